Source: an optimization exercise on an open RTL-to-GDS flow (aim: small area). Production flows keep margins and buffers that such runs may drop. RTL that was checked went through simulation tests only; none was proved equivalent to the original. The runs stand in the order in which they began. Some may have run side by side, so a run need not build on the results above it, and the first need not be the original design. Not every run is shown, and edits may drop behaviour that the tests do not exercise. Only the layout flow was run in run 1; the RTL was not checked for function there. Power and IR drop assume default switching activity.

===== run.sh =====
#!/bin/bash
# synth_recipe.tcl (not shown) runs the flow's synth.tcl, then flattens the netlist and writes it again
# the make line also repeats each setting of config.mk as NAME=value (left out here)
make -C /OpenROAD-flow-scripts/flow DESIGN_CONFIG=/design/flow/config.mk WORK_HOME=/design/flow/orfs CLKGATE_MAP_FILE= SYNTH_SCRIPT=/design/flow/synth_recipe.tcl finish

===== config.mk =====
export PLATFORM = sky130hd
export DESIGN_NAME = Pong_cyclone2
export DESIGN_NICKNAME = Pong_cyclone2
export VERILOG_FILES = /design/flow/design.v
export SDC_FILE = /design/flow/constraint.sdc
export NUM_CORES = 4
export LEC_CHECK = 0
export CAP_MARGIN = 20
export CORE_MARGIN = 2
export CORE_UTILIZATION = 40
export SLEW_MARGIN = 20

===== constraint.sdc =====
create_clock -name core_clock -period 10.0 [get_ports {CLK}]
set_input_delay 2.0000 -clock core_clock [delete_from_list [all_inputs] [get_ports {CLK}]]
set_output_delay 2.0000 -clock core_clock [all_outputs]
set_load 0.01 [all_outputs]

===== design.v =====
module Pong_cyclone2(
    input wire CLK,
    input wire RST_BTN,
    output wire VGA_HS_O,
    output wire VGA_VS_O,
    output wire [3:0] VGA_R,
    output wire [3:0] VGA_G,
    output wire [3:0] VGA_B,
    input key0,
    input key1,
    input key2,
    input key3,
    input startsig
    );
wire rst = ~RST_BTN;
function gt10(input [9:0] a, input [9:0] b);
    integer i; reg g;
    begin
        g = 1'b0;
        for (i = 0; i < 10; i = i + 1)
            g = (a[i] & ~b[i]) | (a[i] & g) | (~b[i] & g);
        gt10 = g;
    end
endfunction
function [9:0] step10(input [9:0] p, input en, input up);
    integer i; reg t;
    begin
        t = en;
        for (i = 0; i < 10; i = i + 1) begin
            step10[i] = p[i] ^ t;
            t = t & ~(p[i] ^ up);
        end
    end
endfunction
reg [10:0] u;
reg [9:0]  v;
wire [9:0] xr = u[10:1];
wire blank = u[10] & u[9] & (u[8] | (u[7] & u[6]));    
wire eol   = u[10] & ~u[9] & u[8] & u[0];               
wire v525  = v[9] & v[3] & v[2] & v[0];                 
always @(posedge CLK)
    if (rst)
        u <= 11'd1727;
    else if (eol)
        u <= 11'd1728;
    else
        u <= u + 11'd1;
always @(posedge CLK)
    if (rst | (v525 & u[0]))
        v <= 10'd0;
    else if (eol)
        v <= v + 10'd1;
assign VGA_HS_O = ~((u >= 11'd1760) & (u < 11'd1952));
assign VGA_VS_O = ~((v >= 10'd490) & (v < 10'd492));
wire vb = v[9] | (v[8] & v[7] & v[6] & v[5]);
wire [8:0] y = vb ? 9'd479 : v[8:0];
reg [2:0] s1, ns1;
reg gos, nsgo, sgo;
wire ss   = s1[2] & ~s1[0];
wire go2  = s1[2] & s1[0];
wire play = ~ss & ~sgo;
reg [14:0] c;
wire ptick = (c == 15'h61ca);
always @(posedge CLK)
    if (rst)
        c <= 15'h03ff;
    else
        c <= {c[13:0], c[14] ^ c[13] ^ ptick};
reg [15:0] cb;
wire btick = (cb == 16'he1b8);
always @(posedge CLK)
    if (rst)
        cb <= 16'hc370;
    else
        cb <= {cb[14:0], cb[15] ^ cb[14] ^ cb[12] ^ cb[3] ^ btick};
reg [9:0] bx;
reg [8:0] by;
reg [8:0] ply1, ply2, pry1, pry2;
wire [9:0] yy = {1'b0, y};
wire [9:0] byy = {1'b0, by};
wire [10:0] dx = {1'b0, xr} - {1'b0, bx};
wire [10:0] dy = {1'b0, yy} - {1'b0, byy};
wire ballx = ~blank & (dx[10:5] == 6'd0) & (dx[4:0] != 5'd0) & (dx[4:0] < 5'd20);
wire bally = (dy[10:5] == 6'd0) & (dy[4:0] != 5'd0) & (dy[4:0] < 5'd20);
wire ball = ballx & bally;
wire pl = (xr != 10'd0) & (xr < 10'd20)
        & gt10(yy, {1'b0, ply1}) & gt10({1'b0, ply2}, yy);
wire pr = (xr > 10'd620) & (xr < 10'd640)
        & gt10(yy, {1'b0, pry1}) & gt10({1'b0, pry2}, yy);
wire inx     = (xr != 10'd0) & (xr < 10'd640);
wire toprow  = (v != 10'd0) & (v < 10'd10);
wire botrow  = (v > 10'd470);
wire top     = inx & toprow;
wire bottom  = inx & botrow;
wire left    = (xr != 10'd0) & (xr < 10'd10) & (v != 10'd0);
wire right   = (xr > 10'd630) & (xr < 10'd640) & (v != 10'd0);
wire border  = top | bottom | left | right;
wire redbg   = inx & (v != 10'd0);
wire ywall = s1[0] ? bottom : top;
wire xpad  = s1[1] ? pr : pl;
wire xwall = s1[1] ? right : left;
always @(posedge CLK)
    if (rst) begin
        s1 <= 3'b100;
        ns1 <= 3'b100;
        gos <= 1'b0;
        nsgo <= 1'b0;
        sgo <= 1'b0;
    end else begin
        s1 <= ns1;
        gos <= gos | go2;
        nsgo <= gos;
        sgo <= nsgo;
        if (ss)
            ns1 <= startsig ? 3'b011 : 3'b100;
        else if (~s1[2]) begin
            if (ball & ywall)
                ns1 <= {1'b0, s1[1], ~s1[0]};
            else if (ball & xpad)
                ns1 <= {1'b0, ~s1[1], s1[0]};
            else if (ball & xwall)
                ns1 <= 3'b101;
        end else
            ns1 <= 3'b101;
    end
wire bmove = ~s1[2] & btick;
wire [9:0] bx_n = step10(bx, bmove, s1[1]);
wire [9:0] by_n = step10({1'b0, by}, bmove, s1[0]);
always @(posedge CLK)
    if (ss) begin
        bx <= 10'd310;
        by <= 9'd230;
    end else begin
        bx <= bx_n;
        by <= by_n[8:0];
    end
wire pmove = play & ptick;
wire lmv = pmove & ~(key3 & key2);
wire rmv = pmove & ~(key1 & key0);
wire lhold = pl & (toprow | botrow);
wire rhold = pr & (toprow | botrow);
wire [9:0] ply1_n = step10({1'b0, ply1}, lmv & ~lhold, ~key3);
wire [9:0] ply2_n = step10({1'b0, ply2}, lmv, ~key3);
wire [9:0] pry1_n = step10({1'b0, pry1}, rmv & ~rhold, ~key1);
wire [9:0] pry2_n = step10({1'b0, pry2}, rmv, ~key1);
always @(posedge CLK)
    if (ss) begin
        ply1 <= 9'd190;
        ply2 <= 9'd290;
        pry1 <= 9'd360;
        pry2 <= 9'd460;
    end else begin
        ply1 <= ply1_n[8:0];
        ply2 <= ply2_n[8:0];
        pry1 <= pry1_n[8:0];
        pry2 <= pry2_n[8:0];
    end
wire t1, t2;
assign t1 = ((xr > 10'd16) & (xr < 10'd48) & (v > 10'd8) & (v < 10'd16)) |
    ((xr > 10'd8) & (xr < 10'd24) & (v > 10'd16) & (v < 10'd24)) |
    ((xr > 10'd8) & (xr < 10'd32) & (v > 10'd24) & (v < 10'd32)) |
    ((xr > 10'd16) & (xr < 10'd40) & (v > 10'd32) & (v < 10'd40)) |
    ((xr > 10'd24) & (xr < 10'd48) & (v > 10'd40) & (v < 10'd48)) |
    ((xr > 10'd32) & (xr < 10'd48) & (v > 10'd48) & (v < 10'd56)) |
    ((xr > 10'd8) & (xr < 10'd40) & (v > 10'd56) & (v < 10'd64)) |
    ((xr > 10'd64) & (xr < 10'd80) & (v > 10'd8) & (v < 10'd16)) |
    ((xr > 10'd64) & (xr < 10'd80) & (v > 10'd16) & (v < 10'd24)) |
    ((xr > 10'd64) & (xr < 10'd80) & (v > 10'd24) & (v < 10'd32)) |
    ((xr > 10'd64) & (xr < 10'd80) & (v > 10'd32) & (v < 10'd40)) |
    ((xr > 10'd64) & (xr < 10'd80) & (v > 10'd40) & (v < 10'd48)) |
    ((xr > 10'd64) & (xr < 10'd88) & (v > 10'd48) & (v < 10'd56)) |
    ((xr > 10'd72) & (xr < 10'd96) & (v > 10'd56) & (v < 10'd64)) |
    ((xr > 10'd96) & (xr < 10'd104) & (v > 10'd48) & (v < 10'd64)) |
    ((xr > 10'd104) & (xr < 10'd112) & (v > 10'd8) & (v < 10'd56)) |
    ((xr > 10'd120) & (xr < 10'd160) & (v > 10'd8) & (v < 10'd16)) |
    ((xr > 10'd120) & (xr < 10'd136) & (v > 10'd16) & (v < 10'd24)) |
    ((xr > 10'd152) & (xr < 10'd168) & (v > 10'd16) & (v < 10'd24)) |
    ((xr > 10'd120) & (xr < 10'd136) & (v > 10'd24) & (v < 10'd32)) |
    ((xr > 10'd160) & (xr < 10'd176) & (v > 10'd24) & (v < 10'd32)) |
    ((xr > 10'd120) & (xr < 10'd136) & (v > 10'd32) & (v < 10'd40)) |
    ((xr > 10'd160) & (xr < 10'd176) & (v > 10'd32) & (v < 10'd40)) |
    ((xr > 10'd120) & (xr < 10'd136) & (v > 10'd40) & (v < 10'd48)) |
    ((xr > 10'd160) & (xr < 10'd176) & (v > 10'd40) & (v < 10'd48)) |
    ((xr > 10'd120) & (xr < 10'd136) & (v > 10'd48) & (v < 10'd56)) |
    ((xr > 10'd152) & (xr < 10'd168) & (v > 10'd48) & (v < 10'd56)) |
    ((xr > 10'd120) & (xr < 10'd160) & (v > 10'd56) & (v < 10'd64)) |
    ((xr > 10'd184) & (xr < 10'd224) & (v > 10'd8) & (v < 10'd16)) |
    ((xr > 10'd184) & (xr < 10'd200) & (v > 10'd16) & (v < 10'd24)) |
    ((xr > 10'd216) & (xr < 10'd232) & (v > 10'd16) & (v < 10'd24)) |
    ((xr > 10'd184) & (xr < 10'd200) & (v > 10'd24) & (v < 10'd32)) |
    ((xr > 10'd224) & (xr < 10'd240) & (v > 10'd24) & (v < 10'd32)) |
    ((xr > 10'd184) & (xr < 10'd200) & (v > 10'd32) & (v < 10'd40)) |
    ((xr > 10'd224) & (xr < 10'd240) & (v > 10'd32) & (v < 10'd40)) |
    ((xr > 10'd184) & (xr < 10'd200) & (v > 10'd40) & (v < 10'd48)) |
    ((xr > 10'd224) & (xr < 10'd240) & (v > 10'd40) & (v < 10'd48)) |
    ((xr > 10'd184) & (xr < 10'd200) & (v > 10'd48) & (v < 10'd56)) |
    ((xr > 10'd216) & (xr < 10'd232) & (v > 10'd48) & (v < 10'd56)) |
    ((xr > 10'd184) & (xr < 10'd224) & (v > 10'd56) & (v < 10'd64)) |
    ((xr > 10'd248) & (xr < 10'd288) & (v > 10'd8) & (v < 10'd16)) |
    ((xr > 10'd248) & (xr < 10'd264) & (v > 10'd16) & (v < 10'd24)) |
    ((xr > 10'd248) & (xr < 10'd280) & (v > 10'd24) & (v < 10'd32)) |
    ((xr > 10'd248) & (xr < 10'd264) & (v > 10'd32) & (v < 10'd40)) |
    ((xr > 10'd248) & (xr < 10'd264) & (v > 10'd40) & (v < 10'd48)) |
    ((xr > 10'd248) & (xr < 10'd264) & (v > 10'd48) & (v < 10'd56)) |
    ((xr > 10'd248) & (xr < 10'd288) & (v > 10'd56) & (v < 10'd64)) |
    ((xr > 10'd296) & (xr < 10'd304) & (v > 10'd8) & (v < 10'd64)) |
    ((xr > 10'd304) & (xr < 10'd312) & (v > 10'd16) & (v < 10'd40)) |
    ((xr > 10'd312) & (xr < 10'd320) & (v > 10'd24) & (v < 10'd48)) |
    ((xr > 10'd320) & (xr < 10'd328) & (v > 10'd32) & (v < 10'd56)) |
    ((xr > 10'd328) & (xr < 10'd336) & (v > 10'd8) & (v < 10'd64)) |
    ((xr > 10'd184) & (xr < 10'd224) & (v > 10'd72) & (v < 10'd80)) |
    ((xr > 10'd184) & (xr < 10'd200) & (v > 10'd80) & (v < 10'd88)) |
    ((xr > 10'd216) & (xr < 10'd232) & (v > 10'd80) & (v < 10'd88)) |
    ((xr > 10'd184) & (xr < 10'd200) & (v > 10'd88) & (v < 10'd96)) |
    ((xr > 10'd224) & (xr < 10'd240) & (v > 10'd88) & (v < 10'd96)) |
    ((xr > 10'd184) & (xr < 10'd200) & (v > 10'd96) & (v < 10'd104)) |
    ((xr > 10'd224) & (xr < 10'd240) & (v > 10'd96) & (v < 10'd104)) |
    ((xr > 10'd184) & (xr < 10'd200) & (v > 10'd104) & (v < 10'd112)) |
    ((xr > 10'd224) & (xr < 10'd240) & (v > 10'd104) & (v < 10'd112)) |
    ((xr > 10'd184) & (xr < 10'd200) & (v > 10'd112) & (v < 10'd120)) |
    ((xr > 10'd216) & (xr < 10'd232) & (v > 10'd112) & (v < 10'd120)) |
    ((xr > 10'd184) & (xr < 10'd224) & (v > 10'd120) & (v < 10'd128)) |
    ((xr > 10'd248) & (xr < 10'd288) & (v > 10'd72) & (v < 10'd80)) |
    ((xr > 10'd248) & (xr < 10'd264) & (v > 10'd80) & (v < 10'd88)) |
    ((xr > 10'd248) & (xr < 10'd280) & (v > 10'd88) & (v < 10'd96)) |
    ((xr > 10'd248) & (xr < 10'd264) & (v > 10'd96) & (v < 10'd104)) |
    ((xr > 10'd248) & (xr < 10'd264) & (v > 10'd104) & (v < 10'd112)) |
    ((xr > 10'd248) & (xr < 10'd264) & (v > 10'd112) & (v < 10'd120)) |
    ((xr > 10'd248) & (xr < 10'd288) & (v > 10'd120) & (v < 10'd128)) |
    ((xr > 10'd304) & (xr < 10'd320) & (v > 10'd72) & (v < 10'd80)) |
    ((xr > 10'd296) & (xr < 10'd304) & (v > 10'd80) & (v < 10'd128)) |
    ((xr > 10'd304) & (xr < 10'd320) & (v > 10'd80) & (v < 10'd88)) |
    ((xr > 10'd304) & (xr < 10'd320) & (v > 10'd104) & (v < 10'd112)) |
    ((xr > 10'd320) & (xr < 10'd328) & (v > 10'd72) & (v < 10'd128)) |
    ((xr > 10'd328) & (xr < 10'd336) & (v > 10'd80) & (v < 10'd128)) |
    ((xr > 10'd344) & (xr < 10'd392) & (v > 10'd72) & (v < 10'd80)) |
    ((xr > 10'd360) & (xr < 10'd376) & (v > 10'd80) & (v < 10'd128)) |
    ((xr > 10'd400) & (xr < 10'd416) & (v > 10'd72) & (v < 10'd128)) |
    ((xr > 10'd416) & (xr < 10'd440) & (v > 10'd96) & (v < 10'd104)) |
    ((xr > 10'd440) & (xr < 10'd456) & (v > 10'd72) & (v < 10'd128)) |
    ((xr > 10'd60) & (xr < 10'd90) & (v > 10'd230) & (v < 10'd400)) |
    ((xr > 10'd90) & (xr < 10'd180) & (v > 10'd230) & (v < 10'd260)) |
    ((xr > 10'd90) & (xr < 10'd180) & (v > 10'd280) & (v < 10'd310)) |
    ((xr > 10'd150) & (xr < 10'd180) & (v > 10'd260) & (v < 10'd280)) |
    ((xr > 10'd200) & (xr < 10'd230) & (v > 10'd230) & (v < 10'd400)) |
    ((xr > 10'd230) & (xr < 10'd290) & (v > 10'd230) & (v < 10'd260)) |
    ((xr > 10'd290) & (xr < 10'd320) & (v > 10'd230) & (v < 10'd400)) |
    ((xr > 10'd230) & (xr < 10'd290) & (v > 10'd370) & (v < 10'd400)) |
    ((xr > 10'd340) & (xr < 10'd370) & (v > 10'd230) & (v < 10'd400)) |
    ((xr > 10'd370) & (xr < 10'd385) & (v > 10'd265) & (v < 10'd320)) |
    ((xr > 10'd385) & (xr < 10'd400) & (v > 10'd285) & (v < 10'd350)) |
    ((xr > 10'd400) & (xr < 10'd430) & (v > 10'd230) & (v < 10'd400)) |
    ((xr > 10'd450) & (xr < 10'd480) & (v > 10'd230) & (v < 10'd400)) |
    ((xr > 10'd480) & (xr < 10'd570) & (v > 10'd230) & (v < 10'd260)) |
    ((xr > 10'd480) & (xr < 10'd570) & (v > 10'd370) & (v < 10'd400)) |
    ((xr > 10'd540) & (xr < 10'd570) & (v > 10'd320) & (v < 10'd370)) |
    ((xr > 10'd510) & (xr < 10'd570) & (v > 10'd290) & (v < 10'd320));
assign t2 = ((xr > 10'd24) & (xr < 10'd56) & (v > 10'd8) & (v < 10'd16)) |
    ((xr > 10'd16) & (xr < 10'd32) & (v > 10'd16) & (v < 10'd24)) |
    ((xr > 10'd8) & (xr < 10'd24) & (v > 10'd24) & (v < 10'd32)) |
    ((xr > 10'd8) & (xr < 10'd24) & (v > 10'd32) & (v < 10'd40)) |
    ((xr > 10'd8) & (xr < 10'd24) & (v > 10'd40) & (v < 10'd48)) |
    ((xr > 10'd16) & (xr < 10'd32) & (v > 10'd48) & (v < 10'd56)) |
    ((xr > 10'd24) & (xr < 10'd64) & (v > 10'd56) & (v < 10'd64)) |
    ((xr > 10'd48) & (xr < 10'd64) & (v > 10'd48) & (v < 10'd56)) |
    ((xr > 10'd48) & (xr < 10'd64) & (v > 10'd40) & (v < 10'd48)) |
    ((xr > 10'd40) & (xr < 10'd64) & (v > 10'd32) & (v < 10'd40)) |
    ((xr > 10'd80) & (xr < 10'd96) & (v > 10'd8) & (v < 10'd16)) |
    ((xr > 10'd72) & (xr < 10'd80) & (v > 10'd16) & (v < 10'd64)) |
    ((xr > 10'd80) & (xr < 10'd96) & (v > 10'd16) & (v < 10'd24)) |
    ((xr > 10'd80) & (xr < 10'd96) & (v > 10'd40) & (v < 10'd48)) |
    ((xr > 10'd96) & (xr < 10'd104) & (v > 10'd8) & (v < 10'd64)) |
    ((xr > 10'd104) & (xr < 10'd112) & (v > 10'd16) & (v < 10'd64)) |
    ((xr > 10'd120) & (xr < 10'd128) & (v > 10'd8) & (v < 10'd60)) |
    ((xr > 10'd128) & (xr < 10'd136) & (v > 10'd16) & (v < 10'd32)) |
    ((xr > 10'd136) & (xr < 10'd144) & (v > 10'd24) & (v < 10'd40)) |
    ((xr > 10'd144) & (xr < 10'd152) & (v > 10'd16) & (v < 10'd32)) |
    ((xr > 10'd152) & (xr < 10'd160) & (v > 10'd8) & (v < 10'd60)) |
    ((xr > 10'd160) & (xr < 10'd168) & (v > 10'd8) & (v < 10'd60)) |
    ((xr > 10'd176) & (xr < 10'd216) & (v > 10'd8) & (v < 10'd16)) |
    ((xr > 10'd176) & (xr < 10'd192) & (v > 10'd16) & (v < 10'd24)) |
    ((xr > 10'd176) & (xr < 10'd208) & (v > 10'd24) & (v < 10'd32)) |
    ((xr > 10'd176) & (xr < 10'd192) & (v > 10'd32) & (v < 10'd40)) |
    ((xr > 10'd176) & (xr < 10'd192) & (v > 10'd40) & (v < 10'd48)) |
    ((xr > 10'd176) & (xr < 10'd192) & (v > 10'd48) & (v < 10'd56)) |
    ((xr > 10'd176) & (xr < 10'd216) & (v > 10'd56) & (v < 10'd64)) |
    ((xr > 10'd256) & (xr < 10'd288) & (v > 10'd8) & (v < 10'd16)) |
    ((xr > 10'd248) & (xr < 10'd264) & (v > 10'd16) & (v < 10'd24)) |
    ((xr > 10'd280) & (xr < 10'd296) & (v > 10'd16) & (v < 10'd24)) |
    ((xr > 10'd240) & (xr < 10'd256) & (v > 10'd24) & (v < 10'd32)) |
    ((xr > 10'd288) & (xr < 10'd304) & (v > 10'd24) & (v < 10'd32)) |
    ((xr > 10'd240) & (xr < 10'd256) & (v > 10'd32) & (v < 10'd40)) |
    ((xr > 10'd288) & (xr < 10'd304) & (v > 10'd32) & (v < 10'd40)) |
    ((xr > 10'd240) & (xr < 10'd256) & (v > 10'd40) & (v < 10'd48)) |
    ((xr > 10'd288) & (xr < 10'd304) & (v > 10'd40) & (v < 10'd48)) |
    ((xr > 10'd248) & (xr < 10'd264) & (v > 10'd48) & (v < 10'd56)) |
    ((xr > 10'd280) & (xr < 10'd296) & (v > 10'd48) & (v < 10'd56)) |
    ((xr > 10'd256) & (xr < 10'd288) & (v > 10'd56) & (v < 10'd64)) |
    ((xr > 10'd312) & (xr < 10'd320) & (v > 10'd8) & (v < 10'd24)) |
    ((xr > 10'd320) & (xr < 10'd328) & (v > 10'd8) & (v < 10'd48)) |
    ((xr > 10'd328) & (xr < 10'd336) & (v > 10'd24) & (v < 10'd72)) |
    ((xr > 10'd336) & (xr < 10'd344) & (v > 10'd56) & (v < 10'd72)) |
    ((xr > 10'd344) & (xr < 10'd352) & (v > 10'd40) & (v < 10'd72)) |
    ((xr > 10'd352) & (xr < 10'd360) & (v > 10'd8) & (v < 10'd40)) |
    ((xr > 10'd360) & (xr < 10'd368) & (v > 10'd8) & (v < 10'd24)) |
    ((xr > 10'd376) & (xr < 10'd416) & (v > 10'd8) & (v < 10'd16)) |
    ((xr > 10'd376) & (xr < 10'd392) & (v > 10'd16) & (v < 10'd24)) |
    ((xr > 10'd376) & (xr < 10'd408) & (v > 10'd24) & (v < 10'd32)) |
    ((xr > 10'd376) & (xr < 10'd392) & (v > 10'd32) & (v < 10'd40)) |
    ((xr > 10'd376) & (xr < 10'd392) & (v > 10'd40) & (v < 10'd48)) |
    ((xr > 10'd376) & (xr < 10'd392) & (v > 10'd48) & (v < 10'd56)) |
    ((xr > 10'd376) & (xr < 10'd416) & (v > 10'd56) & (v < 10'd64)) |
    ((xr > 10'd424) & (xr < 10'd432) & (v > 10'd8) & (v < 10'd64)) |
    ((xr > 10'd432) & (xr < 10'd440) & (v > 10'd8) & (v < 10'd64)) |
    ((xr > 10'd440) & (xr < 10'd464) & (v > 10'd8) & (v < 10'd16)) |
    ((xr > 10'd456) & (xr < 10'd472) & (v > 10'd16) & (v < 10'd24)) |
    ((xr > 10'd456) & (xr < 10'd472) & (v > 10'd24) & (v < 10'd32)) |
    ((xr > 10'd440) & (xr < 10'd464) & (v > 10'd32) & (v < 10'd40)) |
    ((xr > 10'd432) & (xr < 10'd456) & (v > 10'd40) & (v < 10'd48)) |
    ((xr > 10'd456) & (xr < 10'd472) & (v > 10'd48) & (v < 10'd56)) |
    ((xr > 10'd456) & (xr < 10'd480) & (v > 10'd56) & (v < 10'd64));
reg r3, g3, b3;
always @(posedge CLK)
    if (ss) begin
        r3 <= redbg;
        g3 <= t1;
        b3 <= t1;
    end else if (sgo) begin
        r3 <= t2;
        g3 <= t2;
        b3 <= t2;
    end else begin
        r3 <= pr | border;
        g3 <= pl | border;
        b3 <= ball | border;
    end
assign VGA_R = {r3, 3'b000};
assign VGA_G = {g3, 3'b000};
assign VGA_B = {b3, 3'b000};
endmodule

==> qor.txt, run 1 <==
status -> no timing/DRC/antenna violations
area of the multi-input gates -> 7100 µm²
Starting DRT DRC Count -> 1496
Avg Inst Size Synth -> 7.22 µm²
FF/Latch Area -> 2380 µm²
dominant cell type by area after synthesis -> dfxtp_1
first-pass GRT wire length -> 57.7 mm
max_cap viols -> 0
Post-CTS Repair Setup Buffers -> 0
worst ir drop on vdd -> 0.103 mV
Setup CP Type -> reg2reg
Worst EP required -> 10.36 ns
HP Start -> cb[4]
I/O pins -> 21
final WL -> 37.4 mm
area grow syn2layout -> 7.82%
via count -> 10900
Global Route Usage Sum -> 0.279
post_cts resized -> 0
input/output buffers -> 11
Endpoint, Worst Hold -> cb[5]
largest net degree at the start of global routing -> 48
count of different cell masters after synthesis -> 94
Clock Skew -> 0.0153 ns
Finish-stage setup viols -> 0
layout cells sized above 1 -> 0.0661
row count -> 58
Seq cells post-synth -> 119
CP arrival -> 5.08 ns
Clk pin slew, worst setup/hold paths -> 0.06 ns
Main synth FF type -> dfxtp_1
Sink Count -> 119
chip width -> 163 µm
Worst Path Max Fanout -> 31
Fill cells -> 2578
Worst Setup End Kind -> register
DP HPWL -> 27.3 mm
routed len/inst -> 22.1 µm
# diodes -> 0
CTS Buf Count -> 17
Place WS -> 5.43 ns
Final Hold Viols -> 0
core area -> 25000 µm²
CTS root buf -> clkbuf_16
antenna violations before repair -> 0
YS warnings -> 1
Hold Slack -> 0.437 ns
Slew Viols, Final -> 0
Startpoint Class -> register
top-area cell type share of the netlist area -> 0.235
later-pin clock latency in the skew report -> 0.43 ns
placed cells -> 1659
asr flop ratio synth -> 0
CTS Buffer Depth -> 2
Seq/Total Area, Yosys -> 0.235
EDFF count, synth -> 0
GPL Wtd Cong -> 1.02
Synth Cell Area -> 10200 µm²
die footprint -> 26700 µm²
Residual DRC -> 0
Layout Nets -> 1383
initial core utilization -> 0.406
CTS tree -> done
FF-to-FF setup slack -> 5.28 ns
Pwr Density -> 134 nW/µm²
Via density -> 6.43
number of global-route vias before repair -> 10000
H-tree levels -> 4
drt pass-1 iters -> 7
worst slew pin tran -> 1.13 ns
Min-Delay Path Class -> reg2reg
Critical R2R Launch -> v[6]
post-route ant nets -> 0
Worst R2R End -> ns1[1]
P_leak -> 3.77 nW
R2R cell count -> 12
RSZ-0062 raised after global routing -> no
synthesized netlist cell count -> 1407
Hold Path Cell Cnt -> 1
die height -> 163 µm
Tmin final -> 4.72 ns
ranking of synthesized cells by area -> dfxtp_1, nor2_1, a21oi_1
Fin Setup TNS -> 0 ns
Max-slew headroom -> 0.246
fin crit share -> 0.472
final global-route overflow total -> 0
Fmax -> 212 MHz
Final WS setup -> 5.28 ns
Layout Cells excl Fill -> 1691
cts hold-fix bufs -> 0
==> how the worst max path moves through the flow <==
| stage | from | to | slack [ns] | cells past startpoint |
|---|---|---|---|---|
| after floorplan | v[9] | ns1[2] | 6.16 | 15 |
| final | v[6] | ns1[1] | 5.28 | 12 |
| after global routing | v[6] | ns1[1] | 5.03 | 12 |
| after CTS | v[6] | VGA_VS_O | 5.38 | 3 |
| after detailed placement | v[6] | ns1[1] | 5.43 | 12 |
| after global placement | v[6] | ns1[2] | 5.58 | 12 |
==> worst max-delay path: stages (launching register included) <==
cell and delay (ns):
dfxtp_1 0.68, and4_1 0.50, nor3_1 0.56, inv_1 0.12, ha_1 0.36, a21o_1 0.22
a221oi_1 0.40, nor2b_1 0.09, o21a_1 0.19, or4b_2 0.63, a31oi_1 0.38, mux2_2 0.38
o2bb2ai_1 0.13
==> flip-flops by register name, indices dropped and copies added (netlist names), 3 cells and up <==
register	cells
s1	3
ns1	3
u	11
c	15
bx	10
v	10
pry2	9
by	9
cb	16
ply2	9
ply1	9
pry1	9
==> synthesized netlist by cell type, types with 6 or more instances <==
library cell and n:
nor2_1 132, a221oi_1 6, clkbuf_1 75, a2111oi_0 7
nor2b_1 21, o21ai_0 77, ha_1 26, o211ai_1 18
nand3_1 57, or4_1 10, and3_1 20, a211oi_1 14
or3_1 22, nor4bb_1 6, nand4_1 33, o31ai_1 14
o21a_1 9, xnor2_1 47, buf_1 14, o21bai_1 8
nor4_1 25, o221ai_1 8, nand2b_1 50, nor3b_1 6
nand2_1 116, a22oi_1 6, inv_1 48, o2111ai_1 16
and2_1 28, or2_2 7, a21o_1 13, xor2_1 32
dfxtp_1 119, nor3_1 48, maj3_1 6, a21oi_1 89
a21boi_0 6, buf_4 12, buf_2 16, a31oi_1 18
o22ai_1 11
==> cell usage in the layout (no fill, tap or decap), types with 13 or more instances in the layout <==
cell	instances
xnor2_1	47
nor2_1	131
a31oi_1	18
nor2b_1	21
nor3_1	48
nand2_1	116
ha_1	26
nand3_1	57
o211ai_1	18
o31ai_1	14
a21oi_1	89
nand4_1	33
a21o_1	13
o21ai_0	77
and2_1	28
a211oi_1	14
o2111ai_1	16
dfxtp_1	119
or3_1	22
nor4_1	25
clkbuf_16	17
inv_1	48
xor2_1	32
buf_4	21
nand2b_1	50
and3_1	20
==> layer usage <==
layer | part of all wire | vias up | track usage
li1 | - | 5036 | -
met1 | 0.43 | 5121 | 0.382
met2 | 0.43 | 593 | 0.417
met3 | 0.086 | 127 | 0.0505
met4 | 0.051 | 0 | 0.144
met5 | 0 | - | 0
==> through the flow <==
| stage | cell area [µm²] | utilization | power, W |
|---|---|---|---|
| finish | 11000 | 0.437 | 0.00146 |
| detailed placement | 10400 | 0.414 | 0.000838 |
| CTS | 11000 | 0.437 | 0.00146 |
| floorplan | 10200 | - | 0.000745 |
| global route | 11000 | 0.437 | 0.00152 |
| global placement | 10300 | 0.413 | 0.000840 |
==> cell families (layout without fill, tap and decap cells) <==
group | Yosys count | in the layout | synth area share
fa+ha+maj | 34 | 34 | 0.0419
compound gates | 379 | 379 | 0.252
other cells | 1 | 9 | 0.000369
simple gates | 621 | 621 | 0.327
buf+inv | 168 | 114 | 0.0694
flops | 119 | 119 | 0.235
mux | 6 | 6 | 0.00616
xor+xnor | 79 | 79 | 0.0681
==> layout make-up <==
| cell class | instances | share of cell area |
|---|---|---|
| Clock buffer | 17 | 0.0388 |
| Clock inverter | 15 | 0.0157 |
| Inverter | 49 | 0.0168 |
| Multi-Input combinational cell | 1128 | 0.649 |
| Sequential cell | 119 | 0.218 |
| Tap cell | 330 | 0.0377 |
| Timing Repair Buffer | 33 | 0.0249 |
==> report_power, final <==
group | internal [W] | switching [W]
logic | 0.000104 | 0.000222
clock network | 0.000338 | 0.000284
registers | 0.000489 | 0.0000268
==> run 2, diff against run 1 <==
==> design.v (replaced) <==
module Pong_cyclone2(
    input wire CLK,
    input wire RST_BTN,
    output wire VGA_HS_O,
    output wire VGA_VS_O,
    output wire [3:0] VGA_R,
    output wire [3:0] VGA_G,
    output wire [3:0] VGA_B,
    input key0,
    input key1,
    input key2,
    input key3,
    input startsig
    );
wire rst = ~RST_BTN;
function gt10(input [9:0] a, input [9:0] b);
    integer i; reg g;
    begin
        g = 1'b0;
        for (i = 0; i < 10; i = i + 1)
            g = (a[i] & ~b[i]) | (a[i] & g) | (~b[i] & g);
        gt10 = g;
    end
endfunction
function inr(input [9:0] a, input [9:0] b);
    integer i; reg br; reg [9:0] d;
    begin
        br = 1'b0;
        for (i = 0; i < 10; i = i + 1) begin
            d[i] = a[i] ^ b[i] ^ br;
            br = (~a[i] & b[i]) | (~a[i] & br) | (b[i] & br);
        end
        inr = ~br & (d[9:5] == 5'd0) & (d[4:0] != 5'd0) & (d[4:0] < 5'd20);
    end
endfunction
function [9:0] step10(input [9:0] p, input en, input up);
    integer i; reg t;
    begin
        t = en;
        for (i = 0; i < 10; i = i + 1) begin
            step10[i] = p[i] ^ t;
            t = t & ~(p[i] ^ up);
        end
    end
endfunction
reg [10:0] u;
reg [9:0]  v;
wire [9:0] xr = u[10:1];
wire blank = u[10] & u[9] & (u[8] | (u[7] & u[6]));    
wire eol   = u[10] & ~u[9] & u[8] & u[0];               
wire v525  = v[9] & v[3] & v[2] & v[0];                 
always @(posedge CLK)
    if (rst)
        u <= 11'd1727;
    else if (eol)
        u <= 11'd1728;
    else
        u <= u + 11'd1;
always @(posedge CLK)
    if (rst | (v525 & u[0]))
        v <= 10'd0;
    else if (eol)
        v <= v + 10'd1;
assign VGA_HS_O = ~((u >= 11'd1760) & (u < 11'd1952));
assign VGA_VS_O = ~((v >= 10'd490) & (v < 10'd492));
wire vb = v[9] | (v[8] & v[7] & v[6] & v[5]);
wire [8:0] y = vb ? 9'd479 : v[8:0];
reg [2:0] s1, ns1;
reg gos, nsgo, sgo;
wire ss   = s1[2] & ~s1[0];
wire go2  = s1[2] & s1[0];
wire play = ~ss & ~sgo;
reg [14:0] c;
wire ptick = (c == 15'h61ca);
always @(posedge CLK)
    if (rst)
        c <= 15'h03ff;
    else
        c <= {c[13:0], c[14] ^ c[13] ^ ptick};
reg [15:0] cb;
wire btick = (cb == 16'he1b8);
always @(posedge CLK)
    if (rst)
        cb <= 16'hc370;
    else
        cb <= {cb[14:0], cb[15] ^ cb[14] ^ cb[12] ^ cb[3] ^ btick};
reg [9:0] bx;
reg [8:0] by;
reg [8:0] ply1, ply2, pry1, pry2;
wire [9:0] yy = {1'b0, y};
wire [9:0] byy = {1'b0, by};
wire ballx = ~blank & inr(xr, bx);
wire bally = inr(yy, byy);
wire ball = ballx & bally;
wire [8:0] pa = xr[9] ? pry1 : ply1;
wire [8:0] pb = xr[9] ? pry2 : ply2;
wire pin = gt10(yy, {1'b0, pa}) & gt10({1'b0, pb}, yy);
wire pl = (xr != 10'd0) & (xr < 10'd20) & pin;
wire pr = (xr > 10'd620) & (xr < 10'd640) & pin;
wire inx     = (xr != 10'd0) & (xr < 10'd640);
wire toprow  = (v != 10'd0) & (v < 10'd10);
wire botrow  = (v > 10'd470);
wire top     = inx & toprow;
wire bottom  = inx & botrow;
wire left    = (xr != 10'd0) & (xr < 10'd10) & (v != 10'd0);
wire right   = (xr > 10'd630) & (xr < 10'd640) & (v != 10'd0);
wire border  = top | bottom | left | right;
wire redbg   = inx & (v != 10'd0);
wire ywall = s1[0] ? bottom : top;
wire xpad  = s1[1] ? pr : pl;
wire xwall = s1[1] ? right : left;
always @(posedge CLK)
    if (rst) begin
        s1 <= 3'b100;
        ns1 <= 3'b100;
        gos <= 1'b0;
        nsgo <= 1'b0;
        sgo <= 1'b0;
    end else begin
        s1 <= ns1;
        gos <= gos | go2;
        nsgo <= gos;
        sgo <= nsgo;
        if (ss)
            ns1 <= startsig ? 3'b011 : 3'b100;
        else if (~s1[2]) begin
            if (ball & ywall)
                ns1 <= {1'b0, s1[1], ~s1[0]};
            else if (ball & xpad)
                ns1 <= {1'b0, ~s1[1], s1[0]};
            else if (ball & xwall)
                ns1 <= 3'b101;
        end else
            ns1 <= 3'b101;
    end
wire bmove = ~s1[2] & btick;
wire [9:0] bx_n = step10(bx, bmove, s1[1]);
wire [9:0] by_n = step10({1'b0, by}, bmove, s1[0]);
always @(posedge CLK)
    if (ss) begin
        bx <= 10'd310;
        by <= 9'd230;
    end else begin
        bx <= bx_n;
        by <= by_n[8:0];
    end
wire pmove = play & ptick;
wire lmv = pmove & ~(key3 & key2);
wire rmv = pmove & ~(key1 & key0);
wire lhold = pl & (toprow | botrow);
wire rhold = pr & (toprow | botrow);
wire [9:0] ply1_n = step10({1'b0, ply1}, lmv & ~lhold, ~key3);
wire [9:0] ply2_n = step10({1'b0, ply2}, lmv, ~key3);
wire [9:0] pry1_n = step10({1'b0, pry1}, rmv & ~rhold, ~key1);
wire [9:0] pry2_n = step10({1'b0, pry2}, rmv, ~key1);
always @(posedge CLK)
    if (ss) begin
        ply1 <= 9'd190;
        ply2 <= 9'd290;
        pry1 <= 9'd360;
        pry2 <= 9'd460;
    end else begin
        ply1 <= ply1_n[8:0];
        ply2 <= ply2_n[8:0];
        pry1 <= pry1_n[8:0];
        pry2 <= pry2_n[8:0];
    end
wire t1, t2;
assign t1 = ((((xr > 10'd540) & (xr < 10'd570))) & (((v > 10'd230) & (v < 10'd260)) | ((v > 10'd290) & (v < 10'd320)) | ((v > 10'd320) & (v < 10'd370)) | ((v > 10'd370) & (v < 10'd400)))) |
    ((((xr > 10'd344) & (xr < 10'd361))) & (((v > 10'd72) & (v < 10'd80)) | ((v > 10'd230) & (v < 10'd400)))) |
    ((((xr > 10'd400) & (xr < 10'd416)) | ((xr > 10'd450) & (xr < 10'd456))) & (((v > 10'd72) & (v < 10'd128)) | ((v > 10'd230) & (v < 10'd400)))) |
    ((((xr > 10'd64) & (xr < 10'd73))) & (((v > 10'd8) & (v < 10'd16)) | ((v > 10'd16) & (v < 10'd24)) | ((v > 10'd24) & (v < 10'd32)) | ((v > 10'd32) & (v < 10'd40)) | ((v > 10'd40) & (v < 10'd48)) | ((v > 10'd48) & (v < 10'd56)) | ((v > 10'd230) & (v < 10'd400)))) |
    ((((xr > 10'd239) & (xr < 10'd249)) | ((xr > 10'd287) & (xr < 10'd290)) | ((xr > 10'd480) & (xr < 10'd511))) & (((v > 10'd230) & (v < 10'd260)) | ((v > 10'd370) & (v < 10'd400)))) |
    ((((xr > 10'd510) & (xr < 10'd541))) & (((v > 10'd230) & (v < 10'd260)) | ((v > 10'd290) & (v < 10'd320)) | ((v > 10'd370) & (v < 10'd400)))) |
    ((((xr > 10'd60) & (xr < 10'd65)) | ((xr > 10'd290) & (xr < 10'd297)) | (xr == 10'd304) | ((xr > 10'd340) & (xr < 10'd345)) | (xr == 10'd416) | ((xr > 10'd455) & (xr < 10'd480))) & (((v > 10'd230) & (v < 10'd400)))) |
    ((((xr > 10'd160) & (xr < 10'd168))) & (((v > 10'd16) & (v < 10'd24)) | ((v > 10'd24) & (v < 10'd32)) | ((v > 10'd32) & (v < 10'd40)) | ((v > 10'd40) & (v < 10'd48)) | ((v > 10'd48) & (v < 10'd56)) | ((v > 10'd230) & (v < 10'd260)) | ((v > 10'd260) & (v < 10'd280)) | ((v > 10'd280) & (v < 10'd310)))) |
    ((((xr > 10'd328) & (xr < 10'd336))) & (((v > 10'd8) & (v < 10'd64)) | ((v > 10'd80) & (v < 10'd128)))) |
    ((((xr > 10'd416) & (xr < 10'd430))) & (((v > 10'd96) & (v < 10'd104)) | ((v > 10'd230) & (v < 10'd400)))) |
    ((((xr > 10'd216) & (xr < 10'd224))) & (((v > 10'd8) & (v < 10'd16)) | ((v > 10'd16) & (v < 10'd24)) | ((v > 10'd48) & (v < 10'd56)) | ((v > 10'd56) & (v < 10'd64)) | ((v > 10'd72) & (v < 10'd80)) | ((v > 10'd80) & (v < 10'd88)) | ((v > 10'd112) & (v < 10'd120)) | ((v > 10'd120) & (v < 10'd128)) | ((v > 10'd230) & (v < 10'd400)))) |
    ((((xr > 10'd39) & (xr < 10'd48))) & (((v > 10'd8) & (v < 10'd16)) | ((v > 10'd40) & (v < 10'd48)) | ((v > 10'd48) & (v < 10'd56)))) |
    ((((xr > 10'd312) & (xr < 10'd320))) & (((v > 10'd24) & (v < 10'd48)) | ((v > 10'd72) & (v < 10'd80)) | ((v > 10'd80) & (v < 10'd88)) | ((v > 10'd104) & (v < 10'd112)) | ((v > 10'd230) & (v < 10'd400)))) |
    ((((xr > 10'd440) & (xr < 10'd451))) & (((v > 10'd72) & (v < 10'd128)))) |
    ((((xr > 10'd135) & (xr < 10'd151))) & (((v > 10'd8) & (v < 10'd16)) | ((v > 10'd56) & (v < 10'd64)) | ((v > 10'd230) & (v < 10'd260)) | ((v > 10'd280) & (v < 10'd310)))) |
    ((((xr > 10'd248) & (xr < 10'd264))) & (((v > 10'd8) & (v < 10'd16)) | ((v > 10'd16) & (v < 10'd24)) | ((v > 10'd24) & (v < 10'd32)) | ((v > 10'd32) & (v < 10'd40)) | ((v > 10'd40) & (v < 10'd48)) | ((v > 10'd48) & (v < 10'd56)) | ((v > 10'd56) & (v < 10'd64)) | ((v > 10'd72) & (v < 10'd80)) | ((v > 10'd80) & (v < 10'd88)) | ((v > 10'd88) & (v < 10'd96)) | ((v > 10'd96) & (v < 10'd104)) | ((v > 10'd104) & (v < 10'd112)) | ((v > 10'd112) & (v < 10'd120)) | ((v > 10'd120) & (v < 10'd128)) | ((v > 10'd230) & (v < 10'd260)) | ((v > 10'd370) & (v < 10'd400)))) |
    ((((xr > 10'd96) & (xr < 10'd104))) & (((v > 10'd48) & (v < 10'd64)) | ((v > 10'd230) & (v < 10'd260)) | ((v > 10'd280) & (v < 10'd310)))) |
    ((((xr > 10'd200) & (xr < 10'd217))) & (((v > 10'd8) & (v < 10'd16)) | ((v > 10'd56) & (v < 10'd64)) | ((v > 10'd72) & (v < 10'd80)) | ((v > 10'd120) & (v < 10'd128)) | ((v > 10'd230) & (v < 10'd400)))) |
    ((((xr > 10'd184) & (xr < 10'd200))) & (((v > 10'd8) & (v < 10'd16)) | ((v > 10'd16) & (v < 10'd24)) | ((v > 10'd24) & (v < 10'd32)) | ((v > 10'd32) & (v < 10'd40)) | ((v > 10'd40) & (v < 10'd48)) | ((v > 10'd48) & (v < 10'd56)) | ((v > 10'd56) & (v < 10'd64)) | ((v > 10'd72) & (v < 10'd80)) | ((v > 10'd80) & (v < 10'd88)) | ((v > 10'd88) & (v < 10'd96)) | ((v > 10'd96) & (v < 10'd104)) | ((v > 10'd104) & (v < 10'd112)) | ((v > 10'd112) & (v < 10'd120)) | ((v > 10'd120) & (v < 10'd128)))) |
    ((((xr > 10'd296) & (xr < 10'd304))) & (((v > 10'd8) & (v < 10'd64)) | ((v > 10'd80) & (v < 10'd128)) | ((v > 10'd230) & (v < 10'd400)))) |
    ((((xr > 10'd150) & (xr < 10'd153))) & (((v > 10'd8) & (v < 10'd16)) | ((v > 10'd56) & (v < 10'd64)) | ((v > 10'd230) & (v < 10'd260)) | ((v > 10'd260) & (v < 10'd280)) | ((v > 10'd280) & (v < 10'd310)))) |
    ((((xr > 10'd224) & (xr < 10'd230))) & (((v > 10'd16) & (v < 10'd24)) | ((v > 10'd24) & (v < 10'd32)) | ((v > 10'd32) & (v < 10'd40)) | ((v > 10'd40) & (v < 10'd48)) | ((v > 10'd48) & (v < 10'd56)) | ((v > 10'd80) & (v < 10'd88)) | ((v > 10'd88) & (v < 10'd96)) | ((v > 10'd96) & (v < 10'd104)) | ((v > 10'd104) & (v < 10'd112)) | ((v > 10'd112) & (v < 10'd120)) | ((v > 10'd230) & (v < 10'd400)))) |
    ((((xr > 10'd320) & (xr < 10'd328))) & (((v > 10'd32) & (v < 10'd56)) | ((v > 10'd72) & (v < 10'd128)))) |
    ((((xr > 10'd360) & (xr < 10'd370))) & (((v > 10'd72) & (v < 10'd80)) | ((v > 10'd80) & (v < 10'd128)) | ((v > 10'd230) & (v < 10'd400)))) |
    ((((xr > 10'd120) & (xr < 10'd136))) & (((v > 10'd8) & (v < 10'd16)) | ((v > 10'd16) & (v < 10'd24)) | ((v > 10'd24) & (v < 10'd32)) | ((v > 10'd32) & (v < 10'd40)) | ((v > 10'd40) & (v < 10'd48)) | ((v > 10'd48) & (v < 10'd56)) | ((v > 10'd56) & (v < 10'd64)) | ((v > 10'd230) & (v < 10'd260)) | ((v > 10'd280) & (v < 10'd310)))) |
    ((((xr > 10'd304) & (xr < 10'd312))) & (((v > 10'd16) & (v < 10'd40)) | ((v > 10'd72) & (v < 10'd80)) | ((v > 10'd80) & (v < 10'd88)) | ((v > 10'd104) & (v < 10'd112)) | ((v > 10'd230) & (v < 10'd400)))) |
    ((((xr > 10'd375) & (xr < 10'd385))) & (((v > 10'd72) & (v < 10'd80)) | ((v > 10'd265) & (v < 10'd320)))) |
    ((((xr > 10'd279) & (xr < 10'd288))) & (((v > 10'd8) & (v < 10'd16)) | ((v > 10'd56) & (v < 10'd64)) | ((v > 10'd72) & (v < 10'd80)) | ((v > 10'd120) & (v < 10'd128)) | ((v > 10'd230) & (v < 10'd260)) | ((v > 10'd370) & (v < 10'd400)))) |
    ((((xr > 10'd104) & (xr < 10'd112))) & (((v > 10'd8) & (v < 10'd56)) | ((v > 10'd230) & (v < 10'd260)) | ((v > 10'd280) & (v < 10'd310)))) |
    ((((xr > 10'd391) & (xr < 10'd400))) & (((v > 10'd285) & (v < 10'd350)))) |
    (((xr == 10'd312)) & (((v > 10'd72) & (v < 10'd80)) | ((v > 10'd80) & (v < 10'd88)) | ((v > 10'd104) & (v < 10'd112)) | ((v > 10'd230) & (v < 10'd400)))) |
    ((((xr > 10'd385) & (xr < 10'd392))) & (((v > 10'd72) & (v < 10'd80)) | ((v > 10'd285) & (v < 10'd350)))) |
    ((((xr > 10'd16) & (xr < 10'd24))) & (((v > 10'd8) & (v < 10'd16)) | ((v > 10'd16) & (v < 10'd24)) | ((v > 10'd24) & (v < 10'd32)) | ((v > 10'd32) & (v < 10'd40)) | ((v > 10'd56) & (v < 10'd64)))) |
    ((((xr > 10'd72) & (xr < 10'd80))) & (((v > 10'd8) & (v < 10'd16)) | ((v > 10'd16) & (v < 10'd24)) | ((v > 10'd24) & (v < 10'd32)) | ((v > 10'd32) & (v < 10'd40)) | ((v > 10'd40) & (v < 10'd48)) | ((v > 10'd48) & (v < 10'd56)) | ((v > 10'd56) & (v < 10'd64)) | ((v > 10'd230) & (v < 10'd400)))) |
    ((((xr > 10'd167) & (xr < 10'd176))) & (((v > 10'd24) & (v < 10'd32)) | ((v > 10'd32) & (v < 10'd40)) | ((v > 10'd40) & (v < 10'd48)) | ((v > 10'd230) & (v < 10'd260)) | ((v > 10'd260) & (v < 10'd280)) | ((v > 10'd280) & (v < 10'd310)))) |
    (((xr == 10'd96) | (xr == 10'd104) | ((xr > 10'd111) & (xr < 10'd121))) & (((v > 10'd230) & (v < 10'd260)) | ((v > 10'd280) & (v < 10'd310)))) |
    ((((xr > 10'd263) & (xr < 10'd280))) & (((v > 10'd8) & (v < 10'd16)) | ((v > 10'd24) & (v < 10'd32)) | ((v > 10'd56) & (v < 10'd64)) | ((v > 10'd72) & (v < 10'd80)) | ((v > 10'd88) & (v < 10'd96)) | ((v > 10'd120) & (v < 10'd128)) | ((v > 10'd230) & (v < 10'd260)) | ((v > 10'd370) & (v < 10'd400)))) |
    ((((xr > 10'd90) & (xr < 10'd96))) & (((v > 10'd56) & (v < 10'd64)) | ((v > 10'd230) & (v < 10'd260)) | ((v > 10'd280) & (v < 10'd310)))) |
    ((((xr > 10'd152) & (xr < 10'd160))) & (((v > 10'd8) & (v < 10'd16)) | ((v > 10'd16) & (v < 10'd24)) | ((v > 10'd48) & (v < 10'd56)) | ((v > 10'd56) & (v < 10'd64)) | ((v > 10'd230) & (v < 10'd260)) | ((v > 10'd260) & (v < 10'd280)) | ((v > 10'd280) & (v < 10'd310)))) |
    ((((xr > 10'd79) & (xr < 10'd88))) & (((v > 10'd48) & (v < 10'd56)) | ((v > 10'd56) & (v < 10'd64)) | ((v > 10'd230) & (v < 10'd400)))) |
    ((((xr > 10'd370) & (xr < 10'd376))) & (((v > 10'd72) & (v < 10'd80)) | ((v > 10'd80) & (v < 10'd128)) | ((v > 10'd265) & (v < 10'd320)))) |
    ((((xr > 10'd175) & (xr < 10'd180))) & (((v > 10'd230) & (v < 10'd260)) | ((v > 10'd260) & (v < 10'd280)) | ((v > 10'd280) & (v < 10'd310)))) |
    ((((xr > 10'd87) & (xr < 10'd90))) & (((v > 10'd56) & (v < 10'd64)) | ((v > 10'd230) & (v < 10'd400)))) |
    (((xr == 10'd32)) & (((v > 10'd8) & (v < 10'd16)) | ((v > 10'd32) & (v < 10'd40)) | ((v > 10'd40) & (v < 10'd48)) | ((v > 10'd56) & (v < 10'd64)))) |
    ((((xr > 10'd231) & (xr < 10'd240))) & (((v > 10'd24) & (v < 10'd32)) | ((v > 10'd32) & (v < 10'd40)) | ((v > 10'd40) & (v < 10'd48)) | ((v > 10'd88) & (v < 10'd96)) | ((v > 10'd96) & (v < 10'd104)) | ((v > 10'd104) & (v < 10'd112)) | ((v > 10'd230) & (v < 10'd260)) | ((v > 10'd370) & (v < 10'd400)))) |
    ((((xr > 10'd24) & (xr < 10'd32))) & (((v > 10'd8) & (v < 10'd16)) | ((v > 10'd24) & (v < 10'd32)) | ((v > 10'd32) & (v < 10'd40)) | ((v > 10'd40) & (v < 10'd48)) | ((v > 10'd56) & (v < 10'd64)))) |
    ((((xr > 10'd32) & (xr < 10'd40))) & (((v > 10'd8) & (v < 10'd16)) | ((v > 10'd32) & (v < 10'd40)) | ((v > 10'd40) & (v < 10'd48)) | ((v > 10'd48) & (v < 10'd56)) | ((v > 10'd56) & (v < 10'd64)))) |
    ((((xr > 10'd429) & (xr < 10'd440))) & (((v > 10'd96) & (v < 10'd104)))) |
    (((xr == 10'd230)) & (((v > 10'd16) & (v < 10'd24)) | ((v > 10'd24) & (v < 10'd32)) | ((v > 10'd32) & (v < 10'd40)) | ((v > 10'd40) & (v < 10'd48)) | ((v > 10'd48) & (v < 10'd56)) | ((v > 10'd80) & (v < 10'd88)) | ((v > 10'd88) & (v < 10'd96)) | ((v > 10'd96) & (v < 10'd104)) | ((v > 10'd104) & (v < 10'd112)) | ((v > 10'd112) & (v < 10'd120)))) |
    (((xr == 10'd224)) & (((v > 10'd16) & (v < 10'd24)) | ((v > 10'd48) & (v < 10'd56)) | ((v > 10'd80) & (v < 10'd88)) | ((v > 10'd112) & (v < 10'd120)) | ((v > 10'd230) & (v < 10'd400)))) |
    (((xr == 10'd24)) & (((v > 10'd8) & (v < 10'd16)) | ((v > 10'd24) & (v < 10'd32)) | ((v > 10'd32) & (v < 10'd40)) | ((v > 10'd56) & (v < 10'd64)))) |
    (((xr == 10'd231)) & (((v > 10'd16) & (v < 10'd24)) | ((v > 10'd24) & (v < 10'd32)) | ((v > 10'd32) & (v < 10'd40)) | ((v > 10'd40) & (v < 10'd48)) | ((v > 10'd48) & (v < 10'd56)) | ((v > 10'd80) & (v < 10'd88)) | ((v > 10'd88) & (v < 10'd96)) | ((v > 10'd96) & (v < 10'd104)) | ((v > 10'd104) & (v < 10'd112)) | ((v > 10'd112) & (v < 10'd120)) | ((v > 10'd230) & (v < 10'd260)) | ((v > 10'd370) & (v < 10'd400)))) |
    (((xr == 10'd160)) & (((v > 10'd16) & (v < 10'd24)) | ((v > 10'd48) & (v < 10'd56)) | ((v > 10'd230) & (v < 10'd260)) | ((v > 10'd260) & (v < 10'd280)) | ((v > 10'd280) & (v < 10'd310)))) |
    ((((xr > 10'd8) & (xr < 10'd17))) & (((v > 10'd16) & (v < 10'd24)) | ((v > 10'd24) & (v < 10'd32)) | ((v > 10'd56) & (v < 10'd64)))) |
    (((xr == 10'd385)) & (((v > 10'd72) & (v < 10'd80)))) |
    (((xr == 10'd370)) & (((v > 10'd72) & (v < 10'd80)) | ((v > 10'd80) & (v < 10'd128)))) |
    (((xr == 10'd200)) & (((v > 10'd8) & (v < 10'd16)) | ((v > 10'd56) & (v < 10'd64)) | ((v > 10'd72) & (v < 10'd80)) | ((v > 10'd120) & (v < 10'd128)))) |
    (((xr == 10'd90)) & (((v > 10'd56) & (v < 10'd64))));
assign t2 = ((((xr > 10'd96) & (xr < 10'd104)) | ((xr > 10'd424) & (xr < 10'd432)) | ((xr > 10'd432) & (xr < 10'd440))) & (((v > 10'd8) & (v < 10'd64)))) |
    ((((xr > 10'd8) & (xr < 10'd17)) | ((xr > 10'd240) & (xr < 10'd249)) | ((xr > 10'd295) & (xr < 10'd304))) & (((v > 10'd24) & (v < 10'd32)) | ((v > 10'd32) & (v < 10'd40)) | ((v > 10'd40) & (v < 10'd48)))) |
    ((((xr > 10'd328) & (xr < 10'd336))) & (((v > 10'd24) & (v < 10'd72)))) |
    ((((xr > 10'd463) & (xr < 10'd472))) & (((v > 10'd16) & (v < 10'd24)) | ((v > 10'd24) & (v < 10'd32)) | ((v > 10'd48) & (v < 10'd56)) | ((v > 10'd56) & (v < 10'd64)))) |
    ((((xr > 10'd80) & (xr < 10'd96))) & (((v > 10'd8) & (v < 10'd16)) | ((v > 10'd16) & (v < 10'd24)) | ((v > 10'd40) & (v < 10'd48)))) |
    ((((xr > 10'd16) & (xr < 10'd24)) | ((xr > 10'd248) & (xr < 10'd256)) | ((xr > 10'd288) & (xr < 10'd296))) & (((v > 10'd16) & (v < 10'd24)) | ((v > 10'd24) & (v < 10'd32)) | ((v > 10'd32) & (v < 10'd40)) | ((v > 10'd40) & (v < 10'd48)) | ((v > 10'd48) & (v < 10'd56)))) |
    ((((xr > 10'd440) & (xr < 10'd456))) & (((v > 10'd8) & (v < 10'd16)) | ((v > 10'd32) & (v < 10'd40)) | ((v > 10'd40) & (v < 10'd48)))) |
    ((((xr > 10'd120) & (xr < 10'd128)) | ((xr > 10'd152) & (xr < 10'd160)) | ((xr > 10'd160) & (xr < 10'd168))) & (((v > 10'd8) & (v < 10'd60)))) |
    ((((xr > 10'd320) & (xr < 10'd328))) & (((v > 10'd8) & (v < 10'd48)))) |
    ((((xr > 10'd176) & (xr < 10'd192)) | ((xr > 10'd376) & (xr < 10'd392))) & (((v > 10'd8) & (v < 10'd16)) | ((v > 10'd16) & (v < 10'd24)) | ((v > 10'd24) & (v < 10'd32)) | ((v > 10'd32) & (v < 10'd40)) | ((v > 10'd40) & (v < 10'd48)) | ((v > 10'd48) & (v < 10'd56)) | ((v > 10'd56) & (v < 10'd64)))) |
    ((((xr > 10'd191) & (xr < 10'd208)) | ((xr > 10'd391) & (xr < 10'd408))) & (((v > 10'd8) & (v < 10'd16)) | ((v > 10'd24) & (v < 10'd32)) | ((v > 10'd56) & (v < 10'd64)))) |
    ((((xr > 10'd456) & (xr < 10'd464))) & (((v > 10'd8) & (v < 10'd16)) | ((v > 10'd16) & (v < 10'd24)) | ((v > 10'd24) & (v < 10'd32)) | ((v > 10'd32) & (v < 10'd40)) | ((v > 10'd48) & (v < 10'd56)) | ((v > 10'd56) & (v < 10'd64)))) |
    ((((xr > 10'd72) & (xr < 10'd80)) | ((xr > 10'd104) & (xr < 10'd112))) & (((v > 10'd16) & (v < 10'd64)))) |
    ((((xr > 10'd48) & (xr < 10'd56))) & (((v > 10'd8) & (v < 10'd16)) | ((v > 10'd32) & (v < 10'd40)) | ((v > 10'd40) & (v < 10'd48)) | ((v > 10'd48) & (v < 10'd56)) | ((v > 10'd56) & (v < 10'd64)))) |
    (((xr == 10'd24) | (xr == 10'd256) | (xr == 10'd288)) & (((v > 10'd16) & (v < 10'd24)) | ((v > 10'd48) & (v < 10'd56)))) |
    ((((xr > 10'd40) & (xr < 10'd49))) & (((v > 10'd8) & (v < 10'd16)) | ((v > 10'd32) & (v < 10'd40)) | ((v > 10'd56) & (v < 10'd64)))) |
    ((((xr > 10'd31) & (xr < 10'd41)) | ((xr > 10'd207) & (xr < 10'd216)) | ((xr > 10'd263) & (xr < 10'd281)) | ((xr > 10'd407) & (xr < 10'd416))) & (((v > 10'd8) & (v < 10'd16)) | ((v > 10'd56) & (v < 10'd64)))) |
    ((((xr > 10'd24) & (xr < 10'd32)) | ((xr > 10'd256) & (xr < 10'd264)) | ((xr > 10'd280) & (xr < 10'd288))) & (((v > 10'd8) & (v < 10'd16)) | ((v > 10'd16) & (v < 10'd24)) | ((v > 10'd48) & (v < 10'd56)) | ((v > 10'd56) & (v < 10'd64)))) |
    ((((xr > 10'd336) & (xr < 10'd344))) & (((v > 10'd56) & (v < 10'd72)))) |
    ((((xr > 10'd55) & (xr < 10'd64))) & (((v > 10'd32) & (v < 10'd40)) | ((v > 10'd40) & (v < 10'd48)) | ((v > 10'd48) & (v < 10'd56)) | ((v > 10'd56) & (v < 10'd64)))) |
    ((((xr > 10'd312) & (xr < 10'd320)) | ((xr > 10'd360) & (xr < 10'd368))) & (((v > 10'd8) & (v < 10'd24)))) |
    ((((xr > 10'd128) & (xr < 10'd136)) | ((xr > 10'd144) & (xr < 10'd152))) & (((v > 10'd16) & (v < 10'd32)))) |
    ((((xr > 10'd471) & (xr < 10'd480))) & (((v > 10'd56) & (v < 10'd64)))) |
    ((((xr > 10'd344) & (xr < 10'd352))) & (((v > 10'd40) & (v < 10'd72)))) |
    ((((xr > 10'd352) & (xr < 10'd360))) & (((v > 10'd8) & (v < 10'd40)))) |
    ((((xr > 10'd136) & (xr < 10'd144))) & (((v > 10'd24) & (v < 10'd40)))) |
    (((xr == 10'd456)) & (((v > 10'd8) & (v < 10'd16)) | ((v > 10'd32) & (v < 10'd40)))) |
    (((xr == 10'd440)) & (((v > 10'd40) & (v < 10'd48))));
reg r3, g3, b3;
always @(posedge CLK)
    if (ss) begin
        r3 <= redbg;
        g3 <= t1;
        b3 <= t1;
    end else if (sgo) begin
        r3 <= t2;
        g3 <= t2;
        b3 <= t2;
    end else begin
        r3 <= pr | border;
        g3 <= pl | border;
        b3 <= ball | border;
    end
assign VGA_R = {r3, 3'b000};
assign VGA_G = {g3, 3'b000};
assign VGA_B = {b3, 3'b000};
endmodule
--- a/config.mk
+++ b/config.mk
@@ -8,4 +8,6 @@
 export CAP_MARGIN = 20
 export CORE_MARGIN = 2
 export CORE_UTILIZATION = 40
+export CTS_BUF_LIST = sky130_fd_sc_hd__clkbuf_8
+export CTS_CLUSTER_SIZE = 30
 export SLEW_MARGIN = 20
==> run 2 against run 1 <==
Net effect:
- sequential power fell by 2%
- count of clock-buffer cells in the layout unchanged
- clock skew is 0.0033 ns lower
- maximum frequency is 27% lower
- first-iteration DRC count rose by 1.5%
- die area about the same
- critical path type unchanged
- critical endpoint is now ns1[0]
- largest power group is now registers
==> qor.txt, run 2 <==
status -> no timing/DRC/antenna violations
die footprint -> 26700 µm²
Fin Setup TNS -> 0 ns
die height -> 163 µm
count of different cell masters after synthesis -> 104
max reg flops -> 16
Max-slew headroom -> 0.214
most frequent cells after synthesis -> nand2_1, nor2_1, dfxtp_1, o21ai_0, a21oi_1
CTS tree -> done
Final WS setup -> 3.50 ns
asr flop ratio synth -> 0
Worst EP required -> 10.31 ns
CTS Buffer Depth -> 2
Layout Nets -> 1331
drt pass-1 iters -> 7
YS warnings -> 1
CP arrival -> 6.82 ns
number of global-route vias before repair -> 9729
Place WS -> 3.56 ns
Sink Count -> 119
FF-to-FF setup slack -> 3.50 ns
I/O pins -> 21
Worst Setup End Kind -> register
Residual DRC -> 0
Global Route Usage Sum -> 0.308
Tmin final -> 6.50 ns
# diodes -> 0
Seq/Total Area, Yosys -> 0.235
Avg Inst Size Synth -> 7.51 µm²
final WL -> 40.7 mm
Main synth FF type -> dfxtp_1
CP Capture Point -> ns1[0]
core area -> 25000 µm²
Via density -> 6.46
CTS Buf Count -> 17
layout cells sized above 1 -> 0.0854
R2R cell count -> 22
H-tree levels -> 4
Startpoint Class -> register
initial core utilization -> 0.405
synthesized netlist cell count -> 1352
Final Hold Viols -> 0
Fmax -> 154 MHz
routed len/inst -> 24.8 µm
Seq cells post-synth -> 119
fin crit share -> 0.650
cts hold-fix bufs -> 0
post_cts resized -> 0
area grow syn2layout -> 5.32%
most numerous cell in the Yosys netlist -> nand2_1
Final Total Pwr -> 0.00129 W
post-route ant nets -> 0
EDFF count, synth -> 0
Worst Path Max Fanout -> 17
Setup CP Type -> reg2reg
Critical R2R Launch -> u[1]
final global-route overflow total -> 0
Starting DRT DRC Count -> 1518
row count -> 58
Largest regs -> cb (16), c (15), u (11)
RSZ-0062 raised after global routing -> no
Slew Viols, Final -> 0
GPL Wtd Cong -> 1.04
P_leak -> 3.66 nW
commonest non-fill, non-tap cell in the layout -> nand2_1
Worst R2R End -> ns1[0]
Pwr Density -> 121 nW/µm²
Min-Delay Path Class -> reg2reg
Finish-stage setup viols -> 0
dominant cell type by area after synthesis -> dfxtp_1
CP startpoint -> u[1]
chip width -> 163 µm
Fill cells -> 2611
Post-CTS Repair Setup Buffers -> 0
worst slew pin tran -> 1.17 ns
CTS root buf -> clkbuf_8
input/output buffers -> 11
Clock Skew -> 0.0120 ns
Synth Cell Area -> 10200 µm²
top-area cell type share of the netlist area -> 0.235
DP HPWL -> 29.0 mm
Hold Path Cell Cnt -> 1
first-pass GRT wire length -> 61.5 mm
Clk pin slew, worst setup/hold paths -> 0.08 ns
commonest cells after routing, fill and taps aside -> nand2_1, nor2_1, dfxtp_1, o21ai_0, a21oi_1
ranking of synthesized cells by area -> dfxtp_1, nand2_1, nor2_1
via count -> 10600
Biggest register -> cb
worst ir drop on vdd -> 0.109 mV
later-pin clock latency in the skew report -> 0.45 ns
largest net degree at the start of global routing -> 56
max_cap viols -> 0
antenna violations before repair -> 1
[run 2: power breakdown]
part / internal (W) / switching (W)
clock: 0.000232 / 0.000232
combinational: 0.0000821 / 0.000238
sequential: 0.000489 / 0.0000194
total: 0.000803 / 0.000490
[run 2: how the worst min path moves through the flow]
stage / start / end
5_1_grt: cb[7] / cb[8]
3_3_place_gp: cb[8] / cb[9]
6_report: c[8] / c[9]
2_1_floorplan: c[1] / c[2]
4_1_cts: c[8] / c[9]
3_5_place_dp: c[8] / c[9]
[run 2: routing by layer]
layer | vias up | part of all wire | GRT usage
met5 | - | 0 | 0
met4 | 0 | 0.072 | 0.194
met3 | 172 | 0.086 | 0.0703
met2 | 612 | 0.44 | 0.482
met1 | 4968 | 0.40 | 0.384
li1 | 4851 | - | -
[run 2: cell families (layout without fill, tap and decap cells)]
kind of cell,count (synthesis),count (layout),share of synthesized area
AND/OR/NAND/NOR,626,626,0.333
buffers and inverters,155,106,0.0752
adder cells (fa/ha/maj),26,26,0.0446
flip-flops,119,119,0.235
other,1,9,0.000369
XOR/XNOR,72,72,0.0621
AO/OA/AOI/OAI,331,331,0.225
multiplexers,22,22,0.0251
[run 2: final cells by class]
class	count	area (µm²)	share of cell area
tap	330	413	0.0386
inverter	39	146	0.0137
timing repair buffer	35	288	0.0269
sequential	119	2380	0.223
clock buffer	17	234	0.0219
clock inverter	15	179	0.0167
multi-input combinational	1086	7050	0.659
[run 2: through the flow]
| step | hold slack, ns | instances | utilization | area, µm² |
|---|---|---|---|---|
| 4_1_cts | 0.437 | 1640 | 0.427 | 10700 |
| 3_3_place_gp | 0.411 | 1608 | 0.410 | 10300 |
| 5_1_grt | 0.456 | 1641 | 0.427 | 10700 |
| 6_report | 0.435 | 1641 | 0.427 | 10700 |
| 3_5_place_dp | 0.415 | 1608 | 0.410 | 10300 |
| 2_1_floorplan | 0.401 | 1360 | - | 10200 |
[run 2: critical path, cell delays in order (launching register included)]
cell,delay (ns)
dfxtp_1,0.71
inv_1,0.24
ha_1,0.27
fa_1,0.37
fa_1,0.39
fa_1,0.37
inv_1,0.08
fa_1,0.15
inv_1,0.05
fa_1,0.37
fa_1,0.39
fa_1,0.38
fa_1,0.37
inv_1,0.07
fa_1,0.40
nor2_1,0.10
o21ai_0,0.09
a2111oi_1,0.72
nor2b_1,0.26
nand4_1,0.14
a22o_1,0.23
a31oi_1,0.14
a311oi_1,0.06
==> run 3, diff against run 2 <==
==> flow/run.sh (new file) <==
#!/bin/bash
# Layout flow: the standard synthesis, then the combinational cells of its
# netlist are re-mapped for area with ABC (flip-flops kept as they are), then
# the standard layout from floorplan to finish, with a leaner clock tree.
# Each tool writes its full output to a log of its own in this folder.
set -euo pipefail
W=$PWD
LIB=$FLOW_HOME/platforms/sky130hd/lib/sky130_fd_sc_hd__tt_025C_1v80.lib
R=$W/orfs/results/sky130hd/Pong_cyclone2/base

# 1. standard synthesis
bash standard.sh synth > log_1_synth.log 2>&1

# 2. re-map the combinational logic for area
cp $R/1_2_yosys.v $W/synth_standard.v
python3 flow/unmap.py $LIB $W/synth_standard.v $W/remap_in.v > log_2_unmap.log 2>&1
DONT_USE=$(sed -n '/^export DONT_USE_CELLS/,/^#/p' $FLOW_HOME/platforms/sky130hd/config.mk \
  | grep -o 'sky130_fd_sc_hd__[a-z0-9_]*' | sed 's/^/-dont_use /' | tr '\n' ' ')
cat > $W/remap.ys <<YS
read_liberty -lib $LIB
read_verilog $W/remap_in.v
hierarchy -check -top $FLOW_TOP
proc
opt_expr
techmap
opt -fast
abc -liberty $LIB $DONT_USE -script $W/flow/remap.abc
opt_clean -purge
hilomap -singleton -hicell sky130_fd_sc_hd__conb_1 HI -locell sky130_fd_sc_hd__conb_1 LO
splitnets
opt_clean -purge
stat -liberty $LIB
check -assert -mapped
write_verilog -noattr -nohex -nodec $W/remap_out.v
YS
yosys -s $W/remap.ys > log_3_remap.log 2>&1
cp $W/remap_out.v $R/1_2_yosys.v
rm -f $R/1_synth.odb $R/1_synth.sdc
bash standard.sh synth > log_4_synth_odb.log 2>&1

# 3. standard layout, with a clock tree without dummy loads
bash standard.sh \
  "CTS_ARGS=-sink_clustering_enable -repair_clock_nets -dont_use_dummy_load -buf_list sky130_fd_sc_hd__clkbuf_8 -sink_clustering_size 30 -sink_clustering_max_diameter 100" \
  finish > log_5_layout.log 2>&1
==> flow/remap.abc (new file) <==
strash
&get -n
&st
&deepsyn -T 60
&put
dch -f
amap
topo
==> flow/unmap.py (new file) <==
#!/usr/bin/env python3
"""Rewrite a mapped sky130hd netlist so that every combinational cell becomes a
plain Verilog assign of its liberty function. Flip-flops (any cell whose
outputs are state, not a function of its pins) stay as cell instances, so
their names and types are kept.
usage: unmap.py LIB IN.v OUT.v"""
import re, sys

lib, src_path, out_path = sys.argv[1:4]
funcs = {}
cur = pin = None
for line in open(lib):
    m = re.match(r'\s*cell\s*\(\s*"?(\w+)"?\s*\)', line)
    if m:
        cur = m.group(1)
        funcs[cur] = {}
        continue
    m = re.match(r'\s*pin\s*\(\s*"?(\w+)"?\s*\)', line)
    if m:
        pin = m.group(1)
        continue
    m = re.match(r'\s*function\s*:\s*"([^"]*)"', line)
    if m and cur:
        funcs[cur][pin] = m.group(1)


def sequential(cell):
    f = funcs.get(cell, {})
    if not f:
        return True
    return any(re.search(r'\bI?Q\w*\b|IQ', e) for e in f.values())


def ref(n):
    n = n.strip()
    return '(' + n + (' ' if n.startswith('\\') else '') + ')'


def conv(f, conn):
    f = f.replace('!', '~')
    return re.sub(r'\b[A-Za-z_]\w*\b',
                  lambda m: ref(conn[m.group(0)]) if m.group(0) in conn else m.group(0), f)


src = open(src_path).read()
assigns = []
kept = 0


def repl(m):
    global kept
    cell, body = m.group(1), m.group(3)
    if sequential(cell):
        kept += 1
        return m.group(0)
    conn = dict((a, b.strip()) for a, b in re.findall(r'\.(\w+)\(([^()]*)\)', body))
    for p, f in funcs[cell].items():
        if p in conn and conn[p]:
            lhs = conn[p] + (' ' if conn[p].startswith('\\') else '')
            assigns.append('  assign %s = %s;' % (lhs, conv(f, conn)))
    return ''


res = re.sub(r'(sky130_fd_sc_hd__\w+)\s+(\\\S+\s|\S+)\s*\((.*?)\);', repl, src, flags=re.S)
res = res.replace('endmodule', '\n'.join(assigns) + '\nendmodule')
open(out_path, 'w').write(res)
print('kept %d sequential cells, wrote %d assigns' % (kept, len(assigns)))
==> standard.sh (new file) <==
#!/bin/bash
# synth_recipe.tcl (not shown) runs the flow's synth.tcl, then flattens the netlist and writes it again
# the make line also repeats each setting of config.mk as NAME=value (left out here)
make -C /OpenROAD-flow-scripts/flow DESIGN_CONFIG=/design/flow/config.mk WORK_HOME=/design/flow/orfs CLKGATE_MAP_FILE= SYNTH_SCRIPT=/design/flow/synth_recipe.tcl "${@:-finish}"
--- a/config.mk
+++ b/config.mk
@@ -8,6 +8,4 @@
 export CAP_MARGIN = 20
 export CORE_MARGIN = 2
 export CORE_UTILIZATION = 40
-export CTS_BUF_LIST = sky130_fd_sc_hd__clkbuf_8
-export CTS_CLUSTER_SIZE = 30
 export SLEW_MARGIN = 20
removed: run.sh
==> run 3 against run 2 <==
Net effect:
- power shrank 27%
- core utilization is 2.0 points higher
- critical endpoint is now pry1[7]
- hold slack lost 0.018 ns
- non-clock buffer count is 19 lower
- wire length fell by 42%
- sequential power is 0.8% lower
- still clean
- final cell count decreased by 22%
- sequential share of layout area is 8.6 points higher
- combinational power shrank 61%
- register-to-register slack lost 0.17 ns
- design area shrank 28%
==> qor.txt, run 3 <==
critical path's top delay family -> compound AO/OA/AOI/OAI gates
Avg Inst Size Synth -> 6.87 µm²
# diodes -> 0
Startpoint Class -> register
internal power -> 0.000669 W
CP arrival -> 7.04 ns
CP most frequent cell -> nand2_1
Hold Slack -> 0.417 ns
later-pin clock latency in the skew report -> 0.44 ns
Worst EP required -> 10.36 ns
Sink Count -> 119
commonest cells after routing, fill and taps aside -> nor2_1, clkinv_1, dfxtp_1, o21ai_0, a21oi_1
Min-Delay Path Class -> reg2reg
Pwr Density -> 123 nW/µm²
synthesized netlist cell count -> 1021
Largest regs -> cb (16), c (15), u (11)
via count -> 7806
DP HPWL -> 17.3 mm
largest net degree at the start of global routing -> 41
Slowest cell on crit path -> dfxtp_1
CTS Buf Count -> 17
P_leak -> 2.42 nW
GPL Wtd Cong -> 0.994
Synth Cell Area -> 7010 µm²
Fin Setup TNS -> 0 ns
layout cells sized above 1 -> 0.0217
number of global-route vias before repair -> 7056
CTS Buffer Depth -> 2
Clk pin slew, worst setup/hold paths -> 0.06 ns
P_sw -> 0.000277 W
Gate power share -> 0.131
CTS root buf -> clkbuf_8
Global Route Usage Sum -> 0.259
commonest non-fill, non-tap cell in the layout -> nor2_1
post_cts resized -> 0
antenna violations before repair -> 0
Biggest register -> cb
fin crit share -> 0.667
Setup CP Type -> reg2reg
Clock Skew -> 0.0221 ns
die height -> 136 µm
Final Cell Area -> 7710 µm²
Starting DRT DRC Count -> 910
post-route ant nets -> 0
cts hold-fix bufs -> 0
final global-route overflow total -> 0
Fmax -> 150 MHz
Finish-stage setup viols -> 0
max reg flops -> 16
worst ir drop on vdd -> 0.108 mV
RSZ-0062 raised after global routing -> no
Post-Place Cell Area -> 7470 µm²
clock share of power -> 0.337
die footprint -> 18600 µm²
Layout Nets -> 1071
drt pass-1 iters -> 6
Max-slew headroom -> 0.368
Switching Fraction -> 0.293
first-pass GRT wire length -> 37.5 mm
FF-to-FF setup slack -> 3.33 ns
core area -> 17200 µm²
area grow syn2layout -> 9.92%
Seq pwr share -> 0.532
Fill cells -> 1861
Buf+Inv Stages, Crit Path -> 3
initial core utilization -> 0.407
input/output buffers -> 11
max_cap viols -> 0
FF/Latch Area -> 2380 µm²
Slew Viols, Final -> 0
Post-CTS Repair Setup Buffers -> 0
Residual DRC -> 0
row count -> 48
Tmin final -> 6.67 ns
routed len/inst -> 18.3 µm
chip width -> 136 µm
worst slew pin tran -> 0.942 ns
Final Total Pwr -> 0.000946 W
critical path's largest stage delay -> 0.92 ns
Worst Path Max Fanout -> 27
status -> no timing/DRC/antenna violations
I/O pins -> 21
final WL -> 23.5 mm
area of the multi-input gates -> 4120 µm²
Final Hold Viols -> 0
CTS tree -> done
H-tree levels -> 4
Worst Setup End Kind -> register
YS warnings -> 1
Via density -> 6.07
run 3: cell type report:
type,count,share of cell area
clock buffers,17,0.0304
inverters,144,0.0701
well taps,225,0.0365
multi-input cells,766,0.535
flip-flops and latches,119,0.309
repair buffers,16,0.0192
run 3: layer usage:
metal	GRT usage	wire length [µm]
met1	0.362	10600
met2	0.383	10200
met4	0.116	789
met5	0	0
met3	0.0541	1960
run 3: worst paths after layout:
kind | from | to | depth (start not counted)
max reg2reg | u[10] | pry1[7] | 27
min | c[9] | c[10] | 2
max | u[10] | pry1[7] | 27
min reg2reg | c[9] | c[10] | 2
run 3: power groups by stage:
stage	Sequential (W)	Clock, W	Combinational, W
2_1_floorplan	0.000509	0	0.0000749
3_3_place_gp	0.000514	0	0.000122
3_5_place_dp	0.000513	0	0.000119
4_1_cts	0.000503	0.000329	0.000120
5_1_grt	0.000505	0.000346	0.000135
6_report	0.000504	0.000319	0.000124
run 3: metrics by stage:
step	std cells	utilization	worst slack, ns
floorplan	1029	-	4.75
global placement	1270	0.434	3.77
detailed placement	1270	0.434	3.52
CTS	1287	0.447	3.48
global route	1287	0.447	2.49
finish	1287	0.447	3.33
run 3: worst min-delay path, delay by kind of cell, from the launching register on:
family	cells	cell delay (ns)
DFF	1	0.30
buffers and inverters	1	0.05
and+or+nand+nor	1	0.03
==> run 4, diff against run 3 <==
==> flow/run.sh (replaced) <==
#!/bin/bash
# Layout flow: the standard synthesis, then the combinational cells of its
# netlist are re-mapped for area with ABC (flip-flops kept as they are, with
# their names and cell types), then the standard layout from floorplan to
# finish, with a leaner clock tree. Each tool writes its full output to a log
# of its own in this folder.
set -euo pipefail
W=$PWD
LIB=$FLOW_HOME/platforms/sky130hd/lib/sky130_fd_sc_hd__tt_025C_1v80.lib
R=$W/orfs/results/sky130hd/Pong_cyclone2/base

# 1. standard synthesis
bash standard.sh synth > log_1_synth.log 2>&1

# 2. re-map the combinational logic for area: four ABC runs with different
#    random seeds, the smallest result is kept
cp $R/1_2_yosys.v $W/synth_standard.v
python3 flow/unmap.py $LIB $W/synth_standard.v $W/remap_in.v > log_2_unmap.log 2>&1
DONT_USE=$(sed -n '/^export DONT_USE_CELLS/,/^#/p' $FLOW_HOME/platforms/sky130hd/config.mk \
  | grep -o 'sky130_fd_sc_hd__[a-z0-9_]*' | sed 's/^/-dont_use /' | tr '\n' ' ')
for S in 1 2 3 4; do
  sed "s/SEED/$S/" flow/remap.abc > $W/remap_$S.abc
  cat > $W/remap_$S.ys <<YS
read_liberty -lib $LIB
read_verilog $W/remap_in.v
hierarchy -check -top $FLOW_TOP
proc
opt_expr
techmap
opt -fast
abc -liberty $LIB $DONT_USE -script $W/remap_$S.abc
opt_clean -purge
hilomap -singleton -hicell sky130_fd_sc_hd__conb_1 HI -locell sky130_fd_sc_hd__conb_1 LO
splitnets
opt_clean -purge
tee -o $W/remap_$S.stat stat -liberty $LIB
check -assert -mapped
write_verilog -noattr -nohex -nodec $W/remap_out_$S.v
YS
  yosys -s $W/remap_$S.ys > log_3_remap_$S.log 2>&1 &
done
wait
best=""
best_area=""
for S in 1 2 3 4; do
  if [[ -s $W/remap_out_$S.v ]] && grep -q "Chip area" $W/remap_$S.stat; then
    a=$(grep "Chip area" $W/remap_$S.stat | awk '{print $NF}')
    echo "seed $S: area $a" >> log_3_remap_pick.log
    if [[ -z "$best" ]] || awk "BEGIN{exit !($a < $best_area)}"; then best=$S; best_area=$a; fi
  fi
done
echo "picked seed $best ($best_area)" >> log_3_remap_pick.log
if [[ -n "$best" ]]; then
  cp $W/remap_out_$best.v $R/1_2_yosys.v
  rm -f $R/1_synth.odb $R/1_synth.sdc
  bash standard.sh synth > log_4_synth_odb.log 2>&1
fi

# 3. standard layout, with a clock tree of small buffers and no dummy loads
bash standard.sh \
  "CTS_ARGS=-sink_clustering_enable -repair_clock_nets -dont_use_dummy_load -root_buf sky130_fd_sc_hd__clkbuf_8 -buf_list sky130_fd_sc_hd__clkbuf_4 sky130_fd_sc_hd__clkbuf_8 -sink_clustering_size 30 -sink_clustering_max_diameter 100" \
  "BUFFER_PORTS_ARGS=-buffer_cell sky130_fd_sc_hd__buf_1" \
  finish > log_5_layout.log 2>&1
==> flow/remap.abc (replaced) <==
strash
&get -n
&st
&deepsyn -J 40 -T 400 -S SEED
&put
dch -f
amap -F 2 -A 30
topo
==> run 4 against run 3 <==
Net effect:
- the flow now stops in 4_1_cts
- synthesized cell count about the same
- area after synthesis decreased by 0.18%
==> qor.txt, run 4 <==
row count -> 48
I/O pins -> 21
initial core utilization -> 0.407
chip width -> 136 µm
GPL Wtd Cong -> 1.01
Avg Inst Size Synth -> 6.86 µm²
Synth Cell Area -> 7000 µm²
synthesized netlist cell count -> 1020
Failed at -> 4_1_cts
YS warnings -> 1
DP HPWL -> 17.9 mm
tool error -> [ERROR STA-0564] clock_tree_synthesis positional arguments not supported.
die height -> 136 µm
status -> did not finish
input/output buffers -> 11
==> run 4: how the worst max path moves through the flow <==
stage                     startpoint  endpoint  slack [ns]  cells after the start
after floorplan                u[10]   ply1[8]        5.58                     24
after global placement         u[10]   ply1[8]        4.72                     24
after detailed placement       u[10]   ply1[8]        4.43                     24
==> run 4: per-stage QoR <==
stage               setup slack (ns)  cells  cell area, µm²
floorplan                       5.58   1028            7030
global placement                4.72   1268            7380
detailed placement              4.43   1268            7380
==> run 4: power by group through the flow <==
stage                     registers [W]  clock network (W)  logic (W)
after detailed placement       0.000516                  0   0.000124
after global placement         0.000516                  0   0.000127
after floorplan                0.000508                  0  0.0000815
==> run 5, diff against run 4 <==
--- a/flow/run.sh
+++ b/flow/run.sh
@@ -58,6 +58,6 @@
 
 # 3. standard layout, with a clock tree of small buffers and no dummy loads
 bash standard.sh \
-  "CTS_ARGS=-sink_clustering_enable -repair_clock_nets -dont_use_dummy_load -root_buf sky130_fd_sc_hd__clkbuf_8 -buf_list sky130_fd_sc_hd__clkbuf_4 sky130_fd_sc_hd__clkbuf_8 -sink_clustering_size 30 -sink_clustering_max_diameter 100" \
+  "CTS_ARGS=-sink_clustering_enable -repair_clock_nets -dont_use_dummy_load -root_buf sky130_fd_sc_hd__clkbuf_8 -buf_list {sky130_fd_sc_hd__clkbuf_4 sky130_fd_sc_hd__clkbuf_8} -sink_clustering_size 30 -sink_clustering_max_diameter 100" \
   "BUFFER_PORTS_ARGS=-buffer_cell sky130_fd_sc_hd__buf_1" \
   finish > log_5_layout.log 2>&1
==> run 5 against run 4 <==
Net effect:
- the run now finishes clean
- synthesized cell count unchanged
- area after synthesis unchanged
==> qor.txt, run 5 <==
status -> no timing/DRC/antenna violations
Startpoint Class -> register
row count -> 48
Layout Nets -> 1069
Worst EP required -> 10.36 ns
Final Hold Viols -> 0
Fmax -> 174 MHz
P_leak -> 2.43 nW
I/O pins -> 21
Worst Setup End Kind -> register
Tmin final -> 5.76 ns
worst slew pin tran -> 1.02 ns
Final WS setup -> 4.24 ns
die footprint -> 18600 µm²
Post-CTS Repair Setup Buffers -> 0
first-pass GRT wire length -> 38.4 mm
number of global-route vias before repair -> 7160
YS warnings -> 1
DP HPWL -> 17.9 mm
Buf+Inv Stages, Crit Path -> 4
CTS Buf Count -> 17
commonest non-fill, non-tap cell in the layout -> nor2_1
via count -> 7949
cts hold-fix bufs -> 0
worst-path cell chain -> clkinv_1 -> o21ai_0 -> nand2_1 -> o21ai_0 -> o221a_1 -> o22ai_1 -> a31oi_1 -> a211oi_1 -> nor2_1 -> a221oi_1 -> a211oi_1 -> o21ai_0 -> nor4_1 -> a21oi_1 -> o221ai_1 -> clkinv_1 -> and3_1 -> o22ai_1 -> clkinv_1 -> o221ai_1 -> clkinv_1 -> o221ai_1 -> o21ai_0 -> a21oi_1
H-tree levels -> 4
largest net degree at the start of global routing -> 38
Util after Layout -> 0.443
core area -> 17200 µm²
Biggest register -> cb
area grow syn2layout -> 8.81%
chip width -> 136 µm
critical path's top delay family -> compound AO/OA/AOI/OAI gates
Starting DRT DRC Count -> 1072
Max-slew headroom -> 0.303
final global-route overflow total -> 0
worst ir drop on vdd -> 0.103 mV
Largest regs -> cb (16), c (15), u (11)
Fin Setup TNS -> 0 ns
CTS root buf -> clkbuf_8
Pwr Density -> 126 nW/µm²
Clock Skew -> 0.0231 ns
max reg flops -> 16
input/output buffers -> 11
Worst Path Max Fanout -> 31
RSZ-0062 raised after global routing -> no
Synth Cell Area -> 7000 µm²
post_cts resized -> 0
max_cap viols -> 0
Place WS -> 4.43 ns
Slowest cell on crit path -> clkinv_1
antenna violations before repair -> 0
Via density -> 6.19
commonest cells after routing, fill and taps aside -> nor2_1, clkinv_1, dfxtp_1, o21ai_0
final WL -> 24.4 mm
synthesized netlist cell count -> 1020
later-pin clock latency in the skew report -> 0.44 ns
CTS tree -> done
Slew Viols, Final -> 0
drt pass-1 iters -> 6
CTS Buffer Depth -> 2
Avg Inst Size Synth -> 6.86 µm²
Residual DRC -> 0
critical path's largest stage delay -> 0.94 ns
initial core utilization -> 0.407
layout cells sized above 1 -> 0.0198
Sink Count -> 119
fin crit share -> 0.576
Clk pin slew, worst setup/hold paths -> 0.07 ns
post-route ant nets -> 0
Final Total Pwr -> 0.000958 W
CP arrival -> 6.11 ns
Finish-stage setup viols -> 0
# diodes -> 0
routed len/inst -> 19.0 µm
die height -> 136 µm
Setup CP Type -> reg2reg
Global Route Usage Sum -> 0.266
Min-Delay Path Class -> reg2reg
GPL Wtd Cong -> 1.01
-- run 5: power by group --
part	total, W	switching [W]	leakage, nW	internal, W
Combinational	0.000130	0.0000967	1.34	0.0000335
Clock	0.000321	0.000172	0.122	0.000149
Sequential	0.000506	0.0000196	0.970	0.000486
-- run 5: final timing paths --
path              startpoint      end  slack, ns  cells after the start
setup / recovery       u[10]  ply1[8]       4.24                     24
hold reg to reg        cb[2]    cb[3]       0.42                      2
setup reg to reg       u[10]  ply1[8]       4.24                     24
hold / removal         cb[2]    cb[3]       0.42                      2
-- run 5: layout make-up --
| class | instances | area [µm²] |
|---|---|---|
| fillers | 1831 | 9560 |
| flip-flops and latches | 119 | 2380 |
| multi-input cells | 752 | 4060 |
| inverters | 157 | 589 |
| repair buffers | 15 | 71.3 |
| clock buffers | 17 | 234 |
| well taps | 225 | 282 |
-- run 5: metrics by stage --
step | hold WS (ns) | std cells | cell area [µm²]
after floorplan | 0.392 | 1028 | 7030
after global placement | 0.412 | 1268 | 7380
after detailed placement | 0.412 | 1268 | 7380
after CTS | 0.421 | 1285 | 7620
after global routing | 0.433 | 1285 | 7620
final | 0.417 | 1285 | 7620
-- run 5: metal layers --
layer / track usage / share of wire
met5: 0 / 0
met4: 0.107 / 0.030
met3: 0.0567 / 0.086
met2: 0.391 / 0.43
met1: 0.378 / 0.46
-- run 5: tightest hold or removal path, stage by stage (launching register included) --
cell	delay, ns
dfxtp_1	0.30
clkinv_1	0.05
nor2_1	0.03
==> run 6, diff against run 5 <==
--- a/flow/run.sh
+++ b/flow/run.sh
@@ -58,6 +58,6 @@
 
 # 3. standard layout, with a clock tree of small buffers and no dummy loads
 bash standard.sh \
-  "CTS_ARGS=-sink_clustering_enable -repair_clock_nets -dont_use_dummy_load -root_buf sky130_fd_sc_hd__clkbuf_8 -buf_list {sky130_fd_sc_hd__clkbuf_4 sky130_fd_sc_hd__clkbuf_8} -sink_clustering_size 30 -sink_clustering_max_diameter 100" \
+  "CTS_ARGS=-sink_clustering_enable -repair_clock_nets -dont_use_dummy_load -root_buf sky130_fd_sc_hd__clkbuf_8 -buf_list sky130_fd_sc_hd__clkbuf_8 -sink_clustering_size 30 -sink_clustering_max_diameter 100" \
   "BUFFER_PORTS_ARGS=-buffer_cell sky130_fd_sc_hd__buf_1" \
   finish > log_5_layout.log 2>&1
==> run 6 against run 5 <==
Net effect:
- still clean
- largest cell class unchanged
- hold slack did not move
- worst setup slack did not move
- via count did not move
==> qor.txt, run 6 <==
cts hold-fix bufs -> 0
CTS Buffer Depth -> 2
CTS tree -> done
Sink Count -> 119
CP arrival -> 6.11 ns
CTS root buf -> clkbuf_8
Critical R2R Launch -> u[10]
H-tree levels -> 4
die footprint -> 18600 µm²
CP startpoint -> u[10]
Finish-stage setup viols -> 0
row count -> 48
Max-slew headroom -> 0.303
Fin Setup TNS -> 0 ns
HP Start -> cb[2]
Global Route Usage Sum -> 0.266
commonest non-fill, non-tap cell in the layout -> nor2_1
via count -> 7949
commonest cells after routing, fill and taps aside -> nor2_1, clkinv_1, dfxtp_1, o21ai_0
antenna violations before repair -> 0
Final WS setup -> 4.24 ns
chip width -> 136 µm
RSZ-0062 raised after global routing -> no
Synth Cell Area -> 7000 µm²
layout cells sized above 1 -> 0.0198
later-pin clock latency in the skew report -> 0.44 ns
core area -> 17200 µm²
largest net degree at the start of global routing -> 38
first-pass GRT wire length -> 38.4 mm
Seq pwr share -> 0.528
synthesized netlist cell count -> 1020
Switching Fraction -> 0.301
Avg Inst Size Synth -> 6.86 µm²
drt pass-1 iters -> 6
Pwr Density -> 126 nW/µm²
input/output buffers -> 11
final WL -> 24.4 mm
Final Hold Viols -> 0
Via density -> 6.19
worst slew pin tran -> 1.02 ns
Clk pin slew, worst setup/hold paths -> 0.07 ns
routed len/inst -> 19.0 µm
FF-to-FF setup slack -> 4.24 ns
Layout Nets -> 1069
Fill cells -> 1831
Worst EP required -> 10.36 ns
YS warnings -> 1
DP HPWL -> 17.9 mm
Largest regs -> cb (16), c (15), u (11)
Setup CP Type -> reg2reg
Worst Path Max Fanout -> 31
area grow syn2layout -> 8.81%
final global-route overflow total -> 0
P_leak -> 2.43 nW
internal power -> 0.000669 W
Gate power share -> 0.136
initial core utilization -> 0.407
I/O pins -> 21
Worst Setup End Kind -> register
number of global-route vias before repair -> 7160
GPL Wtd Cong -> 1.01
Starting DRT DRC Count -> 1072
die height -> 136 µm
Place WS -> 4.43 ns
Slew Viols, Final -> 0
# diodes -> 0
Biggest register -> cb
Startpoint Class -> register
worst ir drop on vdd -> 0.103 mV
Residual DRC -> 0
Tmin final -> 5.76 ns
max_cap viols -> 0
max reg flops -> 16
CTS Buf Count -> 17
post-route ant nets -> 0
post_cts resized -> 0
Clock Skew -> 0.0231 ns
Fmax -> 174 MHz
Min-Delay Path Class -> reg2reg
P_sw -> 0.000288 W
status -> no timing/DRC/antenna violations
Post-CTS Repair Setup Buffers -> 0
fin crit share -> 0.576
clock share of power -> 0.336
[run 6: per-layer routing]
| metal | up-vias | GRT usage | part of all wire |
|---|---|---|---|
| met5 | - | 0 | 0 |
| met4 | 0 | 0.107 | 0.030 |
| met3 | 66 | 0.0567 | 0.086 |
| met2 | 419 | 0.391 | 0.43 |
| met1 | 3665 | 0.378 | 0.46 |
| li1 | 3799 | - | - |
[run 6: worst paths after layout]
path	to	depth (start not counted)
setup / recovery	ply1[8]	24
hold / removal	cb[3]	2
setup reg to reg	ply1[8]	24
hold reg to reg	cb[3]	2
[run 6: critical path: stages (launching register included)]
cell	delay, ns
dfxtp_1	0.86
clkinv_1	0.94
o21ai_0	0.51
nand2_1	0.09
o21ai_0	0.07
o221a_1	0.20
o22ai_1	0.08
a31oi_1	0.19
a211oi_1	0.07
nor2_1	0.13
a221oi_1	0.05
a211oi_1	0.19
o21ai_0	0.16
nor4_1	0.46
a21oi_1	0.24
o221ai_1	0.17
clkinv_1	0.18
and3_1	0.21
o22ai_1	0.20
clkinv_1	0.11
o221ai_1	0.11
clkinv_1	0.13
o221ai_1	0.10
o21ai_0	0.10
a21oi_1	0.12
[run 6: power by group through the flow]
stage	logic, W	clock network (W)	registers, W
finish	0.000130	0.000321	0.000506
global route	0.000140	0.000344	0.000507
CTS	0.000125	0.000328	0.000505
detailed placement	0.000124	0	0.000516
global placement	0.000127	0	0.000516
floorplan	0.0000815	0	0.000508
[run 6: cell type report]
type | count | area, µm² | share of cell area
sequential | 119 | 2380 | 0.313
multi-input combinational | 752 | 4060 | 0.533
timing repair buffer | 15 | 71.3 | 0.00936
clock buffer | 17 | 234 | 0.0307
tap | 225 | 282 | 0.0370
inverter | 157 | 589 | 0.0774
[run 6: metrics by stage]
stage           util  power [W]  hold WS, ns  cell area [µm²]  cells
4_1_cts        0.443   0.000958        0.421             7620   1285
3_3_place_gp   0.430   0.000643        0.412             7380   1268
3_5_place_dp   0.430   0.000640        0.412             7380   1268
2_1_floorplan      -   0.000590        0.392             7030   1028
6_report       0.443   0.000958        0.417             7620   1285
5_1_grt        0.443   0.000992        0.433             7620   1285
==> run 7, diff against run 6 <==
--- a/flow/run.sh
+++ b/flow/run.sh
@@ -12,13 +12,13 @@
 # 1. standard synthesis
 bash standard.sh synth > log_1_synth.log 2>&1
 
-# 2. re-map the combinational logic for area: four ABC runs with different
-#    random seeds, the smallest result is kept
+# 2. re-map the combinational logic for area: eight ABC runs with different
+#    random seeds (four at a time), the smallest result is kept
 cp $R/1_2_yosys.v $W/synth_standard.v
 python3 flow/unmap.py $LIB $W/synth_standard.v $W/remap_in.v > log_2_unmap.log 2>&1
 DONT_USE=$(sed -n '/^export DONT_USE_CELLS/,/^#/p' $FLOW_HOME/platforms/sky130hd/config.mk \
   | grep -o 'sky130_fd_sc_hd__[a-z0-9_]*' | sed 's/^/-dont_use /' | tr '\n' ' ')
-for S in 1 2 3 4; do
+for S in 1 2 3 4 5 6 7 8; do
   sed "s/SEED/$S/" flow/remap.abc > $W/remap_$S.abc
   cat > $W/remap_$S.ys <<YS
 read_liberty -lib $LIB
@@ -38,11 +38,12 @@
 write_verilog -noattr -nohex -nodec $W/remap_out_$S.v
 YS
   yosys -s $W/remap_$S.ys > log_3_remap_$S.log 2>&1 &
+  if (( S % 4 == 0 )); then wait; fi
 done
 wait
 best=""
 best_area=""
-for S in 1 2 3 4; do
+for S in 1 2 3 4 5 6 7 8; do
   if [[ -s $W/remap_out_$S.v ]] && grep -q "Chip area" $W/remap_$S.stat; then
     a=$(grep "Chip area" $W/remap_$S.stat | awk '{print $NF}')
     echo "seed $S: area $a" >> log_3_remap_pick.log
@@ -58,6 +59,6 @@
 
 # 3. standard layout, with a clock tree of small buffers and no dummy loads
 bash standard.sh \
-  "CTS_ARGS=-sink_clustering_enable -repair_clock_nets -dont_use_dummy_load -root_buf sky130_fd_sc_hd__clkbuf_8 -buf_list sky130_fd_sc_hd__clkbuf_8 -sink_clustering_size 30 -sink_clustering_max_diameter 100" \
+  "CTS_ARGS=-sink_clustering_enable -repair_clock_nets -dont_use_dummy_load -root_buf sky130_fd_sc_hd__clkbuf_16 -buf_list sky130_fd_sc_hd__clkbuf_4 -sink_clustering_size 30 -sink_clustering_max_diameter 100" \
   "BUFFER_PORTS_ARGS=-buffer_cell sky130_fd_sc_hd__buf_1" \
   finish > log_5_layout.log 2>&1
--- a/config.mk
+++ b/config.mk
@@ -7,5 +7,5 @@
 export LEC_CHECK = 0
 export CAP_MARGIN = 20
 export CORE_MARGIN = 2
-export CORE_UTILIZATION = 40
+export CORE_UTILIZATION = 55
 export SLEW_MARGIN = 20
==> run 7 against run 6 <==
Net effect:
- still clean
- via count decreased by 0.73%
- area after synthesis decreased by 1.0%
- hold slack got worse by 0.023 ns
- clock power decreased by 23%
- sequential cell count unchanged
- clock skew increased by 0.021 ns
- non-clock buffer count increased by 1
- sequential power decreased by 1%
- power decreased by 8.9%
- synthesized cell count decreased by 2.7%
- critical endpoint is now pry1[8]
- largest cell class unchanged
- highest routed layer unchanged
==> qor.txt, run 7 <==
CTS Buffer Depth -> 2
clock share of power -> 0.282
Setup CP Type -> reg2reg
first-pass GRT wire length -> 35.4 mm
CP startpoint -> u[10]
FF-to-FF setup slack -> 4.44 ns
Slew Viols, Final -> 0
Critical R2R Launch -> u[10]
final WL -> 22.1 mm
Switching Fraction -> 0.298
Min-Delay Path Class -> reg2reg
antenna violations before repair -> 0
Fmax -> 180 MHz
Gate power share -> 0.143
Worst Setup End Kind -> register
largest net degree at the start of global routing -> 38
Fill cells -> 1154
Seq pwr share -> 0.575
post_cts resized -> 0
Final Total Pwr -> 0.000872 W
RSZ-0062 raised after global routing -> no
Worst R2R End -> pry1[8]
row count -> 40
I/O pins -> 21
internal power -> 0.000612 W
Global Route Usage Sum -> 0.336
Largest regs -> cb (16), c (15), u (11)
Final Cell Area -> 7390 µm²
commonest cells after routing, fill and taps aside -> nor2_1, clkinv_1, dfxtp_1, o21ai_0, nor3_1
synthesized netlist cell count -> 992
FF/Latch Area -> 2380 µm²
Hold Slack -> 0.394 ns
Starting DRT DRC Count -> 1097
Tmin final -> 5.56 ns
drt pass-1 iters -> 8
input/output buffers -> 11
YS warnings -> 1
Buf+Inv Stages, Crit Path -> 6
initial core utilization -> 0.570
number of global-route vias before repair -> 6970
worst-path cell chain -> clkinv_1 -> a21oi_1 -> a222oi_1 -> o22a_1 -> a221o_1 -> a222oi_1 -> clkinv_1 -> a222oi_1 -> o21ai_0 -> nor2_1 -> nand3_1 -> o21ai_0 -> clkinv_1 -> and3_1 -> nand2_1 -> o21ai_0 -> o21ai_0 -> clkinv_1 -> o221ai_1 -> clkinv_1 -> o221ai_1 -> clkinv_1 -> o22ai_1
cts hold-fix bufs -> 0
Fin Setup TNS -> 0 ns
critical path's largest stage delay -> 0.87 ns
Post-CTS Repair Setup Buffers -> 0
Clk pin slew, worst setup/hold paths -> 0.11 ns
Clock Skew -> 0.0441 ns
layout cells sized above 1 -> 0.0213
CTS root buf -> clkbuf_16
Worst Path Max Fanout -> 27
Pwr Density -> 118 nW/µm²
status -> no timing/DRC/antenna violations
CTS Buf Count -> 17
H-tree levels -> 4
chip width -> 116 µm
Biggest register -> cb
# diodes -> 0
Residual DRC -> 0
Avg Inst Size Synth -> 6.98 µm²
worst ir drop on vdd -> 0.111 mV
fin crit share -> 0.556
worst slew pin tran -> 0.982 ns
core area -> 12200 µm²
Via density -> 6.57
DP HPWL -> 16.0 mm
CTS tree -> done
Layout Nets -> 1042
CP Capture Point -> pry1[8]
GPL Wtd Cong -> 1.01
die footprint -> 13500 µm²
Final WS setup -> 4.44 ns
P_sw -> 0.000260 W
CP most frequent cell -> clkinv_1
Startpoint Class -> register
later-pin clock latency in the skew report -> 0.38 ns
R2R cell count -> 23
final global-route overflow total -> 0
max reg flops -> 16
die height -> 116 µm
Post-Place Cell Area -> 7250 µm²
Synth Cell Area -> 6930 µm²
max_cap viols -> 0
Sink Count -> 119
routed len/inst -> 18.4 µm
area grow syn2layout -> 6.70%
commonest non-fill, non-tap cell in the layout -> nor2_1
Place WS -> 4.64 ns
P_leak -> 2.34 nW
via count -> 7891
Levels on crit path -> 23
critical path's top delay family -> compound AO/OA/AOI/OAI gates
Worst EP required -> 10.29 ns
Max-slew headroom -> 0.344
Slowest cell on crit path -> dfxtp_1
CP arrival -> 5.85 ns
area of the multi-input gates -> 4010 µm²
post-route ant nets -> 0
Finish-stage setup viols -> 0
Final Hold Viols -> 0
## run 7: power by group through the flow
stage	clock network, W	logic (W)	registers (W)
floorplan	0	0.0000811	0.000508
global placement	0	0.000122	0.000512
detailed placement	0	0.000119	0.000512
CTS	0.000252	0.000120	0.000501
global route	0.000269	0.000135	0.000503
finish	0.000246	0.000125	0.000501
## run 7: how the worst min path moves through the flow
stage | from | to | slack, ns | cells after the start
floorplan | u[0] | u[0] | 0.39 | 1
global placement | cb[10] | cb[11] | 0.40 | 2
detailed placement | cb[10] | cb[11] | 0.41 | 2
CTS | c[9] | c[10] | 0.40 | 2
global route | c[9] | c[10] | 0.42 | 2
finish | c[9] | c[10] | 0.39 | 2
## run 7: cell type report
class,instances,area share
Multi-Input combinational cell,731,0.543
Sequential cell,119,0.322
Inverter,150,0.0762
Tap cell,168,0.0284
Clock buffer,17,0.0196
Timing Repair Buffer,16,0.0107
## run 7: per-layer routing
| layer | up-vias | share of wire | global-route usage |
|---|---|---|---|
| li1 | 3747 | - | - |
| met1 | 3538 | 0.44 | 0.469 |
| met2 | 506 | 0.41 | 0.476 |
| met3 | 100 | 0.10 | 0.0913 |
| met4 | 0 | 0.047 | 0.165 |
| met5 | - | 0 | 0 |
## run 7: metrics by stage
step / cells / util
3_3_place_gp: 1184 / 0.596
3_5_place_dp: 1184 / 0.596
4_1_cts: 1201 / 0.608
5_1_grt: 1201 / 0.608
2_1_floorplan: 1000 / -
6_report: 1201 / 0.608
## run 7: worst min-delay path, stage by stage, from the launching register on
cell	delay (ns)
dfxtp_1	0.31
clkinv_1	0.05
nor2_1	0.04

==> separate check: timing with driven ports <==
How much do the figures lean on ideal ports? The routed layouts below were timed once more, with nothing changed but the port constraints. Step 1: set_driving_cell puts a clkbuf_16 on CLK and a buf_2 on each other input, an assumption about the parent block. Step 2 moves the port delays by t, midway between the first and last clock arrival at a register: inputs arrive t later, outputs are due t later. That takes back most of the time a late clock gives input paths. Slacks: ideal ports / drivers / drivers and shift; pairs: ideal ports / drivers.
run | shift t [ns] | setup slack, ns | hold slack, ns | worst setup path at the end | worst data-port slew with drivers (ns)
run 1 | 0.477 | 5.277 / 5.248 / 5.277 | 0.437 / 0.437 / 0.437 | register to register | 0.03
run 2 | 0.484 | 3.497 / 3.497 / 3.497 | 0.435 / 0.435 / 0.435 | register to register | 0.03
run 3 | 0.472 | 3.326 / 3.326 / 3.326 | 0.417 / 0.417 / 0.417 | register to register | 0.03
run 5 | 0.464 | 4.245 / 4.245 / 4.245 | 0.417 / 0.417 / 0.417 | register to register | 0.04
run 6 | 0.464 | 4.245 / 4.245 / 4.245 | 0.417 / 0.417 / 0.417 | register to register | 0.04
run 7 | 0.398 | 4.440 / 4.440 / 4.440 | 0.394 / 0.394 / 0.394 | register to register | 0.03
After both steps every run listed still meets setup and hold.
